This design comes from an exercise in tuning for small area on the open sky130 flow, not from production work. RTL that was checked went through simulation tests only; none was proved equivalent to the original. Order is by start time. A run may have started before the one above it ended, and the first run may already hold edits. Not every run is shown, and edits may drop behaviour that the tests do not exercise. The RTL of runs 3 and 6 was laid out without a check of its function. Power and IR drop assume default switching activity.

**flow/run.sh**
```bash
#!/bin/bash
# synth_recipe.tcl (not shown) runs the flow's synth.tcl, then flattens the netlist and writes it again
# the make line also repeats each setting of config.mk as NAME=value (left out here)
make -C /OpenROAD-flow-scripts/flow DESIGN_CONFIG=/design/flow/config.mk WORK_HOME=/design/flow/orfs CLKGATE_MAP_FILE= SYNTH_SCRIPT=/design/flow/synth_recipe.tcl finish
```
**flow/config.mk**
```make
export PLATFORM = sky130hd
export DESIGN_NAME = dvi_tmds_encoder
export DESIGN_NICKNAME = dvi_tmds_encoder
export VERILOG_FILES = /design/flow/design.v
export SDC_FILE = /design/flow/constraint.sdc
export NUM_CORES = 4
export LEC_CHECK = 0
export CAP_MARGIN = 20
export CORE_MARGIN = 2
export CORE_UTILIZATION = 40
export SLEW_MARGIN = 20
```
**flow/design.v**
```verilog
`default_nettype none
module tmds_encoder (
    input  wire       CLK_I,
    input  wire       RST_I,
    input  wire [7:0] D_I,
    input  wire       C0_I,
    input  wire       C1_I,
    input  wire       DE_I,
    output wire [9:0] D_O
);
    reg  [7:0] d_d;
    wire [8:0] q_m, q_m_xor, q_m_xnor;
    reg  [8:0] q_m_d;
    wire [9:0] control_token;
    reg  [9:0] q_out;
    reg  [9:0] q_out_d;
    reg  signed [4:0] n1_d, n1_q_m, n0_q_m;
    wire signed [4:0] int_n1_q_m;
    wire signed [4:0] dc_bias;
    reg  signed [4:0] cnt_t;
    reg  signed [4:0] cnt_t_1;
    reg  c0_d, c1_d, de_d, c0_dd, c1_dd, de_dd;
    wire cond_not_balanced, cond_balanced;
    always @(posedge CLK_I) begin
        de_d <= DE_I & ~RST_I;  
        n1_d <= 5'd0 + D_I[0] + D_I[1] + D_I[2] + D_I[3] + D_I[4] + D_I[5] + D_I[6] + D_I[7];
        d_d  <= D_I;
        c0_d <= C0_I;
        c1_d <= C1_I;
    end
    genvar i;
    assign q_m_xor[0]  = d_d[0];
    assign q_m_xnor[0] = d_d[0];
    generate
        for (i = 1; i < 8; i = i + 1) begin : g_enc
            assign q_m_xor[i]  = q_m_xor[i-1] ^ d_d[i];
            assign q_m_xnor[i] = ~(q_m_xnor[i-1] ^ d_d[i]);
        end
    endgenerate
    assign q_m_xor[8]  = 1'b1;
    assign q_m_xnor[8] = 1'b0;
    assign q_m = (n1_d > 5'sd4 || (n1_d == 5'sd4 && d_d[0] == 1'b0)) ? q_m_xnor : q_m_xor;
    assign int_n1_q_m = 5'd0 + q_m[0] + q_m[1] + q_m[2] + q_m[3] + q_m[4] + q_m[5] + q_m[6] + q_m[7];
    always @(posedge CLK_I) begin
        n1_q_m <= int_n1_q_m;
        n0_q_m <= 5'sd8 - int_n1_q_m;
        q_m_d  <= q_m;
        c0_dd  <= c0_d;
        c1_dd  <= c1_d;
        de_dd  <= de_d;
    end
    assign cond_balanced     = (cnt_t_1 == 5'sd0) || (n1_q_m == n0_q_m);
    assign cond_not_balanced = (cnt_t_1 > 5'sd0 && n1_q_m > n0_q_m) ||
                               (cnt_t_1 < 5'sd0 && n0_q_m > n1_q_m);
    assign control_token = (c1_dd == 1'b0 && c0_dd == 1'b0) ? 10'b1101010100 :
                           (c1_dd == 1'b0 && c0_dd == 1'b1) ? 10'b0010101011 :
                           (c1_dd == 1'b1 && c0_dd == 1'b0) ? 10'b0101010100 :
                                                              10'b1010101011;
    assign dc_bias = n0_q_m - n1_q_m;
    always @(*) begin
        if (de_dd == 1'b0) begin
            q_out = control_token;
            cnt_t = 5'sd0;
        end else if (cond_balanced && q_m_d[8] == 1'b0) begin
            q_out = {~q_m_d[8], q_m_d[8], ~q_m_d[7:0]};
            cnt_t = cnt_t_1 + dc_bias;
        end else if (cond_balanced && q_m_d[8] == 1'b1) begin
            q_out = {~q_m_d[8], q_m_d[8], q_m_d[7:0]};
            cnt_t = cnt_t_1 - dc_bias;
        end else if (cond_not_balanced) begin
            q_out = {1'b1, q_m_d[8], ~q_m_d[7:0]};
            cnt_t = cnt_t_1 + {3'b000, q_m_d[8], 1'b0} + dc_bias;
        end else begin
            q_out = {1'b0, q_m_d[8], q_m_d[7:0]};
            cnt_t = cnt_t_1 - {3'b000, ~q_m_d[8], 1'b0} - dc_bias;
        end
    end
    always @(posedge CLK_I) begin
        cnt_t_1 <= cnt_t;
        q_out_d <= q_out;
    end
    assign D_O = q_out_d;
endmodule
`default_nettype wire
`default_nettype none
module dvi_tmds_encoder (
    input  wire       clk,
    input  wire       rst,
    input  wire [7:0] red,
    input  wire [7:0] green,
    input  wire [7:0] blue,
    input  wire       hsync,
    input  wire       vsync,
    input  wire       de,
    output wire [9:0] tmds_red,
    output wire [9:0] tmds_green,
    output wire [9:0] tmds_blue
);
    tmds_encoder u_red (
        .CLK_I(clk), .RST_I(rst), .D_I(red),
        .C0_I(1'b0), .C1_I(1'b0), .DE_I(de), .D_O(tmds_red)
    );
    tmds_encoder u_green (
        .CLK_I(clk), .RST_I(rst), .D_I(green),
        .C0_I(1'b0), .C1_I(1'b0), .DE_I(de), .D_O(tmds_green)
    );
    tmds_encoder u_blue (
        .CLK_I(clk), .RST_I(rst), .D_I(blue),
        .C0_I(hsync), .C1_I(vsync), .DE_I(de), .D_O(tmds_blue)
    );
endmodule
`default_nettype wire
```
**flow/constraint.sdc**
```tcl
create_clock -name core_clock -period 5.0 [get_ports {clk}]
set_input_delay 1.0000 -clock core_clock [delete_from_list [all_inputs] [get_ports {clk}]]
set_output_delay 1.0000 -clock core_clock [all_outputs]
set_load 0.01 [all_outputs]
```
==> results of run 1 <==
-- final cells by class --
class | instances | share of cell area [%]
clock buffer | 19 | 4.873
clock inverter | 13 | 1.648
inverter | 130 | 5.493
multi-input combinational | 464 | 47.63
sequential | 135 | 30.42
tap | 229 | 3.225
timing repair buffer | 60 | 6.704
-- cells in the mapped netlist (2+ instances only) --
master                       n
sky130_fd_sc_hd__dfxtp_1   135
sky130_fd_sc_hd__inv_1     126
sky130_fd_sc_hd__ha_1       87
sky130_fd_sc_hd__xnor2_1    65
sky130_fd_sc_hd__nand2_1    39
sky130_fd_sc_hd__fa_1       36
sky130_fd_sc_hd__nor2_1     35
sky130_fd_sc_hd__a21oi_1    32
sky130_fd_sc_hd__xor2_1     31
sky130_fd_sc_hd__o21ai_0    24
sky130_fd_sc_hd__nor2b_1    12
sky130_fd_sc_hd__nor3_1     12
sky130_fd_sc_hd__a21o_1      8
sky130_fd_sc_hd__a31oi_1     7
sky130_fd_sc_hd__mux2_2      7
sky130_fd_sc_hd__mux2i_1     7
sky130_fd_sc_hd__o21a_1      7
sky130_fd_sc_hd__clkbuf_1    6
sky130_fd_sc_hd__clkinv_1    4
sky130_fd_sc_hd__nor3b_1     4
sky130_fd_sc_hd__xnor2_4     4
sky130_fd_sc_hd__a211oi_1    3
sky130_fd_sc_hd__a22oi_1     3
sky130_fd_sc_hd__nand3_1     3
sky130_fd_sc_hd__or2_2       3
sky130_fd_sc_hd__xnor2_2     3
sky130_fd_sc_hd__xor2_2      3
sky130_fd_sc_hd__a211oi_2    2
sky130_fd_sc_hd__a21boi_0    2
sky130_fd_sc_hd__a21oi_4     2
sky130_fd_sc_hd__a311oi_1    2
sky130_fd_sc_hd__and3b_1     2
sky130_fd_sc_hd__nand4b_1    2
sky130_fd_sc_hd__o211a_1     2
sky130_fd_sc_hd__o21ai_2     2
sky130_fd_sc_hd__o31ai_1     2
sky130_fd_sc_hd__or2b_1      2
-- metrics by stage --
stage	setup slack [ps]	instance area [sq um]	utilization (%)	hold WS [ps]
6_report	1109	8884	49.12	326.2
5_1_grt	883.7	8884	49.12	333.3
4_1_cts	1065	8877	49.08	329.1
3_5_place_dp	1080	8298	45.88	315.1
3_3_place_gp	1126	8298	45.88	315.1
2_1_floorplan	1266	7446	-	309.6
-- flip-flops by register name, summed over array words and instances (netlist names), 3 cells and up, named ones only --
name             flops
u_red.q_out_d       10
u_red.n1_q_m         3
u_blue.cnt_t_1       4
u_red.d_d            8
u_blue.n1_d          4
u_red.cnt_t_1        4
u_green.n1_q_m       3
u_green.q_m_d        9
u_blue.q_out_d      10
u_green.n1_d         4
u_blue.d_d           8
u_green.n0_q_m       4
u_blue.q_m_d         9
u_red.n0_q_m         4
u_red.q_m_d          9
u_green.cnt_t_1      4
u_green.q_out_d     10
u_blue.n1_q_m        3
u_blue.n0_q_m        4
u_green.d_d          8
u_red.n1_d           4
-- layer usage --
metal / up-vias / track usage (%) / part of all wire [%]
li1: 2487 / - / -
met1: 2130 / 16.48 / 47
met2: 79 / 23.30 / 48
met3: 15 / 3.966 / 4.0
met4: 0 / 4.678 / 1.2
met5: - / 0 / 0
-- how the worst max path moves through the flow --
stage | endpoint | startpoint | cells after the start
after floorplan | u_green.n0_q_m[2] | u_green.d_d[0] | 13
after global placement | u_green.n0_q_m[2] | u_green.d_d[0] | 13
after detailed placement | u_green.n0_q_m[2] | u_green.d_d[0] | 13
after CTS | u_green.n0_q_m[2] | u_green.d_d[0] | 13
after global routing | u_blue.n0_q_m[2] | u_blue.d_d[0] | 13
final | u_green.n0_q_m[2] | u_green.d_d[0] | 13
-- cell families (layout without fill, tap and decap cells) --
family | count (synthesis) | count (layout)
AO/OA/AOI/OAI | 103 | 103
XOR/XNOR | 106 | 106
adder cells (fa/ha/maj) | 123 | 123
buffers and inverters | 137 | 222
flip-flops | 135 | 135
multiplexers | 14 | 14
AND/OR/NAND/NOR | 118 | 118
-- layout by cell type (no fill, tap or decap), types with 3 or more instances in the layout --
cell type	count
sky130_fd_sc_hd__a211oi_1	3
sky130_fd_sc_hd__a21o_1	8
sky130_fd_sc_hd__a21oi_1	32
sky130_fd_sc_hd__a22oi_1	3
sky130_fd_sc_hd__a31oi_1	7
sky130_fd_sc_hd__clkbuf_16	17
sky130_fd_sc_hd__clkdlybuf4s50_1	58
sky130_fd_sc_hd__clkinv_1	4
sky130_fd_sc_hd__clkinv_2	3
sky130_fd_sc_hd__clkinv_4	4
sky130_fd_sc_hd__dfxtp_1	135
sky130_fd_sc_hd__fa_1	36
sky130_fd_sc_hd__ha_1	87
sky130_fd_sc_hd__inv_1	126
sky130_fd_sc_hd__mux2_2	7
sky130_fd_sc_hd__mux2i_1	7
sky130_fd_sc_hd__nand2_1	39
sky130_fd_sc_hd__nand3_1	3
sky130_fd_sc_hd__nor2_1	35
sky130_fd_sc_hd__nor2b_1	12
sky130_fd_sc_hd__nor3_1	12
sky130_fd_sc_hd__nor3b_1	4
sky130_fd_sc_hd__o21a_1	7
sky130_fd_sc_hd__o21ai_0	24
sky130_fd_sc_hd__or2_2	3
sky130_fd_sc_hd__xnor2_1	65
sky130_fd_sc_hd__xnor2_2	3
sky130_fd_sc_hd__xnor2_4	4
sky130_fd_sc_hd__xor2_1	31
sky130_fd_sc_hd__xor2_2	3
==> metrics.log, run 1 <==
[metrics] result of the run: timing/DRC/antenna clean
[metrics] nature of the critical path startpoint: register
[metrics] number of DRC markers in iteration 0: slightly above 100
[metrics] part of the Yosys area used for sequential elements: 36.30%
[metrics] detailed placer's ending HPWL: between 9 and 10 mm
[metrics] Worst Hold Class: register to register
[metrics] total global routing overflow: 0
[metrics] number of endpoints failing setup at the final stage: 0
[metrics] Synth Area in Adders: 24.30%
[metrics] Synth top area share: 36.30%
[metrics] H-tree level count: 4
[metrics] Synth cell types: 47
[metrics] period utilization: 77.83%
[metrics] RePlAce Congestion: ~0.76
[metrics] top post-synthesis cells by area: sky130_fd_sc_hd__dfxtp_1 (36%), sky130_fd_sc_hd__ha_1 (15%), sky130_fd_sc_hd__fa_1 (9.7%), sky130_fd_sc_hd__xnor2_1 (7.6%), sky130_fd_sc_hd__inv_1 (6.4%)
[metrics] DRC violations left: 0
[metrics] pin slew with the least headroom to its limit: 679.3 ps
[metrics] maximum number of pins on one net before global-route repair: 33
[metrics] worst flop-to-flop path endpoint: u_green.n0_q_m[2]
[metrics] FF-to-FF setup slack: 1110 ps
[metrics] class of the most critical setup path: register to register
[metrics] number of enable flip-flop cells after synthesis: 0
[metrics] number of hold-slack violations in the final timing report: 0
[metrics] area added between synthesis and finish: 19.31%
[metrics] cell repeated most along the worst path: sky130_fd_sc_hd__fa_1
[metrics] wire length after detailed routing: 12.27 mm
[metrics] total instance count after detailed placement: 1018
[metrics] clk_skew: 8.214 ps
[metrics] area of the die: 19720 sq um
[metrics] endpoint of the worst hold-timing path: u_blue.de_dd
[metrics] Mapped Cells: roughly 740
[metrics] average cell area after synthesis: 10.12 sq um
[metrics] Register Area: 2703 sq um
[metrics] mux contribution to synthesized area: 2.000%
[metrics] start point of the worst min-delay path: u_green.de_d
[metrics] Critical Path End Type: register
[metrics] number of cells on the worst reg-to-reg path: 13
[metrics] maximum clock path buffer count: 2
[metrics] number of sinks handled by clock tree synthesis: 135
[metrics] multi-input gate area in the final layout: approximately 4200 sq um
[metrics] clock transition at the registers of the reported paths: 60 ps
[metrics] ANT cells: 0
[metrics] Synth Warn #: 1
[metrics] post-synthesis sequential element count: between 100 and 150
[metrics] Synth Cell Area: 7446 sq um
[metrics] buffer and inverter count on the worst path: 3
[metrics] antenna violations before repair: 0
[metrics] fillcell total: about 1700
[metrics] max-slew headroom at the worst pin: between 50% and 60%
[metrics] count of standard-cell rows: 49
[metrics] share of the synthesized area in compound gates (AO/OA/AOI/OAI): approximately 8.9%
[metrics] buffers inserted by post-CTS timing repair: 0
[metrics] clock tree root driver cell: sky130_fd_sc_hd__clkbuf_16
[metrics] standard cell core area: 18090 sq um
[metrics] delay contributed by the slowest stage of the critical path: 500 ps
[metrics] FFs w/ async S/R, synth: 0%
[metrics] unrepaired setup endpoints after global routing: false
[metrics] Worst path top cell family by delay: adder cells
[metrics] input/output buffers: between 50 and 60
[metrics] most used flip-flop cell after synthesis: sky130_fd_sc_hd__dfxtp_1
[metrics] CP Data Required Time: 5290 ps
[metrics] Slew Viols, Final: 0
[metrics] time the worst path needs with I/O delays and setup: 3891 ps
[metrics] average detailed-routed wire length per instance: 11.69 microns
[metrics] worst hold path stage count: 0
[metrics] Worst path slowest cell: sky130_fd_sc_hd__fa_1
[metrics] first-pass GRT wire length: 21.59 mm
[metrics] maximum capacitance violations: 0
[metrics] GRT Overall Usage: 13.65%
[metrics] CTS hold repair buffers: 0
[metrics] TritonCTS Buffers: 17
[metrics] CTS tree: done
[metrics] # resized after CTS: 0
[metrics] layout cells sized above 1: 7.186%
[metrics] main combinational cell family by area after synthesis: adder cells
[metrics] overall die height: 140.4 microns
[metrics] nets in the synthesized netlist: 888
[metrics] cell chain of the critical path: nand2_1 -> a21oi_1 -> xnor2_1 -> ha_1 -> fa_1 -> inv_1 -> fa_1 -> inv_1 -> fa_1 -> inv_1 -> fa_1 -> ha_1 -> xnor2_1
[metrics] critical path arrival: 4190 ps
[metrics] top-level port count: a little under 60
[metrics] die width: 140.4 microns
[metrics] Worst-Skew Late Latency: 420 ps
[metrics] DR vias/cell: 4.487
[metrics] simple-gate share of the synthesized area: approximately 7.5%
[metrics] net total in the final layout: 960
[metrics] Initial DRT Pass Iterations: 4
[metrics] vias in the first global route: 4780
[metrics] number of vias in the routed layout: 4711
[metrics] post-route ant nets: 0
[metrics] maximum clock frequency: around 260 MHz
[metrics] setup tns final: 0 ps
[metrics] Initial Util: 41.17%
[metrics] largest area contributor in the synthesized netlist: sky130_fd_sc_hd__dfxtp_1
[metrics] Worst R2R Start: u_green.d_d[0]
[metrics] xor-xnor portion of the synthesized cell area: ~14%
[metrics] Non-Filler Instances: 1050
[metrics] highest fanout seen on the critical path: 5
Power of run 1 is left out: the tool's default activity adds up to more than one toggle a clock period on the data nets, which glitch-free logic cannot reach.
==> run 2: changes to the inputs <==
==> flow/design.v (replaced) <==
`default_nettype none
module tmds_encoder (
    input  wire       CLK_I,
    input  wire [7:0] D_I,
    input  wire       DE_C,    
    output wire [9:0] SYM_O,   
    output wire [1:0] CTL_O    
);
    reg [7:0] d_a, d_b, d_c;
    reg [3:0] c;               
    wire [3:0] n = d_c[0] + d_c[1] + d_c[2] + d_c[3] +
                   d_c[4] + d_c[5] + d_c[6] + d_c[7];
    wire xn = (n > 4'd4) | (n == 4'd4 & ~d_c[0]);
    wire [7:0] q_x;
    assign q_x[0] = d_c[0];
    genvar i;
    generate
        for (i = 1; i < 8; i = i + 1) begin : g_enc
            assign q_x[i] = q_x[i-1] ^ d_c[i];
        end
    endgenerate
    wire [7:0] q  = q_x ^ {4{xn, 1'b0}};
    wire       q8 = ~xn;
    wire [3:0] p = q[0] + q[1] + q[2] + q[3] + q[4] + q[5] + q[6] + q[7];
    wire [3:0] h = p - 4'd4;   
    wire inv = (c == 4'd0 || h == 4'd0) ? xn : (c[3] == h[3]);
    wire [3:0] c_n = c + (h ^ {4{inv}}) + {3'b000, q8} + {2'b00, inv, 1'b0} - 4'd1;
    always @(posedge CLK_I) begin
        d_a <= D_I;
        d_b <= d_a;
        d_c <= d_b;
        c   <= DE_C ? c_n : 4'd0;
    end
    assign SYM_O = {inv, q8, q ^ {8{inv}}};
    assign CTL_O = d_c[1:0];
endmodule
`default_nettype wire
`default_nettype none
module dvi_tmds_encoder (
    input  wire       clk,
    input  wire       rst,
    input  wire [7:0] red,
    input  wire [7:0] green,
    input  wire [7:0] blue,
    input  wire       hsync,
    input  wire       vsync,
    input  wire       de,
    output wire [9:0] tmds_red,
    output wire [9:0] tmds_green,
    output wire [9:0] tmds_blue
);
    wire de_i = de & ~rst;  
    reg  de_a, de_b, de_c;
    always @(posedge clk) begin
        de_a <= de_i;
        de_b <= de_a;
        de_c <= de_b;
    end
    wire [9:0] sym_r, sym_g, sym_b;
    wire [1:0] ctl_r, ctl_g, ctl_b;
    tmds_encoder u_red (
        .CLK_I(clk), .D_I(red), .DE_C(de_c), .SYM_O(sym_r), .CTL_O(ctl_r)
    );
    tmds_encoder u_green (
        .CLK_I(clk), .D_I(green), .DE_C(de_c), .SYM_O(sym_g), .CTL_O(ctl_g)
    );
    tmds_encoder u_blue (
        .CLK_I(clk), .D_I({blue[7:2], de_i ? blue[1:0] : {vsync, hsync}}),
        .DE_C(de_c), .SYM_O(sym_b), .CTL_O(ctl_b)
    );
    assign tmds_red   = de_c ? sym_r : 10'b1101010100;
    assign tmds_green = de_c ? sym_g : 10'b1101010100;
    assign tmds_blue  = de_c          ? sym_b        :
                        ctl_b == 2'b00 ? 10'b1101010100 :
                        ctl_b == 2'b01 ? 10'b0010101011 :
                        ctl_b == 2'b10 ? 10'b0101010100 :
                                         10'b1010101011;
endmodule
`default_nettype wire
==> run 2 against run 1 <==
Net effect: now fails the layout checks on setup timing; routed wire length decreased by 20%; sequential cell count decreased by 48; sequential share of layout area decreased by 7.0 points; first-iteration DRC count decreased by 11%; utilization rose by 17 points.
==> metrics.log, run 2 <==
[metrics] result of the run: complete, but fails checks
[metrics] Fail Reasons: setup timing
[metrics] CP Data Required Time: 5240 ps (-50 ps)
[metrics] post-route ant nets: 0 (unchanged)
[metrics] delay contributed by the slowest stage of the critical path: 500 ps (about the same)
[metrics] mux contribution to synthesized area: 1.776% (-0.22 points)
[metrics] Critical Path End Type: register
[metrics] Synth top area share: 37.46% (+1.2 points)
[metrics] most common library cell in the layout ignoring fill and taps: sky130_fd_sc_hd__buf_4
[metrics] setup tns final: -102870 ps (-102870 ps)
[metrics] Synth cell types: 44 (-6.4%)
[metrics] vias in the first global route: 3600 (-25%)
[metrics] Worst-Skew Late Latency: 340 ps (-80 ps)
[metrics] nets in the synthesized netlist: 509 (-43%)
[metrics] number of enable flip-flop cells after synthesis: 0 (unchanged)
[metrics] Synth Warn #: 2 (+1)
[metrics] maximum capacitance violations: 0 (unchanged)
[metrics] maximum number of pins on one net before global-route repair: 32 (-3.0%)
[metrics] number of DRC markers in iteration 0: 91 (-11%)
[metrics] Worst Hold Class: register to register
[metrics] count of standard-cell rows: 39 (-20%)
[metrics] simple-gate share of the synthesized area: 7.912% (+0.45 points)
[metrics] setup slack of the critical path after layout: -2937 ps (-4045 ps)
[metrics] CTS tree: done
[metrics] time the worst path needs with I/O delays and setup: 7937 ps (+4045 ps)
[metrics] GRT Overall Usage: 15.75% (+2.1 points)
[metrics] top post-synthesis cells by area: sky130_fd_sc_hd__dfxtp_1 (37%), sky130_fd_sc_hd__fa_1 (14%), sky130_fd_sc_hd__xnor2_1 (10%), sky130_fd_sc_hd__ha_1 (9.7%), sky130_fd_sc_hd__inv_1 (5.4%)
[metrics] antenna violations before repair: 0 (unchanged)
[metrics] final core occ: 65.69% (+17 points)
[metrics] fillcell total: 860 (-49%)
[metrics] pin slew with the least headroom to its limit: 598.4 ps (-80.92 ps)
[metrics] clock transition at the registers of the reported paths: 70 ps (about the same)
[metrics] xor-xnor portion of the synthesized cell area: 16.79% (+2.7 points)
[metrics] FF-to-FF setup slack: -2940 ps (-4050 ps)
[metrics] FFs w/ async S/R, synth: 0% (unchanged)
[metrics] number of sinks handled by clock tree synthesis: 87 (-36%)
[metrics] buffer and inverter count on the worst path: 8 (+5)
[metrics] area of the die: 12500 sq um (-37%)
[metrics] Synth Cell Area: 4649 sq um (-38%)
[metrics] Non-Filler Instances: 778 (-26%)
[metrics] hold_ws: 321.8 ps (-4.330 ps)
[metrics] Worst path top cell family by delay: adder cells
[metrics] period utilization: 158.7% (+81 points)
[metrics] net total in the final layout: 728 (-24%)
[metrics] critical path arrival: 8170 ps (+3980 ps)
[metrics] DR vias/cell: 4.343 (-3.2%)
[metrics] largest area contributor in the synthesized netlist: sky130_fd_sc_hd__dfxtp_1
[metrics] input/output buffers: 58 (unchanged)
[metrics] layout cells sized above 1: 51.02% (+44 points)
[metrics] first-pass GRT wire length: 15.76 mm (-27%)
[metrics] Slew Viols, Final: 0 (unchanged)
[metrics] capturing element of the worst setup path: u_green.c[3]
[metrics] standard cell core area: 11370 sq um (-37%)
[metrics] nature of the critical path startpoint: register
[metrics] Worst path depth: 33 (+20)
[metrics] most frequent cells in the layout: sky130_fd_sc_hd__buf_4 (130), sky130_fd_sc_hd__dfxtp_1 (81), sky130_fd_sc_hd__inv_1 (52), sky130_fd_sc_hd__clkdlybuf4s50_1 (28), sky130_fd_sc_hd__buf_6 (28)
[metrics] part of the Yosys area used for sequential elements: 37.46% (+1.2 points)
[metrics] maximum clock frequency: 126.0 MHz (-51%)
[metrics] main combinational cell family by area after synthesis: adder cells
[metrics] maximum clock path buffer count: 2 (unchanged)
[metrics] TritonCTS Buffers: 9 (-8)
[metrics] die width: 111.8 microns (-20%)
[metrics] top post-synthesis cells by count: sky130_fd_sc_hd__dfxtp_1 (87), sky130_fd_sc_hd__inv_1 (67), sky130_fd_sc_hd__xnor2_1 (53), sky130_fd_sc_hd__ha_1 (36), sky130_fd_sc_hd__fa_1 (33)
[metrics] clock tree root driver cell: sky130_fd_sc_hd__clkbuf_16
[metrics] most frequently used cell type in the post-synthesis netlist: sky130_fd_sc_hd__dfxtp_1
[metrics] CTS hold repair buffers: 0 (unchanged)
[metrics] number of endpoints failing setup at the final stage: 39 (+39)
[metrics] total instance count after detailed placement: 694 (-32%)
[metrics] unrepaired setup endpoints after global routing: true
[metrics] Initial DRT Pass Iterations: 4 (unchanged)
[metrics] overall die height: 111.8 microns (-20%)
[metrics] Setup crit start: u_green.d_c[0]
[metrics] post-synthesis sequential element count: 87 (-36%)
[metrics] worst flop-to-flop path endpoint: u_green.c[3]
[metrics] number of cells on the worst reg-to-reg path: 33 (+20)
[metrics] number of vias in the routed layout: 3379 (-28%)
[metrics] Synth Area in Adders: 23.90% (-0.40 points)
[metrics] average cell area after synthesis: 11.31 sq um (+12%)
[metrics] Worst path slowest cell: sky130_fd_sc_hd__fa_1
[metrics] most used flip-flop cell after synthesis: sky130_fd_sc_hd__dfxtp_1
[metrics] top-level port count: 59 (unchanged)
[metrics] area added between synthesis and finish: 60.63%
[metrics] Worst R2R Start: u_green.d_c[0]
[metrics] highest fanout seen on the critical path: 3 (-2)
[metrics] detailed placer's ending HPWL: 6.582 mm (-31%)
[metrics] total global routing overflow: 0 (unchanged)
[metrics] max-slew headroom at the worst pin: 60.05% (+6.6 points)
[metrics] wire length after detailed routing: 9.815 mm (-20%)
[metrics] H-tree level count: 3 (-1)
[metrics] RePlAce Congestion: 0.8310 (+9.2%)
[metrics] share of the synthesized area in compound gates (AO/OA/AOI/OAI): 5.436% (-3.5 points)
[metrics] ANT cells: 0 (unchanged)
[metrics] average detailed-routed wire length per instance: 12.62 microns (+7.9%)
[metrics] DRC violations left: 0 (unchanged)
[metrics] Initial Util: 40.89% (-0.28 points)
[metrics] Mapped Cells: 411 (-44%)
[metrics] clk_skew: 8.211 ps (-0.003750 ps)
[metrics] number of hold-slack violations in the final timing report: 0 (unchanged)
[metrics] class of the most critical setup path: register to register
## run 2: changes by cell type in the layout (fill, tap and decap cells not counted), moves of 28 or more
cell                              change
sky130_fd_sc_hd__buf_4              +128
sky130_fd_sc_hd__inv_1               -74
sky130_fd_sc_hd__ha_1                -62
sky130_fd_sc_hd__dfxtp_1             -54
sky130_fd_sc_hd__xnor2_1             -38
sky130_fd_sc_hd__clkdlybuf4s50_1     -30
sky130_fd_sc_hd__buf_6               +28
sky130_fd_sc_hd__nand2_1             -28
## run 2: layout make-up
cell class,count,area [sq um],area share [%]
Inverter,67,254.0,3.401
Timing Repair Buffer,216,1787,23.92
Sequential cell,87,1749,23.42
Tap cell,143,178.9,2.396
Clock buffer,10,239.0,3.200
Multi-Input combinational cell,249,3194,42.77
Clock inverter,6,66.31,0.8879
## run 2: worst min-delay path by stage
stage / from / endpoint / slack, ps / cells past startpoint
4_1_cts: u_red.d_b[4] / u_red.d_c[4] / 320 / 0
6_report: u_red.d_b[4] / u_red.d_c[4] / 320 / 0
3_5_place_dp: u_blue.d_b[0] / u_blue.d_c[0] / 310 / 0
5_1_grt: u_green.d_b[0] / u_green.d_c[0] / 330 / 0
3_3_place_gp: u_green.d_b[4] / u_green.d_c[4] / 310 / 0
2_1_floorplan: u_blue.d_b[0] / u_blue.d_c[0] / 310 / 0
## run 2: routing by layer
metal / share of wire, % / GRT usage, %
met1: 41 / 17.32
met2: 54 / 28.85
met3: 2.7 / 3.484
met4: 1.9 / 7.160
met5: 0 / 0
## run 2: cell families (layout without fill, tap and decap cells)
group / Yosys count / in the layout
AO/OA/AOI/OAI: 32 / 32
adder cells (fa/ha/maj): 69 / 69
XOR/XNOR: 77 / 77
buffers and inverters: 75 / 299
multiplexers: 8 / 8
AND/OR/NAND/NOR: 63 / 63
flip-flops: 87 / 87
## run 2: what timing repair did
item,CTS,global route
setup endpoints to repair,40,42
setup buffers,57,16
gates cloned,1,0
gates resized for setup,172,50
pin swaps,24,19
## run 2: metrics by stage
step	cell area (sq um)	setup slack, ps
global placement	6245	-2778
global route	7468	-3254
detailed placement	6245	-2851
CTS	7147	-2916
floorplan	4861	-2892
finish	7468	-2937
Power of run 2 is left out for the same reason.
==> run 3: changes to the inputs <==
--- a/flow/design.v
+++ b/flow/design.v
@@ -7,31 +7,31 @@
     output wire [1:0] CTL_O    
 );
-    reg [7:0] d_a, d_b, d_c;
+    reg [7:0] d_a, d_b;
+    reg [8:0] q_m;
     reg [3:0] c;               
-    wire [3:0] n = d_c[0] + d_c[1] + d_c[2] + d_c[3] +
-                   d_c[4] + d_c[5] + d_c[6] + d_c[7];
-    wire xn = (n > 4'd4) | (n == 4'd4 & ~d_c[0]);
+    wire [2:0] n7 = d_b[1] + d_b[2] + d_b[3] + d_b[4] + d_b[5] + d_b[6] + d_b[7];
+    wire xn = n7[2];
     wire [7:0] q_x;
-    assign q_x[0] = d_c[0];
+    assign q_x[0] = d_b[0];
     genvar i;
     generate
         for (i = 1; i < 8; i = i + 1) begin : g_enc
-            assign q_x[i] = q_x[i-1] ^ d_c[i];
+            assign q_x[i] = q_x[i-1] ^ d_b[i];
         end
     endgenerate
-    wire [7:0] q  = q_x ^ {4{xn, 1'b0}};
-    wire       q8 = ~xn;
+    wire [7:0] q  = q_m[7:0];
+    wire       q8 = q_m[8];
     wire [3:0] p = q[0] + q[1] + q[2] + q[3] + q[4] + q[5] + q[6] + q[7];
     wire [3:0] h = p - 4'd4;   
-    wire inv = (c == 4'd0 || h == 4'd0) ? xn : (c[3] == h[3]);
+    wire inv = (c == 4'd0 || h == 4'd0) ? ~q8 : (c[3] == h[3]);
     wire [3:0] c_n = c + (h ^ {4{inv}}) + {3'b000, q8} + {2'b00, inv, 1'b0} - 4'd1;
     always @(posedge CLK_I) begin
         d_a <= D_I;
         d_b <= d_a;
-        d_c <= d_b;
+        q_m <= {~xn, q_x ^ {4{xn, 1'b0}}};
         c   <= DE_C ? c_n : 4'd0;
     end
     assign SYM_O = {inv, q8, q ^ {8{inv}}};
-    assign CTL_O = d_c[1:0];
+    assign CTL_O = {q[1] ^ q[0] ^ ~q8, q[0]};
 endmodule
 `default_nettype wire
@@ -71,5 +71,5 @@
     assign tmds_red   = de_c ? sym_r : 10'b1101010100;
     assign tmds_green = de_c ? sym_g : 10'b1101010100;
-    assign tmds_blue  = de_c          ? sym_b        :
+    assign tmds_blue  = de_c           ? sym_b          :
                         ctl_b == 2'b00 ? 10'b1101010100 :
                         ctl_b == 2'b01 ? 10'b0010101011 :
==> run 3 against run 2 <==
Net effect: still fails the layout checks on setup timing; routed wire length down 5.0%; global-route usage is 0.20 points lower; critical path type is now register to output pin; worst hold slack better by 4.4 ps; cell count decreased by 8.1%; area after synthesis down 0.67%; non-clock buffer count down 112; utilization decreased by 12 points; highest routed layer unchanged; largest cell class unchanged; sequential share of layout area up 6.3 points; register-to-register slack improved by 2700 ps.
==> metrics.log, run 3 <==
[metrics] Placed Area: 5590 sq um (-10%)
[metrics] most frequent cells in the layout: sky130_fd_sc_hd__dfxtp_1 (84), sky130_fd_sc_hd__inv_1 (76), sky130_fd_sc_hd__xnor2_1 (46), sky130_fd_sc_hd__buf_4 (37), sky130_fd_sc_hd__clkdlybuf4s50_1 (31)
[metrics] die width: 111.5 microns (-0.33%)
[metrics] pin slew with the least headroom to its limit: 898.5 ps (+300.1 ps)
[metrics] max-slew headroom at the worst pin: 39.88% (-20 points)
[metrics] multi-input gate area in the final layout: 2674 sq um (-16%)
[metrics] area added between synthesis and finish: 32.00%
[metrics] hold_ws: 326.2 ps (+4.382 ps)
[metrics] Initial DRT Pass Iterations: 4 (unchanged)
[metrics] H-tree level count: 3 (unchanged)
[metrics] setup slack of the critical path after layout: -209.9 ps (+2727 ps)
[metrics] largest area contributor in the synthesized netlist: sky130_fd_sc_hd__dfxtp_1
[metrics] layout cells sized above 1: 26.40% (-25 points)
[metrics] maximum number of pins on one net before global-route repair: 26 (-19%)
[metrics] critical path arrival: 4210 ps (-3960 ps)
[metrics] Worst R2R Start: u_red.q_m[1]
[metrics] mux contribution to synthesized area: 0.7315% (-1.0 points)
[metrics] top post-synthesis cells by area: sky130_fd_sc_hd__dfxtp_1 (39%), sky130_fd_sc_hd__fa_1 (12%), sky130_fd_sc_hd__ha_1 (8.9%), sky130_fd_sc_hd__xnor2_1 (8.9%), sky130_fd_sc_hd__inv_1 (6.7%)
[metrics] time the worst path needs with I/O delays and setup: 5210 ps (-2727 ps)
[metrics] maximum clock path buffer count: 2 (unchanged)
[metrics] detailed placer's ending HPWL: 6.853 mm (+4.1%)
[metrics] Synth Warn #: 2 (unchanged)
[metrics] DRC violations left: 0 (unchanged)
[metrics] antenna violations before repair: 0 (unchanged)
[metrics] post-synthesis sequential element count: 90 (+3.4%)
[metrics] Synth cell types: 38 (-14%)
[metrics] Worst Hold Class: register to register
[metrics] vias in the first global route: 3459 (-3.9%)
[metrics] part of the Yosys area used for sequential elements: 39.01% (+1.6 points)
[metrics] wire length after detailed routing: 9.324 mm (-5.0%)
[metrics] number of vias in the routed layout: 3358 (-0.62%)
[metrics] net total in the final layout: 656 (-9.9%)
[metrics] highest fanout seen on the critical path: 5 (+2)
[metrics] clk_skew: 6.176 ps (-2.035 ps)
[metrics] class of the most critical setup path: register to output pin
[metrics] main combinational cell family by area after synthesis: adder cells
[metrics] clock tree root driver cell: sky130_fd_sc_hd__clkbuf_16
[metrics] most frequently used cell type in the post-synthesis netlist: sky130_fd_sc_hd__dfxtp_1
[metrics] number of endpoints failing setup at the final stage: 23 (-41%)
[metrics] result of the run: complete, but fails checks
[metrics] clock transition at the registers of the reported paths: 70 ps (about the same)
[metrics] overall die height: 111.5 microns (-0.33%)
[metrics] Synth Area in Adders: 20.64% (-3.3 points)
[metrics] number of enable flip-flop cells after synthesis: 0 (unchanged)
[metrics] CP Data Required Time: 4000 ps (-1240 ps)
[metrics] nets in the synthesized netlist: 551 (+8.3%)
[metrics] Worst path slowest cell: sky130_fd_sc_hd__fa_1
[metrics] average detailed-routed wire length per instance: 13.04 microns (+3.4%)
[metrics] Slew Viols, Final: 0 (unchanged)
[metrics] Register Area: 1812 sq um (+3.6%)
[metrics] simple-gate share of the synthesized area: 10.65% (+2.7 points)
[metrics] number of hold-slack violations in the final timing report: 0 (unchanged)
[metrics] input/output buffers: 58 (unchanged)
[metrics] average cell area after synthesis: 9.996 sq um (-12%)
[metrics] xor-xnor portion of the synthesized cell area: 11.76% (-5.0 points)
[metrics] GRT Overall Usage: 15.55% (-0.20 points)
[metrics] start point of the worst min-delay path: u_green.d_a[7]
[metrics] RePlAce Congestion: 0.8500 (+2.3%)
[metrics] DR vias/cell: 4.697 (+8.1%)
[metrics] most used flip-flop cell after synthesis: sky130_fd_sc_hd__dfxtp_1
[metrics] area of the die: 12420 sq um (-0.65%)
[metrics] number of DRC markers in iteration 0: 140 (+54%)
[metrics] top-level port count: 59 (unchanged)
[metrics] ANT cells: 0 (unchanged)
[metrics] FFs w/ async S/R, synth: 0% (unchanged)
[metrics] first-pass GRT wire length: 15.64 mm (-0.74%)
[metrics] largest registers: u_blue.q_m: 9 flops, u_green.q_m: 9 flops, u_red.q_m: 9 flops
[metrics] period utilization: 104.2% (-55 points)
[metrics] maximum clock frequency: 191.9 MHz (+52%)
[metrics] most common library cell in the layout ignoring fill and taps: sky130_fd_sc_hd__dfxtp_1
[metrics] post-route ant nets: 0 (unchanged)
[metrics] maximum capacitance violations: 0 (unchanged)
[metrics] nature of the critical path startpoint: register
[metrics] buffer and inverter count on the worst path: 6 (-2)
[metrics] Initial Util: 40.79% (-0.10 points)
[metrics] unrepaired setup endpoints after global routing: true
[metrics] CTS hold repair buffers: 0 (unchanged)
[metrics] cell chain of the critical path: ha_4 -> inv_2 -> fa_1 -> fa_1 -> fa_2 -> inv_2 -> fa_1 -> nor2b_2 -> a221o_1 -> o211ai_2 -> buf_4 -> buf_6 -> buf_6 -> nor3_1 -> o21ai_0 -> clkdlybuf4s15_1
[metrics] total global routing overflow: 0 (unchanged)
[metrics] top post-synthesis cells by count: sky130_fd_sc_hd__dfxtp_1 (90), sky130_fd_sc_hd__inv_1 (83), sky130_fd_sc_hd__xnor2_1 (47), sky130_fd_sc_hd__ha_1 (33), sky130_fd_sc_hd__nor3_1 (28)
[metrics] post-route cell area: 6096 sq um (-18%)
[metrics] cell repeated most along the worst path: sky130_fd_sc_hd__fa_1
[metrics] Worst path top cell family by delay: adder cells
[metrics] Setup crit start: u_green.q_m[1]
[metrics] Synth Cell Area: 4618 sq um (-0.67%)
[metrics] Worst-Skew Late Latency: 340 ps (about the same)
[metrics] number of sinks handled by clock tree synthesis: 90 (+3.4%)
[metrics] share of the synthesized area in compound gates (AO/OA/AOI/OAI): 9.401% (+4.0 points)
[metrics] Mapped Cells: 462 (+12%)
[metrics] TritonCTS Buffers: 9 (unchanged)
[metrics] standard cell core area: 11320 sq um (-0.43%)
[metrics] fillcell total: 1023 (+19%)
[metrics] CTS tree: done
[metrics] delay contributed by the slowest stage of the critical path: 520 ps (+20 ps)
[metrics] Critical Path End Type: output pin
[metrics] Synth top area share: 39.01% (+1.6 points)
[metrics] count of standard-cell rows: 39 (unchanged)
[metrics] Fail Reasons: setup timing
==> run 3: final timing paths <==
check / endpoint / slack [ps] / depth (start not counted)
min reg2reg: u_green.d_b[7] / 330 / 0
max: tmds_green[2] / -210 / 16
min: u_green.d_b[7] / 330 / 0
max reg2reg: u_red.c[3] / -190 / 23
==> run 3: metrics by stage <==
stage / setup WS (ps) / utilization (%) / setup TNS [ps] / instances
after floorplan: -227.0 / - / -227.0 / 462
after global placement: -183.0 / 49.38 / -1962 / 685
after detailed placement: -345.3 / 49.38 / -4282 / 685
after CTS: -225.8 / 53.21 / -2017 / 711
after global routing: -401.9 / 53.85 / -6830 / 715
final: -209.9 / 53.85 / -2156 / 715
==> run 3: logic make-up (layout without fill, tap and decap cells) <==
| kind of cell | after synthesis | in the layout |
|---|---|---|
| buf+inv | 94 | 204 |
| xor+xnor | 62 | 62 |
| simple gates | 89 | 89 |
| flops | 90 | 90 |
| fa+ha+maj | 60 | 60 |
| mux | 3 | 3 |
| compound gates | 64 | 64 |
==> run 3: cell type report <==
| cell class | count | area share [%] |
|---|---|---|
| Multi-Input combinational cell | 278 | 43.86 |
| Sequential cell | 90 | 29.72 |
| Timing Repair Buffer | 104 | 13.71 |
| Inverter | 84 | 5.172 |
| Clock buffer | 12 | 4.044 |
| Tap cell | 143 | 2.935 |
| Clock inverter | 4 | 0.5542 |
==> run 3: layer usage <==
metal / global-route usage [%] / part of all wire [%] / vias up
met1: 18.74 / 44 / 1557
met5: 0 / 0 / -
met3: 3.103 / 3.8 / 19
met2: 27.07 / 50 / 75
li1: - / - / 1707
met4: 6.667 / 2.3 / 0
==> run 3: repair_timing <==
action                                  CTS  global route
gates cloned                              1             0
resized for setup                       155            27
setup buffers                             9             6
pin swaps                                23            18
endpoints found under the setup margin   30            33
==> run 3: worst register-to-register path, stage by stage (launching register included) <==
cell                       delay (ps)
sky130_fd_sc_hd__dfxtp_4          360
sky130_fd_sc_hd__ha_4             270
sky130_fd_sc_hd__inv_2             30
sky130_fd_sc_hd__fa_1             450
sky130_fd_sc_hd__fa_1             510
sky130_fd_sc_hd__fa_2             230
sky130_fd_sc_hd__inv_2             40
sky130_fd_sc_hd__fa_1             510
sky130_fd_sc_hd__nor2b_2           60
sky130_fd_sc_hd__a221o_1          350
sky130_fd_sc_hd__o211ai_2         190
sky130_fd_sc_hd__buf_4            150
sky130_fd_sc_hd__nor2_4            30
sky130_fd_sc_hd__xnor2_1          140
sky130_fd_sc_hd__ha_2             200
sky130_fd_sc_hd__fa_1             410
sky130_fd_sc_hd__inv_1             70
sky130_fd_sc_hd__ha_2             170
sky130_fd_sc_hd__inv_2             30
sky130_fd_sc_hd__fa_2             320
sky130_fd_sc_hd__xor2_1           160
sky130_fd_sc_hd__xnor2_1          190
sky130_fd_sc_hd__nand3_1          100
sky130_fd_sc_hd__a21oi_1          140
Power of run 3 is left out for the same reason.
==> run 4: changes to the inputs <==
==> flow/design.v (replaced) <==
`default_nettype none
module tmds_encoder #(
    parameter SYNC = 0
) (
    input  wire       CLK_I,
    input  wire [7:0] D_I,
    input  wire       DE_B,    
    input  wire       DE_C,    
    output wire [9:0] D_O
);
    reg [7:0] d_a, d_b;
    reg [7:0] q;               
    reg       q8;              
    reg [3:0] c;               
    function [1:0] fa;         
        input a, b, ci;
        fa = {(a & b) | (a & ci) | (b & ci), a ^ b ^ ci};
    endfunction
    wire [1:0] f1 = fa(d_b[1], d_b[2], d_b[3]);
    wire [1:0] f2 = fa(d_b[4], d_b[5], d_b[6]);
    wire [1:0] f3 = fa(f1[0], f2[0], d_b[7]);
    wire       xn = fa(f1[1], f2[1], f3[1]) >> 1;
    wire [7:0] q_x;            
    assign q_x[0] = d_b[0];
    assign q_x[1] = d_b[0] ^ d_b[1];
    assign q_x[2] = q_x[1] ^ d_b[2];
    assign q_x[3] = d_b[0] ^ f1[0];
    assign q_x[4] = q_x[3] ^ d_b[4];
    assign q_x[5] = q_x[4] ^ d_b[5];
    assign q_x[6] = q_x[3] ^ f2[0];
    assign q_x[7] = q_x[6] ^ d_b[7];
    wire [7:0] k  = SYNC ? (8'b10101011 ^ {8{d_b[1]}}) : 8'b10101011;
    wire       k8 = SYNC ? ~d_b[0] : 1'b1;
    wire [1:0] g1 = fa(q[0], q[1], q[2]);
    wire [1:0] g2 = fa(q[3], q[4], q[5]);
    wire [1:0] g3 = fa(g1[0], g2[0], q[6]);
    wire [1:0] g4 = fa(g1[1], g2[1], g3[1]);
    wire p0 = g3[0] ^ q[7];
    wire f  = g3[0] & q[7];
    wire p1 = g4[0] ^ f;
    wire hc = g4[0] & f;
    wire p2 = g4[1] ^ hc;
    wire p3 = g4[1] & hc;
    wire p_lt4 = ~g4[1] & ~hc;               
    wire p_eq4 = p2 & ~p3 & ~p1 & ~p0;       
    wire c_z   = ~(c[0] | c[1] | c[2] | c[3]);
    wire s_d = (c_z | p_eq4) ? ~q8 : ~(c[3] ^ p_lt4);
    wire s   = DE_C ? s_d : (SYNC ? ~(q[0] ^ q8) : 1'b1);
    wire m3 = p3 | (p2 & (p1 | p0));
    wire [3:0] m = {m3, m3 | ~(p3 | p2 | p1 | p0), p1 ^ p0, p0};
    wire [3:0] x = m ^ {4{~s}};
    wire [1:0] a0 = fa(c[0], x[0], q8);
    wire [1:0] a1 = fa(c[1], x[1], a0[1]);
    wire [1:0] a2 = fa(c[2], x[2], a1[1]);
    wire [3:0] c_n = {c[3] ^ x[3] ^ a2[1], a2[0], a1[0], a0[0]};
    always @(posedge CLK_I) begin
        d_a <= D_I;
        d_b <= d_a;
        q   <= DE_B ? (q_x ^ {4{xn, 1'b0}}) : k;
        q8  <= DE_B ? ~xn : k8;
        c   <= DE_C ? c_n : 4'd0;
    end
    assign D_O = {s, q8, q ^ {8{s}}};
endmodule
`default_nettype wire
`default_nettype none
module dvi_tmds_encoder (
    input  wire       clk,
    input  wire       rst,
    input  wire [7:0] red,
    input  wire [7:0] green,
    input  wire [7:0] blue,
    input  wire       hsync,
    input  wire       vsync,
    input  wire       de,
    output wire [9:0] tmds_red,
    output wire [9:0] tmds_green,
    output wire [9:0] tmds_blue
);
    wire de_i = de & ~rst;  
    reg  de_a, de_b, de_c;
    always @(posedge clk) begin
        de_a <= de_i;
        de_b <= de_a;
        de_c <= de_b;
    end
    tmds_encoder #(.SYNC(0)) u_red (
        .CLK_I(clk), .D_I(red), .DE_B(de_b), .DE_C(de_c), .D_O(tmds_red)
    );
    tmds_encoder #(.SYNC(0)) u_green (
        .CLK_I(clk), .D_I(green), .DE_B(de_b), .DE_C(de_c), .D_O(tmds_green)
    );
    tmds_encoder #(.SYNC(1)) u_blue (
        .CLK_I(clk), .D_I({blue[7:2], de_i ? blue[1:0] : {vsync, hsync}}),
        .DE_B(de_b), .DE_C(de_c), .D_O(tmds_blue)
    );
endmodule
`default_nettype wire
==> run 4 against run 3 <==
Net effect: now clean on timing, DRC and antenna; cell count shrank 16%; global-route usage fell by 2.1 points; sequential cell count did not move; first-iteration DRC count fell by 43%; critical path depth rose by 4; fmax rose by 5.9%; synthesized cell count is 15% lower.
==> metrics.log, run 4 <==
[metrics] detailed placer's ending HPWL: 5.510 mm (-20%)
[metrics] standard cell core area: 10370 sq um (-8.4%)
[metrics] result of the run: timing/DRC/antenna clean
[metrics] largest area contributor in the synthesized netlist: sky130_fd_sc_hd__dfxtp_1
[metrics] maximum capacitance violations: 0 (unchanged)
[metrics] Worst path top cell family by delay: adder cells
[metrics] GRT Overall Usage: 13.40% (-2.1 points)
[metrics] top post-synthesis cells by area: sky130_fd_sc_hd__dfxtp_1 (42%), sky130_fd_sc_hd__fa_1 (13%), sky130_fd_sc_hd__xnor2_1 (12%), sky130_fd_sc_hd__ha_1 (5.3%), sky130_fd_sc_hd__inv_1 (3.9%)
[metrics] post-route ant nets: 0 (unchanged)
[metrics] DR vias/cell: 4.416 (-6.0%)
[metrics] wire length after detailed routing: 7.437 mm (-20%)
[metrics] Worst path slowest cell: sky130_fd_sc_hd__fa_1
[metrics] die width: 107.4 microns (-3.6%)
[metrics] Max rail drop VDD: between 0.0002 and 0.0003 V
[metrics] TritonCTS Buffers: 9 (unchanged)
[metrics] CP Data Required Time: 5280 ps (+1280 ps)
[metrics] CTS hold repair buffers: 0 (unchanged)
[metrics] first-pass GRT wire length: 12.08 mm (-23%)
[metrics] DRC violations left: 0 (unchanged)
[metrics] final core occ: 52.80% (-1.0 points)
[metrics] number of cells on the worst reg-to-reg path: 20 (-13%)
[metrics] post-synthesis sequential element count: 90 (unchanged)
[metrics] Slew Viols, Final: 0 (unchanged)
[metrics] Worst Hold Class: register to register
[metrics] period utilization: 98.36% (-5.8 points)
[metrics] Worst-Skew Late Latency: 350 ps (about the same)
[metrics] FF-to-FF setup slack: 80 ps (+270 ps)
[metrics] top-level port count: 59 (unchanged)
[metrics] Worst R2R Start: u_blue.q[2]
[metrics] cell chain of the critical path: inv_2 -> fa_1 -> inv_2 -> fa_2 -> fa_1 -> ha_2 -> inv_2 -> ha_4 -> a21o_1 -> a311oi_4 -> inv_4 -> xnor2_4 -> fa_2 -> inv_2 -> fa_2 -> fa_2 -> xnor2_2 -> o21a_1 -> or3_1 -> mux2i_1
[metrics] Synth Area in Adders: 19.06% (-1.6 points)
[metrics] start point of the worst min-delay path: u_red.d_a[0]
[metrics] time the worst path needs with I/O delays and setup: 4918 ps (-292.1 ps)
[metrics] hold_ws: 326.5 ps (+0.2860 ps)
[metrics] number of endpoints failing setup at the final stage: 0 (-100%)
[metrics] Initial DRT Pass Iterations: 4 (unchanged)
[metrics] ANT cells: 0 (unchanged)
[metrics] Synth Cell Area: 4280 sq um (-7.3%)
[metrics] design internal power: 1.911 mW
[metrics] Synth cell types: 45 (+18%)
[metrics] nets in the synthesized netlist: 467 (-15%)
[metrics] highest fanout seen on the critical path: 3 (-2)
[metrics] Sw Ratio: 38.94%
[metrics] clock network fraction of design power: approximately 14%
[metrics] number of vias in the routed layout: 2654 (-21%)
[metrics] layout cells sized above 1: 24.30% (-2.1 points)
[metrics] CTS tree: done
[metrics] mux contribution to synthesized area: 1.929% (+1.2 points)
[metrics] number of hold-slack violations in the final timing report: 0 (unchanged)
[metrics] antenna violations before repair: 0 (unchanged)
[metrics] nature of the critical path startpoint: register
[metrics] combinational power share: 58.3%
[metrics] FFs w/ async S/R, synth: 0% (unchanged)
[metrics] area added between synthesis and finish: 27.92%
[metrics] H-tree level count: 3 (unchanged)
[metrics] clock tree root driver cell: sky130_fd_sc_hd__clkbuf_8
[metrics] average detailed-routed wire length per instance: 12.37 microns (-5.1%)
[metrics] max-slew headroom at the worst pin: 48.04% (+8.2 points)
[metrics] Initial Util: 41.28% (+0.48 points)
[metrics] net total in the final layout: 534 (-19%)
[metrics] count of standard-cell rows: 37 (-5.1%)
[metrics] maximum clock frequency: 203.3 MHz (+5.9%)
[metrics] number of DRC markers in iteration 0: 80 (-43%)
[metrics] Non-Filler Instances: 601 (-16%)
[metrics] Worst path depth: 20 (+4)
[metrics] worst flop-to-flop path endpoint: u_blue.c[3]
[metrics] class of the most critical setup path: register to register
[metrics] number of enable flip-flop cells after synthesis: 0 (unchanged)
[metrics] Critical Path End Type: register
[metrics] vias in the first global route: 2622 (-24%)
[metrics] input/output buffers: 58 (unchanged)
[metrics] maximum number of pins on one net before global-route repair: 24 (-7.7%)
[metrics] most frequent cells in the layout: sky130_fd_sc_hd__dfxtp_1 (82), sky130_fd_sc_hd__xnor2_1 (42), sky130_fd_sc_hd__inv_1 (35), sky130_fd_sc_hd__clkdlybuf4s50_1 (31), sky130_fd_sc_hd__fa_1 (19)
[metrics] part of the Yosys area used for sequential elements: 42.09% (+3.1 points)
[metrics] buffer and inverter count on the worst path: 5 (-1)
[metrics] clock transition at the registers of the reported paths: 90 ps (+20 ps)
[metrics] most common library cell in the layout ignoring fill and taps: sky130_fd_sc_hd__dfxtp_1
[metrics] overall die height: 107.4 microns (-3.6%)
[metrics] xor-xnor portion of the synthesized cell area: 14.44% (+2.7 points)
[metrics] Synth Warn #: 3 (+1)
[metrics] RePlAce Congestion: 0.8140 (-4.2%)
[metrics] worst hold path stage count: 0 (unchanged)
[metrics] critical path arrival: 5200 ps (+990 ps)
[metrics] average cell area after synthesis: 10.89 sq um (+9.0%)
[metrics] main combinational cell family by area after synthesis: adder cells
[metrics] pin slew with the least headroom to its limit: 778.3 ps (-120.3 ps)
[metrics] Sequential Power Share: 27.6%
[metrics] total instance count after detailed placement: 573 (-16%)
[metrics] unrepaired setup endpoints after global routing: true
[metrics] endpoint of the worst hold-timing path: u_red.d_b[0]
[metrics] total global routing overflow: 0 (unchanged)
[metrics] leakage dissipation: 2.273 nW
[metrics] net load switching power: about 1.2 mW
[metrics] Mapped Cells: 393 (-15%)
[metrics] area of the die: 11540 sq um (-7.1%)
[metrics] maximum clock path buffer count: 2 (unchanged)
[metrics] number of sinks handled by clock tree synthesis: 90 (unchanged)
[metrics] clk_skew: 9.115 ps (+2.940 ps)
[metrics] top post-synthesis cells by count: sky130_fd_sc_hd__dfxtp_1 (90), sky130_fd_sc_hd__xnor2_1 (57), sky130_fd_sc_hd__inv_1 (44), sky130_fd_sc_hd__fa_1 (27), sky130_fd_sc_hd__ha_1 (18)
[metrics] most used flip-flop cell after synthesis: sky130_fd_sc_hd__dfxtp_1
[metrics] simple-gate share of the synthesized area: 7.454% (-3.2 points)
[metrics] share of the synthesized area in compound gates (AO/OA/AOI/OAI): 8.857% (-0.54 points)
[metrics] areal power density over the cells: approximately 570 nW/um^2
[metrics] most frequently used cell type in the post-synthesis netlist: sky130_fd_sc_hd__dfxtp_1
[metrics] Synth top area share: 42.09% (+3.1 points)
[metrics] setup tns final: 0 ps (+2156 ps)
[metrics] delay contributed by the slowest stage of the critical path: 560 ps (+40 ps)
run 4: per-stage QoR:
stage | total power, mW | setup WS (ps) | cell area, sq um
floorplan | 2.056 | 25.33 | 4314
global placement | 2.433 | 95.06 | 5002
detailed placement | 2.486 | -22.57 | 5002
CTS | 2.962 | -38.37 | 5255
global route | 3.430 | -70.47 | 5475
finish | 3.130 | 82.19 | 5475
run 4: logic make-up (layout without fill, tap and decap cells):
| group | count (synthesis) | after routing |
|---|---|---|
| compound gates | 53 | 53 |
| mux | 8 | 8 |
| simple gates | 60 | 60 |
| buf+inv | 63 | 135 |
| xor+xnor | 69 | 69 |
| fa+ha+maj | 50 | 50 |
| flops | 90 | 90 |
run 4: power by group through the flow:
| stage | registers, mW | clock network, mW | logic (mW) |
|---|---|---|---|
| after floorplan | 0.856 | 0 | 1.20 |
| after global placement | 0.877 | 0 | 1.56 |
| after detailed placement | 0.877 | 0 | 1.61 |
| after CTS | 0.864 | 0.458 | 1.64 |
| after global routing | 0.877 | 0.487 | 2.07 |
| final | 0.865 | 0.440 | 1.83 |
run 4: what timing repair did:
action,CTS,global route
setup endpoints to repair,28,27
gates resized for setup,65,70
buffers inserted,2,8
pin swaps,3,21
cloned,1,1
run 4: how the worst max path moves through the flow:
| stage | startpoint | endpoint |
|---|---|---|
| after floorplan | u_blue.q[0] | u_blue.c[3] |
| after global placement | u_green.q[0] | tmds_green[3] |
| after detailed placement | u_green.q[0] | tmds_green[1] |
| after CTS | u_red.q[0] | tmds_red[0] |
| after global routing | u_blue.q[1] | u_blue.c[3] |
| final | u_blue.q[2] | u_blue.c[3] |
run 4: final cells by class:
cell class,count,area (sq um)
fill,938,4895
multi-input combinational,240,2482
sequential,90,1814
timing repair buffer,74,656.9
inverter,45,171.4
tap,136,170.2
clock buffer,10,137.6
clock inverter,6,42.54
run 4: worst register-to-register path, stage by stage (launching register included):
cell                       delay, ps
sky130_fd_sc_hd__dfxtp_2         330
sky130_fd_sc_hd__inv_2            40
sky130_fd_sc_hd__fa_1            560
sky130_fd_sc_hd__inv_2            50
sky130_fd_sc_hd__fa_2            360
sky130_fd_sc_hd__fa_1            560
sky130_fd_sc_hd__ha_2            190
sky130_fd_sc_hd__inv_2            50
sky130_fd_sc_hd__ha_4            230
sky130_fd_sc_hd__a21o_1          180
sky130_fd_sc_hd__a311oi_4        390
sky130_fd_sc_hd__inv_4            80
sky130_fd_sc_hd__xnor2_4         150
sky130_fd_sc_hd__fa_2            220
sky130_fd_sc_hd__inv_2            40
sky130_fd_sc_hd__fa_2            330
sky130_fd_sc_hd__fa_2            360
sky130_fd_sc_hd__xnor2_2         160
sky130_fd_sc_hd__o21a_1          120
sky130_fd_sc_hd__or3_1           340
sky130_fd_sc_hd__mux2i_1         120
run 4: metal layers:
metal | GRT usage (%) | part of all wire [%] | vias to the layer above
met5 | 0 | 0 | -
met3 | 2.179 | 2.4 | 12
met1 | 16.67 | 46 | 1204
met4 | 6.868 | 2.2 | 0
met2 | 22.42 | 49 | 39
li1 | - | - | 1399
==> run 5: changes to the inputs <==
==> flow/flow/run.sh (new file) <==
#!/bin/bash
# Standard ORFS layout (standard.sh) with a few settings changed:
#  - ports buffered with the smallest buffer, sky130_fd_sc_hd__buf_1
#  - clock tree without dummy loads
#  - power recovery (downsizing of non-critical cells) after global routing
# Each ORFS step writes its full log under orfs/logs/; make's output goes to
# standard.log here.
set -euo pipefail
bash standard.sh finish \
  "BUFFER_PORTS_ARGS=-buffer_cell sky130_fd_sc_hd__buf_1" \
  "CTS_ARGS=-sink_clustering_enable -repair_clock_nets -dont_use_dummy_load" \
  RECOVER_POWER=100 \
  > standard.log 2>&1
==> flow/standard.sh (new file) <==
#!/bin/bash
# synth_recipe.tcl (not shown) runs the flow's synth.tcl, then flattens the netlist and writes it again
# the make line also repeats each setting of config.mk as NAME=value (left out here)
make -C /OpenROAD-flow-scripts/flow DESIGN_CONFIG=/design/flow/config.mk WORK_HOME=/design/flow/orfs CLKGATE_MAP_FILE= SYNTH_SCRIPT=/design/flow/synth_recipe.tcl "${@:-finish}"
removed: flow/run.sh
==> run 5 against run 4 <==
Net effect: sequential power barely moved; combinational power shrank 9.8%; cell count is 2.8% lower; worst hold slack worse by 13 ps; synthesized cell count is the same; first-iteration DRC count fell by 38%; highest routed layer unchanged; non-clock buffer count decreased by 10.
==> metrics.log, run 5 <==
[metrics] highest fanout seen on the critical path: 3 (unchanged)
[metrics] average detailed-routed wire length per instance: 11.41 microns (-7.8%)
[metrics] worst slack, placed: -39.35 ps (-16.78 ps)
[metrics] standard cell core area: 10370 sq um (unchanged)
[metrics] layout cells sized above 1: 12.95% (-11 points)
[metrics] Synth Cell Area: 4280 sq um (unchanged)
[metrics] count of standard-cell rows: 37 (unchanged)
[metrics] total instance count after detailed placement: 573 (unchanged)
[metrics] Synth Warn #: 3 (unchanged)
[metrics] Worst Hold Class: register to register
[metrics] ANT cells: 0 (unchanged)
[metrics] Critical Path End Type: register
[metrics] net total in the final layout: 524 (-1.9%)
[metrics] Worst path slowest cell: sky130_fd_sc_hd__fa_1
[metrics] first-pass GRT wire length: 11.35 mm (-6.0%)
[metrics] unrepaired setup endpoints after global routing: true
[metrics] Synth cell types: 45 (unchanged)
[metrics] post-synthesis sequential element count: 90 (unchanged)
[metrics] FFs w/ async S/R, synth: 0% (unchanged)
[metrics] leakage dissipation: 1.953 nW (-14%)
[metrics] area of the die: 11540 sq um (unchanged)
[metrics] TritonCTS Buffers: 9 (unchanged)
[metrics] number of hold-slack violations in the final timing report: 0 (unchanged)
[metrics] antenna violations before repair: 0 (unchanged)
[metrics] Sw Ratio: 38.97% (about the same)
[metrics] top post-synthesis cells by area: sky130_fd_sc_hd__dfxtp_1 (42%), sky130_fd_sc_hd__fa_1 (13%), sky130_fd_sc_hd__xnor2_1 (12%), sky130_fd_sc_hd__ha_1 (5.3%), sky130_fd_sc_hd__inv_1 (3.9%)
[metrics] area added between synthesis and finish: 14.21%
[metrics] vias in the first global route: 2560 (-2.4%)
[metrics] Non-Filler Instances: 584 (-2.8%)
[metrics] maximum clock path buffer count: 2 (unchanged)
[metrics] Sequential Power Share: 30.0% (+2.4 points)
[metrics] number of vias in the routed layout: 2576 (-2.9%)
[metrics] Placed Area: 4639 sq um (-7.3%)
[metrics] Synth top area share: 42.09% (unchanged)
[metrics] total global routing overflow: 0 (unchanged)
[metrics] net load switching power: 1.121 mW (-8.0%)
[metrics] largest area contributor in the synthesized netlist: sky130_fd_sc_hd__dfxtp_1
[metrics] setup slack of the critical path after layout: 145.7 ps (+63.52 ps)
[metrics] buffer and inverter count on the worst path: 5 (unchanged)
[metrics] DRC violations left: 0 (unchanged)
[metrics] most used flip-flop cell after synthesis: sky130_fd_sc_hd__dfxtp_1
[metrics] max-slew headroom at the worst pin: 49.39% (+1.3 points)
[metrics] most common library cell in the layout ignoring fill and taps: sky130_fd_sc_hd__dfxtp_1
[metrics] cell chain of the critical path: inv_2 -> fa_1 -> inv_2 -> fa_2 -> fa_1 -> ha_2 -> inv_2 -> ha_4 -> a21o_1 -> a311oi_4 -> inv_4 -> xnor2_4 -> fa_2 -> inv_2 -> fa_2 -> fa_2 -> xnor2_2 -> nor3_2 -> or3_1 -> mux2i_1
[metrics] post-route cell area: 4888 sq um (-11%)
[metrics] part of the Yosys area used for sequential elements: 42.09% (unchanged)
[metrics] clk_skew: 17.02 ps (+7.904 ps)
[metrics] CTS hold repair buffers: 0 (unchanged)
[metrics] detailed placer's ending HPWL: 5.253 mm (-4.7%)
[metrics] period utilization: 97.09% (-1.3 points)
[metrics] die width: 107.4 microns (unchanged)
[metrics] DR vias/cell: 4.411 (-0.11%)
[metrics] H-tree level count: 3 (unchanged)
[metrics] maximum number of pins on one net before global-route repair: 24 (unchanged)
[metrics] combinational power share: 57.3% (-1.0 points)
[metrics] sum of internal, switching and leakage power: 2.877 mW (-8.1%)
[metrics] delay contributed by the slowest stage of the critical path: 550 ps (about the same)
[metrics] nature of the critical path startpoint: register
[metrics] critical path arrival: 5110 ps (-90 ps)
[metrics] final core occ: 47.14% (-5.7 points)
[metrics] maximum capacitance violations: 0 (unchanged)
[metrics] number of endpoints failing setup at the final stage: 0 (unchanged)
[metrics] average cell area after synthesis: 10.89 sq um (unchanged)
[metrics] class of the most critical setup path: register to register
[metrics] post-route ant nets: 0 (unchanged)
[metrics] overall die height: 107.4 microns (unchanged)
[metrics] most frequently used cell type in the post-synthesis netlist: sky130_fd_sc_hd__dfxtp_1
[metrics] time the worst path needs with I/O delays and setup: 4854 ps (-63.52 ps)
[metrics] areal power density over the cells: 588.5 nW/um^2 (+2.9%)
[metrics] clock network fraction of design power: 12.7% (-1.4 points)
[metrics] number of sinks handled by clock tree synthesis: 90 (unchanged)
[metrics] result of the run: timing/DRC/antenna clean
[metrics] design internal power: 1.756 mW (-8.1%)
[metrics] clock tree root driver cell: sky130_fd_sc_hd__clkbuf_8
[metrics] top post-synthesis cells by count: sky130_fd_sc_hd__dfxtp_1 (90), sky130_fd_sc_hd__xnor2_1 (57), sky130_fd_sc_hd__inv_1 (44), sky130_fd_sc_hd__fa_1 (27), sky130_fd_sc_hd__ha_1 (18)
[metrics] fillcell total: 1007 (+7.4%)
[metrics] nets in the synthesized netlist: 467 (unchanged)
[metrics] Initial DRT Pass Iterations: 4 (unchanged)
[metrics] number of enable flip-flop cells after synthesis: 0 (unchanged)
[metrics] Slew Viols, Final: 0 (unchanged)
[metrics] GRT Overall Usage: 12.37% (-1.0 points)
[metrics] input/output buffers: 58 (unchanged)
[metrics] Max rail drop VDD: 0.0001994 V (-23%)
[metrics] clock transition at the registers of the reported paths: 80 ps (about the same)
[metrics] RePlAce Congestion: 0.7912 (-2.8%)
[metrics] Mapped Cells: 393 (unchanged)
[metrics] Worst-Skew Late Latency: 340 ps (about the same)
[metrics] pin slew with the least headroom to its limit: 758.2 ps (-20.09 ps)
[metrics] CTS tree: done
[metrics] setup tns final: 0 ps (unchanged)
[metrics] top-level port count: 59 (unchanged)
[metrics] CP Data Required Time: 5260 ps (-20 ps)
[metrics] hold_ws: 313.6 ps (-12.88 ps)
[metrics] Initial Util: 41.28% (unchanged)
[metrics] wire length after detailed routing: 6.666 mm (-10%)
[metrics] most frequent cells in the layout: sky130_fd_sc_hd__dfxtp_1 (87), sky130_fd_sc_hd__buf_1 (56), sky130_fd_sc_hd__xnor2_1 (52), sky130_fd_sc_hd__inv_1 (38), sky130_fd_sc_hd__fa_1 (19)
[metrics] maximum clock frequency: 206.0 MHz (+1.3%)
[metrics] number of DRC markers in iteration 0: 50 (-38%)
[metrics] Worst path top cell family by delay: adder cells
-- run 5: logic make-up (layout without fill, tap and decap cells) --
| logic type | after synthesis | in the layout | share of synthesized area, % |
|---|---|---|---|
| buffers and inverters | 63 | 118 | 6.168 |
| adders and majority gates | 50 | 50 | 19.06 |
| DFF | 90 | 90 | 42.09 |
| AOI/OAI and AO/OA | 53 | 53 | 8.857 |
| and+or+nand+nor | 60 | 60 | 7.453 |
| xor gates and xnor gates | 69 | 69 | 14.44 |
| muxes | 8 | 8 | 1.929 |
-- run 5: area by class of cell --
class / instances / area (sq um) / area share, %
multi-input cells: 240 / 2349 / 48.04
flip-flops and latches: 90 / 1805 / 36.93
repair buffers: 64 / 269.0 / 5.503
inverters: 45 / 171.4 / 3.507
well taps: 136 / 170.2 / 3.481
clock buffers: 9 / 123.9 / 2.534
-- run 5: worst reg2reg max path: stages, from the launching register on --
cell and delay [ps]:
sky130_fd_sc_hd__dfxtp_2 320, sky130_fd_sc_hd__inv_2 40, sky130_fd_sc_hd__fa_1 540, sky130_fd_sc_hd__inv_2 40
sky130_fd_sc_hd__fa_2 360, sky130_fd_sc_hd__fa_1 550, sky130_fd_sc_hd__ha_2 190, sky130_fd_sc_hd__inv_2 60
sky130_fd_sc_hd__ha_4 230, sky130_fd_sc_hd__a21o_1 180, sky130_fd_sc_hd__a311oi_4 320, sky130_fd_sc_hd__inv_4 80
sky130_fd_sc_hd__xnor2_4 150, sky130_fd_sc_hd__fa_2 220, sky130_fd_sc_hd__inv_2 40, sky130_fd_sc_hd__fa_2 330
sky130_fd_sc_hd__fa_2 360, sky130_fd_sc_hd__xnor2_2 210, sky130_fd_sc_hd__nor3_2 70, sky130_fd_sc_hd__or3_1 350
sky130_fd_sc_hd__mux2i_1 140
-- run 5: power groups by stage --
stage          logic (mW)  clock network (mW)  registers (mW)
2_1_floorplan        1.20                   0           0.856
3_3_place_gp         1.42                   0           0.877
4_1_cts              1.52               0.386           0.862
5_1_grt              1.85               0.414           0.875
3_5_place_dp         1.47                   0           0.879
6_report             1.65               0.365           0.864
-- run 5: path summary, 6_finish.rpt --
path / end / from / slack (ps) / cells past startpoint
min: u_green.d_b[4] / u_green.d_a[4] / 310 / 0
max: u_blue.c[3] / u_blue.q[2] / 150 / 20
min reg2reg: u_green.d_b[4] / u_green.d_a[4] / 310 / 0
max reg2reg: u_blue.c[3] / u_blue.q[2] / 150 / 20
-- run 5: what timing repair did --
action	CTS	global route
setup endpoints to repair	1	12
setup buffers	0	2
gates resized for setup	4	26
pin swaps	0	18
-- run 5: per-layer routing --
layer	vias to the layer above	track usage [%]	wire, microns
met3	5	2.906	252
met4	0	5.037	79
li1	1362	-	-
met1	1171	15.81	3175
met2	38	20.21	3158
met5	-	0	0
==> run 6: changes to the inputs <==
--- a/flow/design.v
+++ b/flow/design.v
@@ -12,4 +12,5 @@
     reg [7:0] q;               
     reg       q8;              
+    reg [3:0] m;               
     reg [3:0] c;               
     function [1:0] fa;         
@@ -30,23 +31,24 @@
     assign q_x[6] = q_x[3] ^ f2[0];
     assign q_x[7] = q_x[6] ^ d_b[7];
-    wire [7:0] k  = SYNC ? (8'b10101011 ^ {8{d_b[1]}}) : 8'b10101011;
-    wire       k8 = SYNC ? ~d_b[0] : 1'b1;
-    wire [1:0] g1 = fa(q[0], q[1], q[2]);
-    wire [1:0] g2 = fa(q[3], q[4], q[5]);
-    wire [1:0] g3 = fa(g1[0], g2[0], q[6]);
+    wire [7:0] q_b = q_x ^ {4{xn, 1'b0}};
+    wire [1:0] g1 = fa(q_b[0], q_b[1], q_b[2]);
+    wire [1:0] g2 = fa(q_b[3], q_b[4], q_b[5]);
+    wire [1:0] g3 = fa(g1[0], g2[0], q_b[6]);
     wire [1:0] g4 = fa(g1[1], g2[1], g3[1]);
-    wire p0 = g3[0] ^ q[7];
-    wire f  = g3[0] & q[7];
+    wire p0 = g3[0] ^ q_b[7];
+    wire f  = g3[0] & q_b[7];
     wire p1 = g4[0] ^ f;
     wire hc = g4[0] & f;
     wire p2 = g4[1] ^ hc;
     wire p3 = g4[1] & hc;
-    wire p_lt4 = ~g4[1] & ~hc;               
-    wire p_eq4 = p2 & ~p3 & ~p1 & ~p0;       
+    wire m3 = p3 | (p2 & (p1 | p0));
+    wire [3:0] m_b = {m3, m3 | ~(p3 | p2 | p1 | p0), p1 ^ p0, p0};
+    wire [7:0] k  = SYNC ? (8'b10101011 ^ {8{d_b[1]}}) : 8'b10101011;
+    wire       k8 = SYNC ? ~d_b[0] : 1'b1;
+    wire m_z   = ~(m[0] | m[1] | m[2] | m[3]);    
+    wire m_pos = ~m[3] & ~m_z;                    
     wire c_z   = ~(c[0] | c[1] | c[2] | c[3]);
-    wire s_d = (c_z | p_eq4) ? ~q8 : ~(c[3] ^ p_lt4);
+    wire s_d = (c_z | m_z) ? ~q8 : ~(c[3] ^ m_pos);
     wire s   = DE_C ? s_d : (SYNC ? ~(q[0] ^ q8) : 1'b1);
-    wire m3 = p3 | (p2 & (p1 | p0));
-    wire [3:0] m = {m3, m3 | ~(p3 | p2 | p1 | p0), p1 ^ p0, p0};
     wire [3:0] x = m ^ {4{~s}};
     wire [1:0] a0 = fa(c[0], x[0], q8);
@@ -57,6 +59,7 @@
         d_a <= D_I;
         d_b <= d_a;
-        q   <= DE_B ? (q_x ^ {4{xn, 1'b0}}) : k;
+        q   <= DE_B ? q_b : k;
         q8  <= DE_B ? ~xn : k8;
+        m   <= m_b;
         c   <= DE_C ? c_n : 4'd0;
     end
==> run 6 against run 5 <==
Net effect: routed wire length is 9.4% higher; sequential cell count is 12 higher; area after synthesis is 11% higher; first-iteration DRC count is 68% higher; highest routed layer unchanged; clock power is 55% higher.
==> metrics.log, run 6 <==
[metrics] antenna violations before repair: 0 (unchanged)
[metrics] layout cells sized above 1: 5.081% (-7.9 points)
[metrics] critical path arrival: 4830 ps (-280 ps)
[metrics] multi-input gate area in the final layout: 2337 sq um (-0.48%)
[metrics] most used flip-flop cell after synthesis: sky130_fd_sc_hd__dfxtp_1
[metrics] share of the synthesized area in compound gates (AO/OA/AOI/OAI): 6.215% (-2.6 points)
[metrics] highest fanout seen on the critical path: 8 (+5)
[metrics] total global routing overflow: 0 (unchanged)
[metrics] Slew Viols, Final: 0 (unchanged)
[metrics] max-slew headroom at the worst pin: 42.60% (-6.8 points)
[metrics] largest area contributor in the synthesized netlist: sky130_fd_sc_hd__dfxtp_1
[metrics] first-pass GRT wire length: 12.10 mm (+6.6%)
[metrics] Critical Path End Type: register
[metrics] Initial DRT Pass Iterations: 15 (+11)
[metrics] Synth cell types: 49 (+8.9%)
[metrics] number of sinks handled by clock tree synthesis: 102 (+13%)
[metrics] number of vias in the routed layout: 2842 (+10%)
[metrics] overall die height: 113.0 microns (+5.2%)
[metrics] TritonCTS Buffers: 9 (unchanged)
[metrics] maximum clock path buffer count: 2 (unchanged)
[metrics] CTS tree: done
[metrics] Synth Warn #: 3 (unchanged)
[metrics] FFs w/ async S/R, synth: 0% (unchanged)
[metrics] # resized after CTS: 0 (-4)
[metrics] Synth Area in Adders: 15.59% (-3.5 points)
[metrics] result of the run: timing/DRC/antenna clean
[metrics] DRC violations left: 0 (unchanged)
[metrics] post-route cell area: 5226 sq um (+6.9%)
[metrics] top post-synthesis cells by area: sky130_fd_sc_hd__dfxtp_1 (43%), sky130_fd_sc_hd__xnor2_1 (11%), sky130_fd_sc_hd__fa_1 (10%), sky130_fd_sc_hd__inv_1 (4.3%), sky130_fd_sc_hd__ha_1 (4.0%)
[metrics] detailed-routing wirelength on met1: 3.626 mm (+14%)
[metrics] net load switching power: 1.044 mW (-6.9%)
[metrics] clock network fraction of design power: 19.1% (+6.4 points)
[metrics] Sequential Power Share: 36.0% (+6.0 points)
[metrics] number of hold-slack violations in the final timing report: 0 (unchanged)
[metrics] top-level port count: 59 (unchanged)
[metrics] Worst Hold Class: register to register
[metrics] top post-synthesis cells by count: sky130_fd_sc_hd__dfxtp_1 (102), sky130_fd_sc_hd__xnor2_1 (60), sky130_fd_sc_hd__inv_1 (55), sky130_fd_sc_hd__fa_1 (24)
[metrics] count of standard-cell rows: 39 (+5.4%)
[metrics] part of the Yosys area used for sequential elements: 42.98% (+0.89 points)
[metrics] H-tree level count: 3 (unchanged)
[metrics] Mapped Cells: 445 (+13%)
[metrics] area added between synthesis and finish: 10.01%
[metrics] leakage dissipation: 2.129 nW (+9.0%)
[metrics] combinational power share: 44.9% (-12 points)
[metrics] Placed Area: 5027 sq um (+8.4%)
[metrics] nets in the synthesized netlist: 513 (+9.9%)
[metrics] Synth top area share: 42.98% (+0.89 points)
[metrics] class of the most critical setup path: register to register
[metrics] period utilization: 92.11% (-5.0 points)
[metrics] Sw Ratio: 35.30% (-3.7 points)
[metrics] Initial Util: 41.25% (about the same)
[metrics] net total in the final layout: 562 (+7.3%)
[metrics] RePlAce Congestion: 0.7506 (-5.1%)
[metrics] main combinational cell family by area after synthesis: adder cells
[metrics] maximum number of pins on one net before global-route repair: 25 (+4.2%)
[metrics] nature of the critical path startpoint: register
[metrics] areal power density over the cells: 566.0 nW/um^2 (-3.8%)
[metrics] post-route ant nets: 0 (unchanged)
[metrics] pin slew with the least headroom to its limit: 859.9 ps (+101.7 ps)
[metrics] Worst-Skew Late Latency: 330 ps (about the same)
[metrics] buffers inserted by post-CTS timing repair: 0 (unchanged)
[metrics] number of endpoints failing setup at the final stage: 0 (unchanged)
[metrics] number of enable flip-flop cells after synthesis: 0 (unchanged)
[metrics] met3 wire length: 316 microns (+25%)
[metrics] CTS hold repair buffers: 0 (unchanged)
[metrics] input/output buffers: 58 (unchanged)
[metrics] wire length after detailed routing: 7.294 mm (+9.4%)
[metrics] maximum clock frequency: 217.1 MHz (+5.4%)
[metrics] time the worst path needs with I/O delays and setup: 4605 ps (-248.8 ps)
[metrics] DR vias/cell: 4.476 (+1.5%)
[metrics] clk_skew: 9.483 ps (-7.537 ps)
[metrics] CP Data Required Time: 5220 ps (-40 ps)
[metrics] vias in the first global route: 2675 (+4.5%)
[metrics] detailed placer's ending HPWL: 5.715 mm (+8.8%)
[metrics] ANT cells: 0 (unchanged)
[metrics] number of DRC markers in iteration 0: 84 (+68%)
[metrics] top metal layer carrying routed signals: met4
[metrics] mux contribution to synthesized area: 3.187% (+1.3 points)
[metrics] unrepaired setup endpoints after global routing: false
[metrics] xor-xnor portion of the synthesized cell area: 15.25% (+0.81 points)
[metrics] Synth Cell Area: 4751 sq um (+11%)
[metrics] design internal power: 1.914 mW (+9.0%)
[metrics] worst hold path stage count: 0 (unchanged)
[metrics] met2 wire length: 3.248 mm (+2.8%)
[metrics] die width: 113.0 microns (+5.2%)
[metrics] standard cell core area: 11520 sq um (+11%)
[metrics] most frequently used cell type in the post-synthesis netlist: sky130_fd_sc_hd__dfxtp_1
[metrics] clock transition at the registers of the reported paths: 60 ps (-20 ps)
[metrics] post-synthesis sequential element count: 102 (+13%)
[metrics] average cell area after synthesis: 10.68 sq um (-2.0%)
[metrics] most frequent cells in the layout: sky130_fd_sc_hd__dfxtp_1 (102), sky130_fd_sc_hd__xnor2_1 (60), sky130_fd_sc_hd__buf_1 (58), sky130_fd_sc_hd__inv_1 (55), sky130_fd_sc_hd__fa_1 (24)
[metrics] maximum capacitance violations: 0 (unchanged)
[metrics] fillcell total: 1101 (+9.3%)
[metrics] clock tree root driver cell: sky130_fd_sc_hd__clkbuf_16
[metrics] most common library cell in the layout ignoring fill and taps: sky130_fd_sc_hd__dfxtp_1
[metrics] setup tns final: 0 ps (unchanged)
[metrics] simple-gate share of the synthesized area: 9.349% (+1.9 points)
[metrics] average detailed-routed wire length per instance: 11.49 microns (+0.63%)
[metrics] FF-to-FF setup slack: 390 ps (+250 ps)
[metrics] Max rail drop VDD: 0.0001728 V (-13%)
[metrics] area of the die: 12760 sq um (+11%)
[metrics] number of cells on the worst reg-to-reg path: 16 (-20%)
[metrics] Register Area: 2042 sq um (+13%)
[metrics] GRT Overall Usage: 11.99% (-0.39 points)
run 6: worst paths after layout:
check	endpoint	startpoint
max	u_blue.m[2]	u_blue.d_b[1]
min	u_green.d_b[2]	u_green.d_a[2]
max reg2reg	u_blue.m[2]	u_blue.d_b[1]
min reg2reg	u_green.d_b[2]	u_green.d_a[2]
run 6: power by group through the flow:
stage / sequential, mW / clock, mW / combinational, mW
final: 1.07 / 0.565 / 1.33
after global routing: 1.08 / 0.617 / 1.55
after CTS: 1.07 / 0.586 / 1.36
after detailed placement: 1.08 / 0 / 1.35
after global placement: 1.08 / 0 / 1.29
after floorplan: 1.06 / 0 / 1.10
run 6: through the flow:
step	std cells	hold slack [ps]	utilization (%)	power [mW]	worst slack [ps]
2_1_floorplan	445	309.6	-	2.156	776.7
3_3_place_gp	626	310.6	43.65	2.367	596.7
3_5_place_dp	626	312.1	43.65	2.431	455.5
4_1_cts	635	324.8	45.61	3.017	448.2
5_1_grt	635	330.2	45.38	3.249	135.4
6_report	635	324.4	45.38	2.958	394.6
run 6: area by class of cell:
class | count | area share (%)
Multi-Input combinational cell | 264 | 44.72
Sequential cell | 102 | 39.07
Timing Repair Buffer | 61 | 4.453
Clock buffer | 9 | 4.309
Inverter | 56 | 4.022
Tap cell | 143 | 3.424
run 6: kinds of logic after synthesis:
group                    Yosys count
buffers and inverters             79
adder cells (fa/ha/maj)           46
multiplexers                      14
XOR/XNOR                          81
AND/OR/NAND/NOR                   79
flip-flops                       102
AO/OA/AOI/OAI                     44
run 6: per-layer routing:
layer	up-vias	track usage (%)
li1	1486	-
met1	1297	16.04
met2	53	18.15
met3	6	3.214
met4	0	5.610
met5	-	0
run 6: worst max-delay path, cell delays in order (launching register included):
cell	delay (ps)
sky130_fd_sc_hd__dfxtp_1	420
sky130_fd_sc_hd__inv_1	130
sky130_fd_sc_hd__fa_1	710
sky130_fd_sc_hd__nor2b_1	230
sky130_fd_sc_hd__o21ai_0	130
sky130_fd_sc_hd__maj3_2	370
sky130_fd_sc_hd__xnor2_1	160
sky130_fd_sc_hd__fa_1	510
sky130_fd_sc_hd__inv_1	50
sky130_fd_sc_hd__fa_1	400
sky130_fd_sc_hd__fa_1	450
sky130_fd_sc_hd__ha_1	300
sky130_fd_sc_hd__inv_1	80
sky130_fd_sc_hd__ha_1	140
sky130_fd_sc_hd__inv_1	40
sky130_fd_sc_hd__a21o_1	180
sky130_fd_sc_hd__a31o_2	210

[static timing again, ports no longer ideal]
In the flow no input, the clock included, has a driving cell. The finished layouts below were timed again as built, in two steps.
Step 1 sets driving cells, clkbuf_16 on the clock port and buf_2 on the other inputs (assumed; they add their load-dependent delay and slew).
Step 2 times the ports against the registers' clock, not the clock port: input delays grow and output delays shrink by t, the midpoint of the rising clock arrivals with the driver on.
Slacks: ideal / step 1 / step 2; pairs: ideal / step 1.
| run | t (ns) | setup WS [ns] | clock arrival spread, ns | worst register clock-pin slew, ns |
|---|---|---|---|---|
| run 1 | 0.459 | 1.109 / 1.109 / 1.109 | 0.010 / 0.010 | 0.06 / 0.06 |
| run 2 | 0.373 | -2.937 / -2.973 / -2.937 | 0.008 / 0.008 | 0.07 / 0.07 |
| run 3 | 0.370 | -0.210 / -0.247 / -0.185 | 0.008 / 0.008 | 0.07 / 0.07 |
| run 4 | 0.372 | 0.082 / 0.067 / 0.082 | 0.010 / 0.009 | 0.09 / 0.09 |
| run 5 | 0.358 | 0.146 / 0.146 / 0.146 | 0.018 / 0.018 | 0.08 / 0.08 |
| run 6 | 0.366 | 0.395 / 0.395 / 0.395 | 0.010 / 0.010 | 0.06 / 0.06 |
